This is an optimization exercise on Yosys and OpenROAD, whose aim is a short achievable clock period and few clock cycles, not a production implementation.
The RTL was checked by simulation tests, not by an equivalence proof against the original design.
Runs are listed by start time; runs that overlapped did not see each other's results, and the first one shown may already differ from the original design.
Not every run is shown, and edits may drop behaviour that the tests do not exercise.

==> flow/design.v <==
module FemtoRV32(
   input          clk,
   output [31:0] mem_addr,   
   output [31:0] mem_wdata,  
   output  [3:0] mem_wmask,  
   input  [31:0] mem_rdata,  
   output        mem_rstrb,  
   input         mem_rbusy,  
   input         mem_wbusy,  
   input         interrupt_request,
   input         reset       
);
   localparam AW = 24;
   wire bus_free = !mem_rbusy & !mem_wbusy;
   reg [31:0] registerFile [31:0];
   reg [AW-1:2] fa;           
   reg          fskip;        
   reg          f_inflight;   
   reg          f_skip;       
   reg          f_kill;       
   reg   [15:0] q0, q1, q2, q3, q4, q5;
   reg    [2:0] qn;           
   reg [AW-1:1] dpc;          
   wire        f_arrive = f_inflight & !mem_rbusy & !f_kill;
   wire [15:0] inc0 = f_skip ? mem_rdata[31:16] : mem_rdata[15:0];
   wire [15:0] inc1 = mem_rdata[31:16];
   wire  [1:0] inc_n = f_arrive ? (f_skip ? 2'd1 : 2'd2) : 2'd0;
   wire [15:0] qa [0:5];
   assign qa[0] = q0; assign qa[1] = q1; assign qa[2] = q2;
   assign qa[3] = q3; assign qa[4] = q4; assign qa[5] = q5;
   wire [15:0] vw [0:7];
   genvar gj;
   generate
      for (gj = 0; gj < 8; gj = gj + 1) begin : g_view
         if (gj < 6) begin : g_q
            assign vw[gj] = (gj < qn) ? qa[gj] :
                            (gj == qn) ? inc0 : inc1;
         end else begin : g_i
            assign vw[gj] = (gj == qn) ? inc0 : inc1;
         end
      end
   endgenerate
   wire  [3:0] vn = {1'b0, qn} + {2'b0, inc_n};
   wire [15:0] v0 = vw[0];
   wire [15:0] v1 = vw[1];
   wire        d_long  = &v0[1:0];
   wire        d_valid = (vn != 0) & (!d_long | (vn > 4'd1));
   wire [31:0] dI;
   femto_decompressor _decomp ( .c({v1, v0}), .d(dI) );
   wire d_isLoad    =  (dI[6:2] == 5'b00000);
   wire d_isALUimm  =  (dI[6:2] == 5'b00100);
   wire d_isAUIPC   =  (dI[6:2] == 5'b00101);
   wire d_isStore   =  (dI[6:2] == 5'b01000);
   wire d_isALUreg  =  (dI[6:2] == 5'b01100);
   wire d_isLUI     =  (dI[6:2] == 5'b01101);
   wire d_isBranch  =  (dI[6:2] == 5'b11000);
   wire d_isJALR    =  (dI[6:2] == 5'b11001);
   wire d_isJAL     =  (dI[6:2] == 5'b11011);
   wire d_isSYSTEM  =  (dI[6:2] == 5'b11100);
   wire d_isMul     =  d_isALUreg & dI[25] & !dI[14];
   wire d_isDiv     =  d_isALUreg & dI[25] &  dI[14];
   wire [4:0] d_rs1 = dI[19:15];
   wire [4:0] d_rs2 = dI[24:20];
   wire [4:0] d_rd  = dI[11:7];
   wire [31:0] d_Uimm = {    dI[31],   dI[30:12], {12{1'b0}}};
   wire [31:0] d_Iimm = {{21{dI[31]}}, dI[30:20]};
   wire [31:0] d_Simm = {{21{dI[31]}}, dI[30:25], dI[11:7]};
   wire [31:0] d_Bimm = {{20{dI[31]}}, dI[7], dI[30:25], dI[11:8], 1'b0};
   wire [31:0] d_Jimm = {{12{dI[31]}}, dI[19:12], dI[20], dI[30:21], 1'b0};
   wire [AW-1:1] d_pcn = dpc + (d_long ? 2 : 1);
   wire [AW-1:0] d_tgt = {dpc, 1'b0} + (dI[3] ? d_Jimm[AW-1:0] :
                                        dI[4] ? d_Uimm[AW-1:0] :
                                                d_Bimm[AW-1:0]);
   reg          e_valid;
   reg   [31:0] e_ins;
   reg   [31:0] e_rs1, e_rs2, e_op2, e_imm;
   reg [AW-1:1] e_pcn;
   reg [AW-1:0] e_tgt;
   reg          e_isLoad, e_isStore, e_isBranch, e_isJAL, e_isJALR;
   reg          e_isALU, e_isLUI, e_isAUIPC, e_isSYSTEM, e_isMul, e_isDiv;
   reg          e_wb, e_mret, e_simple, e_csrw;
   reg          w_valid;      
   reg    [4:0] w_rd;
   reg    [2:0] w_f3;
   reg    [1:0] w_lo;
   wire         w_arr = w_valid & !mem_rbusy;
   wire [4:0] e_rd = e_ins[11:7];
   (* onehot *)
   wire [7:0] funct3Is = 8'b00000001 << e_ins[14:12];
   wire [31:0] aluIn1 = e_rs1;
   wire [31:0] aluIn2 = e_op2;
   wire [31:0] aluPlus = aluIn1 + aluIn2;
   wire [32:0] aluMinus = {1'b1, ~aluIn2} + {1'b0,aluIn1} + 33'b1;
   wire        LT  = (aluIn1[31] ^ aluIn2[31]) ? aluIn1[31] : aluMinus[32];
   wire        LTU = aluMinus[32];
   wire        EQ  = (aluIn1 == aluIn2);
   wire [31:0] shifter_in = funct3Is[1] ?
     {aluIn1[ 0], aluIn1[ 1], aluIn1[ 2], aluIn1[ 3], aluIn1[ 4], aluIn1[ 5],
      aluIn1[ 6], aluIn1[ 7], aluIn1[ 8], aluIn1[ 9], aluIn1[10], aluIn1[11],
      aluIn1[12], aluIn1[13], aluIn1[14], aluIn1[15], aluIn1[16], aluIn1[17],
      aluIn1[18], aluIn1[19], aluIn1[20], aluIn1[21], aluIn1[22], aluIn1[23],
      aluIn1[24], aluIn1[25], aluIn1[26], aluIn1[27], aluIn1[28], aluIn1[29],
      aluIn1[30], aluIn1[31]} : aluIn1;
   /*verilator lint_off WIDTH*/
   wire [31:0] shifter =
               $signed({e_ins[30] & aluIn1[31], shifter_in}) >>> aluIn2[4:0];
   /*verilator lint_on WIDTH*/
   wire [31:0] leftshift = {
     shifter[ 0], shifter[ 1], shifter[ 2], shifter[ 3], shifter[ 4],
     shifter[ 5], shifter[ 6], shifter[ 7], shifter[ 8], shifter[ 9],
     shifter[10], shifter[11], shifter[12], shifter[13], shifter[14],
     shifter[15], shifter[16], shifter[17], shifter[18], shifter[19],
     shifter[20], shifter[21], shifter[22], shifter[23], shifter[24],
     shifter[25], shifter[26], shifter[27], shifter[28], shifter[29],
     shifter[30], shifter[31]};
   wire [31:0] aluOut_base =
     (funct3Is[0]  ? e_ins[30] & e_ins[5] ? aluMinus[31:0] : aluPlus : 32'b0) |
     (funct3Is[1]  ? leftshift                                       : 32'b0) |
     (funct3Is[2]  ? {31'b0, LT}                                     : 32'b0) |
     (funct3Is[3]  ? {31'b0, LTU}                                    : 32'b0) |
     (funct3Is[4]  ? aluIn1 ^ aluIn2                                 : 32'b0) |
     (funct3Is[5]  ? shifter                                         : 32'b0) |
     (funct3Is[6]  ? aluIn1 | aluIn2                                 : 32'b0) |
     (funct3Is[7]  ? aluIn1 & aluIn2                                 : 32'b0) ;
   wire predicate =
        funct3Is[0] &  EQ  |  
        funct3Is[1] & !EQ  |  
        funct3Is[4] &  LT  |  
        funct3Is[5] & !LT  |  
        funct3Is[6] &  LTU |  
        funct3Is[7] & !LTU ;  
   reg         mul_ph;
   reg  [63:0] mul_s, mul_c;
   wire        sign1 = e_rs1[31] &  funct3Is[1];
   wire        sign2 = e_rs2[31] & (funct3Is[1] | funct3Is[2]);
   wire [63:0] csa_s, csa_c;
   femto_mul_csa _mul ( .a({sign1, e_rs1}), .b({sign2, e_rs2}),
                        .s(csa_s), .c(csa_c) );
   wire [63:0] mul_prod = mul_s + mul_c;
   wire [31:0] mul_res  = funct3Is[0] ? mul_prod[31:0] : mul_prod[63:32];
   always @(posedge clk) begin
      mul_s <= csa_s;
      mul_c <= csa_c;
      if (!reset)
         mul_ph <= 1'b0;
      else
         mul_ph <= e_valid & e_isMul & !mul_ph;
   end
   reg  [1:0] div_st;
   reg [31:0] div_a, div_b;      
   reg [31:0] div_r, div_q;
   reg [32:0] div_d, div_m;
   reg        div_sign;
   function [5:0] nbits(input [31:0] x);    
      integer k;
      begin
         nbits = 6'd0;
         for (k = 0; k < 32; k = k + 1)
            if (x[k]) nbits = k + 1;
      end
   endfunction
   wire [5:0] div_na = nbits(div_a);
   wire [5:0] div_nb = nbits(div_b);
   wire [6:0] div_k  = {1'b0, div_na} - {1'b0, div_nb};   
   wire [5:0] div_p  = div_k[5:0] + {5'b0, ~div_k[0]};
   wire        div_ge1 = {1'b0, div_r} >= div_d;
   wire [31:0] div_r1  = div_ge1 ? div_r - div_d[31:0] : div_r;
   wire [31:0] div_q1  = div_ge1 ? div_q | div_m[31:0] : div_q;
   wire [32:0] div_d2  = div_d >> 1;
   wire [32:0] div_m2  = div_m >> 1;
   wire        div_ge2 = {1'b0, div_r1} >= div_d2;
   wire [31:0] div_r2  = div_ge2 ? div_r1 - div_d2[31:0] : div_r1;
   wire [31:0] div_q2  = div_ge2 ? div_q1 | div_m2[31:0] : div_q1;
   wire [31:0] div_absa = ~e_ins[12] & e_rs1[31] ? -e_rs1 : e_rs1;
   always @(posedge clk) begin
      if (!reset) begin
         div_st <= 2'd0;
      end else if (e_valid & e_isDiv) begin
         case (div_st)
            2'd0: begin
               div_a <= div_absa;
               div_b <= ~e_ins[12] & e_rs2[31] ? -e_rs2 : e_rs2;
               div_sign <= ~e_ins[12] & (e_ins[13] ? e_rs1[31] :
                                          (e_rs1[31] != e_rs2[31]) & |e_rs2);
               div_r <= div_absa;
               div_q <= 32'hFFFFFFFF;
               div_st <= (e_rs2 == 32'b0) ? 2'd3 : 2'd1;
            end
            2'd1: begin
               div_q <= 32'b0;
               if (div_k[6]) begin
                  div_st <= 2'd3;
               end else begin
                  div_d <= {1'b0, div_b} << div_p;
                  div_m <= 33'b1 << div_p;
                  div_st <= 2'd2;
               end
            end
            2'd2: begin
               div_r <= div_r2;
               div_q <= div_q2;
               div_d <= div_d >> 2;
               div_m <= div_m >> 2;
               if (div_m[1]) div_st <= 2'd3;
            end
            default: begin
               div_st <= 2'd0;
            end
         endcase
      end
   end
   wire [31:0] div_raw = e_ins[13] ? div_r : div_q;
   wire [31:0] div_res = div_sign ? -div_raw : div_raw;
   reg  [AW-1:0] mepc;
   reg  [AW-1:0] mtvec;
   reg           mstatus;
   reg           mcause;
   reg           pending;
   reg  [63:0]   cycles;
   always @(posedge clk) cycles <= cycles + 1;
   wire sel_mstatus = (e_ins[31:20] == 12'h300);
   wire sel_mtvec   = (e_ins[31:20] == 12'h305);
   wire sel_mepc    = (e_ins[31:20] == 12'h341);
   wire sel_mcause  = (e_ins[31:20] == 12'h342);
   wire sel_cycles  = (e_ins[31:20] == 12'hC00);
   wire sel_cyclesh = (e_ins[31:20] == 12'hC80);
   /*verilator lint_off WIDTH*/
   wire [31:0] CSR_read =
     (sel_mstatus ? {28'b0, mstatus, 3'b0} : 32'b0) |
     (sel_mtvec   ? mtvec                  : 32'b0) |
     (sel_mepc    ? mepc                   : 32'b0) |
     (sel_mcause  ? {mcause, 31'b0}        : 32'b0) |
     (sel_cycles  ? cycles[31:0]           : 32'b0) |
     (sel_cyclesh ? cycles[63:32]          : 32'b0) ;
   /*verilator lint_on WIDTH*/
   wire [31:0] CSR_modifier = e_ins[14] ? {27'd0, e_ins[19:15]} : e_rs1;
   wire [31:0] CSR_write = (e_ins[13:12] == 2'b10) ? CSR_modifier | CSR_read  :
                           (e_ins[13:12] == 2'b11) ? ~CSR_modifier & CSR_read :
                                                     CSR_modifier ;
   wire irq_take = e_valid & e_simple & pending & mstatus & ~mcause;
   always @(posedge clk) begin
      pending <= reset & (interrupt_request | (pending & ~irq_take));
   end
   wire          br_taken = e_isBranch & predicate;
   wire [AW-1:0] jalr_tgt = {aluPlus[AW-1:1], 1'b0};
   wire [AW-1:0] e_next   = e_isJALR            ? jalr_tgt :
                            (e_isJAL | br_taken) ? e_tgt    :
                            e_mret               ? mepc     :
                                                   {e_pcn, 1'b0};
   wire          redirect = e_valid & (e_isJAL | e_isJALR | br_taken |
                                       e_mret | irq_take);
   wire [AW-1:0] tgt      = irq_take ? mtvec : e_next;
   wire          e_ctl    = e_valid & (e_isBranch | e_isJAL | e_mret | irq_take);
   wire [AW-1:0] ctl_tgt  = irq_take ? mtvec : e_mret ? mepc : e_tgt;
   wire          e_jalr   = e_valid & e_isJALR & !irq_take;
   wire [AW-1:0] ls_addr = e_rs1[AW-1:0] + e_imm[AW-1:0];
   wire mem_byteAccess     = e_ins[13:12] == 2'b00;
   wire mem_halfwordAccess = e_ins[13:12] == 2'b01;
   wire [15:0] LOAD_halfword = w_lo[1] ? mem_rdata[31:16] : mem_rdata[15:0];
   wire  [7:0] LOAD_byte     = w_lo[0] ? LOAD_halfword[15:8] : LOAD_halfword[7:0];
   wire        LOAD_sign =
        !w_f3[2] & ((w_f3[1:0] == 2'b00) ? LOAD_byte[7] : LOAD_halfword[15]);
   wire [31:0] LOAD_data =
     (w_f3[1:0] == 2'b00) ? {{24{LOAD_sign}},     LOAD_byte} :
     (w_f3[1:0] == 2'b01) ? {{16{LOAD_sign}}, LOAD_halfword} :
                            mem_rdata ;
   assign mem_wdata[ 7: 0] = e_rs2[7:0];
   assign mem_wdata[15: 8] = ls_addr[0] ? e_rs2[7:0]  : e_rs2[15: 8];
   assign mem_wdata[23:16] = ls_addr[1] ? e_rs2[7:0]  : e_rs2[23:16];
   assign mem_wdata[31:24] = ls_addr[0] ? e_rs2[7:0]  :
                             ls_addr[1] ? e_rs2[15:8] : e_rs2[31:24];
   wire [3:0] STORE_wmask =
              mem_byteAccess      ?
                    (ls_addr[1] ?
                          (ls_addr[0] ? 4'b1000 : 4'b0100) :
                          (ls_addr[0] ? 4'b0010 : 4'b0001)
                    ) :
              mem_halfwordAccess ?
                    (ls_addr[1] ? 4'b1100 : 4'b0011) :
              4'b1111;
   wire e_bus    = e_valid & (e_isLoad | e_isStore);
   wire ld_issue = e_valid & e_isLoad & bus_free;
   wire st_issue = e_valid & e_isStore & bus_free;
   wire e_done = e_valid & (
                   e_isLoad  ? bus_free :
                   e_isStore ? bus_free :
                   e_isMul   ? mul_ph :
                   e_isDiv   ? (div_st == 2'd3) :
                               1'b1 );
   /*verilator lint_off WIDTH*/
   wire [31:0] e_result =
      (e_isSYSTEM          ? CSR_read                : 32'b0) |
      (e_isLUI             ? {e_ins[31:12], 12'b0}   : 32'b0) |
      (e_isALU             ? aluOut_base             : 32'b0) |
      (e_isMul             ? mul_res                 : 32'b0) |
      (e_isDiv             ? div_res                 : 32'b0) |
      (e_isAUIPC           ? e_tgt                   : 32'b0) |
      (e_isJALR | e_isJAL  ? {e_pcn, 1'b0}           : 32'b0);
   /*verilator lint_on WIDTH*/
   wire e_wr = e_done & e_wb & !e_isLoad;
   wire w_wr = w_arr & !(e_wr & (e_rd == w_rd));
   always @(posedge clk) begin
      if (w_wr) registerFile[w_rd] <= LOAD_data;
      if (e_wr) registerFile[e_rd] <= e_result;
   end
   always @(posedge clk) begin
      if (!reset)
         w_valid <= 1'b0;
      else
         w_valid <= ld_issue ? e_wb :
                    w_valid & mem_rbusy & !(e_wr & (e_rd == w_rd));
      if (ld_issue) begin
         w_rd <= e_rd;
         w_f3 <= e_ins[14:12];
         w_lo <= ls_addr[1:0];
      end
   end
   always @(posedge clk) begin
      if (!reset) begin
         mstatus <= 1'b0;
         mcause  <= 1'b0;
      end else begin
         if (e_valid & e_csrw) begin
            if (sel_mstatus) mstatus <= CSR_write[3];
            if (sel_mtvec  ) mtvec   <= CSR_write[AW-1:0];
         end
         if (irq_take) begin
            mcause <= 1'b1;
            mepc   <= e_next;
         end else if (e_valid & e_mret) begin
            mcause <= 1'b0;
         end
      end
   end
   wire [31:0] rf1 = (d_rs1 == 5'd0) ? 32'b0 : registerFile[d_rs1];
   wire [31:0] rf2 = (d_rs2 == 5'd0) ? 32'b0 : registerFile[d_rs2];
   wire        fe1 = e_wr & (e_rd == d_rs1);
   wire        fe2 = e_wr & (e_rd == d_rs2);
   wire        fw1 = w_valid & (w_rd == d_rs1);
   wire        fw2 = w_valid & (w_rd == d_rs2);
   wire [31:0] d_op1 = fe1 ? e_result : fw1 & !mem_rbusy ? LOAD_data : rf1;
   wire [31:0] d_op2 = fe2 ? e_result : fw2 & !mem_rbusy ? LOAD_data : rf2;
   wire d_use1 = !(d_isLUI | d_isAUIPC | d_isJAL);
   wire d_use2 = d_isALUreg | d_isBranch | d_isStore;
   wire eld    = e_valid & e_isLoad & e_wb;
   wire hz     = d_use1 & (eld & (e_rd == d_rs1) | !fe1 & fw1 & mem_rbusy) |
                 d_use2 & (eld & (e_rd == d_rs2) | !fe2 & fw2 & mem_rbusy);
   wire e_accept = !e_valid | e_done;
   wire d_adv    = d_valid & e_accept & !redirect & !hz;
   wire f_want   = ({1'b0, qn} + (f_inflight ? 4'd2 : 4'd0)) <= 4'd4;
   wire f_issue  = bus_free & !e_bus & !e_jalr & (e_ctl | f_want);
   wire f_spec   = f_issue & e_ctl;   
   assign mem_rstrb = ld_issue | f_issue;
   assign mem_wmask = st_issue ? STORE_wmask : 4'b0000;
   assign mem_addr  = e_bus ? {8'b0, ls_addr} :
                      e_ctl ? {8'b0, ctl_tgt[AW-1:2], 2'b00} :
                              {8'b0, fa, 2'b00};
   wire [1:0] cons = d_adv ? (d_long ? 2'd2 : 2'd1) : 2'd0;
   wire [3:0] vn_next = vn - {2'b0, cons};
   always @(posedge clk) begin
      q0 <= vw[cons + 0];
      q1 <= vw[cons + 1];
      q2 <= vw[cons + 2];
      q3 <= vw[cons + 3];
      q4 <= vw[cons + 4];
      q5 <= vw[cons + 5];
   end
   always @(posedge clk) begin
      if (!reset) begin
         fa         <= 0;
         fskip      <= 1'b0;
         f_inflight <= 1'b0;
         f_skip     <= 1'b0;
         f_kill     <= 1'b0;
         qn         <= 3'd0;
         dpc        <= 0;
      end else begin
         f_inflight <= f_issue | (f_inflight & mem_rbusy);
         f_kill     <= f_issue ? f_spec & !redirect :
                       f_inflight & mem_rbusy & (f_kill | redirect);
         if (f_issue)
            f_skip  <= f_spec ? ctl_tgt[1] : fskip;
         if (redirect) begin
            qn    <= 3'd0;
            dpc   <= tgt[AW-1:1];
            fa    <= f_spec ? tgt[AW-1:2] + 1 : tgt[AW-1:2];
            fskip <= f_spec ? 1'b0 : tgt[1];
         end else begin
            qn    <= vn_next[2:0];
            if (d_adv) dpc <= d_pcn;
            if (f_issue & !f_spec) begin
               fa    <= fa + 1;
               fskip <= 1'b0;
            end
         end
      end
   end
   always @(posedge clk) begin
      if (!reset) begin
         e_valid  <= 1'b0;
      end else begin
         if (d_adv) e_valid <= 1'b1;
         else if (e_done) e_valid <= 1'b0;
      end
      if (d_adv) begin
         e_ins      <= dI;
         e_rs1      <= d_op1;
         e_rs2      <= d_op2;
         e_op2      <= (d_isALUreg | d_isBranch) ? d_op2 :
                       d_isStore ? d_Simm : d_Iimm;
         e_imm      <= d_isStore ? d_Simm : d_Iimm;
         e_pcn      <= d_pcn;
         e_tgt      <= d_tgt;
         e_isLoad   <= d_isLoad;
         e_isStore  <= d_isStore;
         e_isBranch <= d_isBranch;
         e_isJAL    <= d_isJAL;
         e_isJALR   <= d_isJALR;
         e_isALU    <= (d_isALUimm | d_isALUreg) & !d_isMul & !d_isDiv;
         e_isLUI    <= d_isLUI;
         e_isAUIPC  <= d_isAUIPC;
         e_isSYSTEM <= d_isSYSTEM;
         e_isMul    <= d_isMul;
         e_isDiv    <= d_isDiv;
         e_wb       <= !(d_isBranch | d_isStore) & (d_rd != 5'd0);
         e_mret     <= d_isSYSTEM & (dI[14:12] == 3'b000);
         e_csrw     <= d_isSYSTEM & (dI[14:12] != 3'b000);
         e_simple   <= !(d_isLoad | d_isStore | d_isMul | d_isDiv);
      end
   end
endmodule
module femto_decompressor(
   input  wire [31:0] c,
   output reg  [31:0] d
);
   localparam illegal = 32'h00000000;
   localparam unknown = 32'h00000000;
   wire [4:0] rcl = {2'b01, c[4:2]};
   wire [4:0] rch = {2'b01, c[9:7]};
   wire [4:0] rwl  = c[ 6:2];
   wire [4:0] rwh  = c[11:7];
   localparam x0 = 5'b00000;
   localparam x1 = 5'b00001;
   localparam x2 = 5'b00010;
   wire  [4:0]    shiftImm = c[6:2];
   wire [11:0] addi4spnImm = {2'b00, c[10:7], c[12:11], c[5], c[6], 2'b00};
   wire [11:0]     lwswImm = {5'b00000, c[5], c[12:10] , c[6], 2'b00};
   wire [11:0]     lwspImm = {4'b0000, c[3:2], c[12], c[6:4], 2'b00};
   wire [11:0]     swspImm = {4'b0000, c[8:7], c[12:9], 2'b00};
   wire [11:0] addi16spImm = {{ 3{c[12]}}, c[4:3], c[5], c[2], c[6], 4'b0000};
   wire [11:0]      addImm = {{ 7{c[12]}}, c[6:2]};
   /*verilator lint_off UNUSED*/
   wire [12:0]        bImm = {{ 5{c[12]}}, c[6:5], c[2], c[11:10], c[4:3], 1'b0};
   wire [20:0]      jalImm = {{10{c[12]}}, c[8], c[10:9], c[6], c[7], c[2], c[11], c[5:3], 1'b0};
   wire [31:0]      luiImm = {{15{c[12]}}, c[6:2], 12'b000000000000};
   /*verilator lint_on UNUSED*/
   always @*
   casez (c[15:0])
      16'b???___????????_???_11 : d =                                                                            c  ;
/*verilator lint_off CASEOVERLAP*/
      16'b000___00000000_000_00 : d =                                                                       illegal ;
      16'b000___????????_???_00 : d = {      addi4spnImm,             x2, 3'b000,                 rcl, 7'b00100_11} ;
/*verilator lint_on CASEOVERLAP*/
      16'b010_???_???_??_???_00 : d = {          lwswImm,            rch, 3'b010,                 rcl, 7'b00000_11} ;
      16'b110_???_???_??_???_00 : d = {    lwswImm[11:5],       rcl, rch, 3'b010,        lwswImm[4:0], 7'b01000_11} ;
      16'b000_???_???_??_???_01 : d = {           addImm,            rwh, 3'b000,                 rwh, 7'b00100_11} ;
      16'b001____???????????_01 : d = {     jalImm[20], jalImm[10:1], jalImm[11], jalImm[19:12],   x1, 7'b11011_11} ;
      16'b010__?_?????_?????_01 : d = {           addImm,             x0, 3'b000,                 rwh, 7'b00100_11} ;
      16'b011__?_00010_?????_01 : d = {      addi16spImm,            rwh, 3'b000,                 rwh, 7'b00100_11} ;
      16'b011__?_?????_?????_01 : d = {    luiImm[31:12],                                         rwh, 7'b01101_11} ;
      16'b100_?_00_???_?????_01 : d = {       7'b0000000,  shiftImm, rch, 3'b101,                 rch, 7'b00100_11} ;
      16'b100_?_01_???_?????_01 : d = {       7'b0100000,  shiftImm, rch, 3'b101,                 rch, 7'b00100_11} ;
      16'b100_?_10_???_?????_01 : d = {           addImm,            rch, 3'b111,                 rch, 7'b00100_11} ;
      16'b100_011_???_00_???_01 : d = {       7'b0100000,       rcl, rch, 3'b000,                 rch, 7'b01100_11} ;
      16'b100_011_???_01_???_01 : d = {       7'b0000000,       rcl, rch, 3'b100,                 rch, 7'b01100_11} ;
      16'b100_011_???_10_???_01 : d = {       7'b0000000,       rcl, rch, 3'b110,                 rch, 7'b01100_11} ;
      16'b100_011_???_11_???_01 : d = {       7'b0000000,       rcl, rch, 3'b111,                 rch, 7'b01100_11} ;
      16'b101____???????????_01 : d = {     jalImm[20], jalImm[10:1], jalImm[11], jalImm[19:12],   x0, 7'b11011_11} ;
      16'b110__???_???_?????_01 : d = {bImm[12], bImm[10:5],     x0, rch, 3'b000, bImm[4:1], bImm[11], 7'b11000_11} ;
      16'b111__???_???_?????_01 : d = {bImm[12], bImm[10:5],     x0, rch, 3'b001, bImm[4:1], bImm[11], 7'b11000_11} ;
      16'b000__?_?????_?????_10 : d = {        7'b0000000, shiftImm, rwh, 3'b001,                 rwh, 7'b00100_11} ;
      16'b010__?_?????_?????_10 : d = {           lwspImm,            x2, 3'b010,                 rwh, 7'b00000_11} ;
      16'b100__0_?????_00000_10 : d = {  12'b000000000000,           rwh, 3'b000,                  x0, 7'b11001_11} ;
      16'b100__0_?????_?????_10 : d = {        7'b0000000,      rwl,  x0, 3'b000,                 rwh, 7'b01100_11} ;
      16'b100__1_?????_00000_10 : d = {  12'b000000000000,           rwh, 3'b000,                  x1, 7'b11001_11} ;
      16'b100__1_?????_?????_10 : d = {        7'b0000000,      rwl, rwh, 3'b000,                 rwh, 7'b01100_11} ;
      16'b110__?_?????_?????_10 : d = {     swspImm[11:5],      rwl,  x2, 3'b010,        swspImm[4:0], 7'b01000_11} ;
      default:                    d =                                                                       unknown ;
   endcase
endmodule
module femto_mul_csa(input [32:0] a, input [32:0] b, output [63:0] s, output [63:0] c);
   wire [63:0] ax = {{31{a[32]}}, a};
   wire [63:0] pp0 = {64{b[0]}} & (ax << 0);
   wire [63:0] pp1 = {64{b[1]}} & (ax << 1);
   wire [63:0] pp2 = {64{b[2]}} & (ax << 2);
   wire [63:0] pp3 = {64{b[3]}} & (ax << 3);
   wire [63:0] pp4 = {64{b[4]}} & (ax << 4);
   wire [63:0] pp5 = {64{b[5]}} & (ax << 5);
   wire [63:0] pp6 = {64{b[6]}} & (ax << 6);
   wire [63:0] pp7 = {64{b[7]}} & (ax << 7);
   wire [63:0] pp8 = {64{b[8]}} & (ax << 8);
   wire [63:0] pp9 = {64{b[9]}} & (ax << 9);
   wire [63:0] pp10 = {64{b[10]}} & (ax << 10);
   wire [63:0] pp11 = {64{b[11]}} & (ax << 11);
   wire [63:0] pp12 = {64{b[12]}} & (ax << 12);
   wire [63:0] pp13 = {64{b[13]}} & (ax << 13);
   wire [63:0] pp14 = {64{b[14]}} & (ax << 14);
   wire [63:0] pp15 = {64{b[15]}} & (ax << 15);
   wire [63:0] pp16 = {64{b[16]}} & (ax << 16);
   wire [63:0] pp17 = {64{b[17]}} & (ax << 17);
   wire [63:0] pp18 = {64{b[18]}} & (ax << 18);
   wire [63:0] pp19 = {64{b[19]}} & (ax << 19);
   wire [63:0] pp20 = {64{b[20]}} & (ax << 20);
   wire [63:0] pp21 = {64{b[21]}} & (ax << 21);
   wire [63:0] pp22 = {64{b[22]}} & (ax << 22);
   wire [63:0] pp23 = {64{b[23]}} & (ax << 23);
   wire [63:0] pp24 = {64{b[24]}} & (ax << 24);
   wire [63:0] pp25 = {64{b[25]}} & (ax << 25);
   wire [63:0] pp26 = {64{b[26]}} & (ax << 26);
   wire [63:0] pp27 = {64{b[27]}} & (ax << 27);
   wire [63:0] pp28 = {64{b[28]}} & (ax << 28);
   wire [63:0] pp29 = {64{b[29]}} & (ax << 29);
   wire [63:0] pp30 = {64{b[30]}} & (ax << 30);
   wire [63:0] pp31 = {64{b[31]}} & (ax << 31);
   wire [63:0] pp32 = {64{b[32]}} & {~ax[31:0], 32'hFFFFFFFF};
   wire [63:0] pp33 = {63'b0, b[32]};
   wire [63:0] s0_0 = pp0 ^ pp1 ^ pp2;
   wire [63:0] c0_0_w = (pp0 & pp1) | (pp0 & pp2) | (pp1 & pp2);
   wire [63:0] c0_0 = {c0_0_w[62:0], 1'b0};
   wire [63:0] s0_1 = pp3 ^ pp4 ^ pp5;
   wire [63:0] c0_1_w = (pp3 & pp4) | (pp3 & pp5) | (pp4 & pp5);
   wire [63:0] c0_1 = {c0_1_w[62:0], 1'b0};
   wire [63:0] s0_2 = pp6 ^ pp7 ^ pp8;
   wire [63:0] c0_2_w = (pp6 & pp7) | (pp6 & pp8) | (pp7 & pp8);
   wire [63:0] c0_2 = {c0_2_w[62:0], 1'b0};
   wire [63:0] s0_3 = pp9 ^ pp10 ^ pp11;
   wire [63:0] c0_3_w = (pp9 & pp10) | (pp9 & pp11) | (pp10 & pp11);
   wire [63:0] c0_3 = {c0_3_w[62:0], 1'b0};
   wire [63:0] s0_4 = pp12 ^ pp13 ^ pp14;
   wire [63:0] c0_4_w = (pp12 & pp13) | (pp12 & pp14) | (pp13 & pp14);
   wire [63:0] c0_4 = {c0_4_w[62:0], 1'b0};
   wire [63:0] s0_5 = pp15 ^ pp16 ^ pp17;
   wire [63:0] c0_5_w = (pp15 & pp16) | (pp15 & pp17) | (pp16 & pp17);
   wire [63:0] c0_5 = {c0_5_w[62:0], 1'b0};
   wire [63:0] s0_6 = pp18 ^ pp19 ^ pp20;
   wire [63:0] c0_6_w = (pp18 & pp19) | (pp18 & pp20) | (pp19 & pp20);
   wire [63:0] c0_6 = {c0_6_w[62:0], 1'b0};
   wire [63:0] s0_7 = pp21 ^ pp22 ^ pp23;
   wire [63:0] c0_7_w = (pp21 & pp22) | (pp21 & pp23) | (pp22 & pp23);
   wire [63:0] c0_7 = {c0_7_w[62:0], 1'b0};
   wire [63:0] s0_8 = pp24 ^ pp25 ^ pp26;
   wire [63:0] c0_8_w = (pp24 & pp25) | (pp24 & pp26) | (pp25 & pp26);
   wire [63:0] c0_8 = {c0_8_w[62:0], 1'b0};
   wire [63:0] s0_9 = pp27 ^ pp28 ^ pp29;
   wire [63:0] c0_9_w = (pp27 & pp28) | (pp27 & pp29) | (pp28 & pp29);
   wire [63:0] c0_9 = {c0_9_w[62:0], 1'b0};
   wire [63:0] s0_10 = pp30 ^ pp31 ^ pp32;
   wire [63:0] c0_10_w = (pp30 & pp31) | (pp30 & pp32) | (pp31 & pp32);
   wire [63:0] c0_10 = {c0_10_w[62:0], 1'b0};
   wire [63:0] s1_0 = s0_0 ^ c0_0 ^ s0_1;
   wire [63:0] c1_0_w = (s0_0 & c0_0) | (s0_0 & s0_1) | (c0_0 & s0_1);
   wire [63:0] c1_0 = {c1_0_w[62:0], 1'b0};
   wire [63:0] s1_1 = c0_1 ^ s0_2 ^ c0_2;
   wire [63:0] c1_1_w = (c0_1 & s0_2) | (c0_1 & c0_2) | (s0_2 & c0_2);
   wire [63:0] c1_1 = {c1_1_w[62:0], 1'b0};
   wire [63:0] s1_2 = s0_3 ^ c0_3 ^ s0_4;
   wire [63:0] c1_2_w = (s0_3 & c0_3) | (s0_3 & s0_4) | (c0_3 & s0_4);
   wire [63:0] c1_2 = {c1_2_w[62:0], 1'b0};
   wire [63:0] s1_3 = c0_4 ^ s0_5 ^ c0_5;
   wire [63:0] c1_3_w = (c0_4 & s0_5) | (c0_4 & c0_5) | (s0_5 & c0_5);
   wire [63:0] c1_3 = {c1_3_w[62:0], 1'b0};
   wire [63:0] s1_4 = s0_6 ^ c0_6 ^ s0_7;
   wire [63:0] c1_4_w = (s0_6 & c0_6) | (s0_6 & s0_7) | (c0_6 & s0_7);
   wire [63:0] c1_4 = {c1_4_w[62:0], 1'b0};
   wire [63:0] s1_5 = c0_7 ^ s0_8 ^ c0_8;
   wire [63:0] c1_5_w = (c0_7 & s0_8) | (c0_7 & c0_8) | (s0_8 & c0_8);
   wire [63:0] c1_5 = {c1_5_w[62:0], 1'b0};
   wire [63:0] s1_6 = s0_9 ^ c0_9 ^ s0_10;
   wire [63:0] c1_6_w = (s0_9 & c0_9) | (s0_9 & s0_10) | (c0_9 & s0_10);
   wire [63:0] c1_6 = {c1_6_w[62:0], 1'b0};
   wire [63:0] s2_0 = s1_0 ^ c1_0 ^ s1_1;
   wire [63:0] c2_0_w = (s1_0 & c1_0) | (s1_0 & s1_1) | (c1_0 & s1_1);
   wire [63:0] c2_0 = {c2_0_w[62:0], 1'b0};
   wire [63:0] s2_1 = c1_1 ^ s1_2 ^ c1_2;
   wire [63:0] c2_1_w = (c1_1 & s1_2) | (c1_1 & c1_2) | (s1_2 & c1_2);
   wire [63:0] c2_1 = {c2_1_w[62:0], 1'b0};
   wire [63:0] s2_2 = s1_3 ^ c1_3 ^ s1_4;
   wire [63:0] c2_2_w = (s1_3 & c1_3) | (s1_3 & s1_4) | (c1_3 & s1_4);
   wire [63:0] c2_2 = {c2_2_w[62:0], 1'b0};
   wire [63:0] s2_3 = c1_4 ^ s1_5 ^ c1_5;
   wire [63:0] c2_3_w = (c1_4 & s1_5) | (c1_4 & c1_5) | (s1_5 & c1_5);
   wire [63:0] c2_3 = {c2_3_w[62:0], 1'b0};
   wire [63:0] s2_4 = s1_6 ^ c1_6 ^ c0_10;
   wire [63:0] c2_4_w = (s1_6 & c1_6) | (s1_6 & c0_10) | (c1_6 & c0_10);
   wire [63:0] c2_4 = {c2_4_w[62:0], 1'b0};
   wire [63:0] s3_0 = s2_0 ^ c2_0 ^ s2_1;
   wire [63:0] c3_0_w = (s2_0 & c2_0) | (s2_0 & s2_1) | (c2_0 & s2_1);
   wire [63:0] c3_0 = {c3_0_w[62:0], 1'b0};
   wire [63:0] s3_1 = c2_1 ^ s2_2 ^ c2_2;
   wire [63:0] c3_1_w = (c2_1 & s2_2) | (c2_1 & c2_2) | (s2_2 & c2_2);
   wire [63:0] c3_1 = {c3_1_w[62:0], 1'b0};
   wire [63:0] s3_2 = s2_3 ^ c2_3 ^ s2_4;
   wire [63:0] c3_2_w = (s2_3 & c2_3) | (s2_3 & s2_4) | (c2_3 & s2_4);
   wire [63:0] c3_2 = {c3_2_w[62:0], 1'b0};
   wire [63:0] s4_0 = s3_0 ^ c3_0 ^ s3_1;
   wire [63:0] c4_0_w = (s3_0 & c3_0) | (s3_0 & s3_1) | (c3_0 & s3_1);
   wire [63:0] c4_0 = {c4_0_w[62:0], 1'b0};
   wire [63:0] s4_1 = c3_1 ^ s3_2 ^ c3_2;
   wire [63:0] c4_1_w = (c3_1 & s3_2) | (c3_1 & c3_2) | (s3_2 & c3_2);
   wire [63:0] c4_1 = {c4_1_w[62:0], 1'b0};
   wire [63:0] s5_0 = s4_0 ^ c4_0 ^ s4_1;
   wire [63:0] c5_0_w = (s4_0 & c4_0) | (s4_0 & s4_1) | (c4_0 & s4_1);
   wire [63:0] c5_0 = {c5_0_w[62:0], 1'b0};
   wire [63:0] s5_1 = c4_1 ^ c2_4 ^ pp33;
   wire [63:0] c5_1_w = (c4_1 & c2_4) | (c4_1 & pp33) | (c2_4 & pp33);
   wire [63:0] c5_1 = {c5_1_w[62:0], 1'b0};
   wire [63:0] s6_0 = s5_0 ^ c5_0 ^ s5_1;
   wire [63:0] c6_0_w = (s5_0 & c5_0) | (s5_0 & s5_1) | (c5_0 & s5_1);
   wire [63:0] c6_0 = {c6_0_w[62:0], 1'b0};
   wire [63:0] s7_0 = s6_0 ^ c6_0 ^ c5_1;
   wire [63:0] c7_0_w = (s6_0 & c6_0) | (s6_0 & c5_1) | (c6_0 & c5_1);
   wire [63:0] c7_0 = {c7_0_w[62:0], 1'b0};
   assign s = s7_0;
   assign c = c7_0;
endmodule
==> flow/run.sh <==
#!/bin/bash
# synth_recipe.tcl (not shown) runs the flow's synth.tcl, then flattens the netlist and writes it again
# the make line also repeats each setting of config.mk as NAME=value (left out here)
make -C /OpenROAD-flow-scripts/flow DESIGN_CONFIG=/design/flow/config.mk WORK_HOME=/design/flow/orfs CLKGATE_MAP_FILE= SYNTH_SCRIPT=/design/flow/synth_recipe.tcl finish
==> flow/config.mk <==
export PLATFORM = sky130hd
export DESIGN_NAME = FemtoRV32
export DESIGN_NICKNAME = FemtoRV32
export VERILOG_FILES = /design/flow/design.v
export SDC_FILE = /design/flow/constraint.sdc
export NUM_CORES = 4
export LEC_CHECK = 0
export CAP_MARGIN = 20
export CORE_MARGIN = 2
export CORE_UTILIZATION = 40
export SETUP_SLACK_MARGIN = 5
export SLEW_MARGIN = 20
==> flow/constraint.sdc <==
create_clock -name core_clock -period 12.0 [get_ports {clk}]
set_input_delay 2.4000 -clock core_clock [delete_from_list [all_inputs] [get_ports {clk}]]
set_output_delay 2.4000 -clock core_clock [all_outputs]
set_load 0.01 [all_outputs]
==> summary.md, run 1 <==
| Metric | Value |
|---|---|
| WL/cell | `30.29 um` |
| Worst setup path class | `reg2out` |
| Vias/cell | `6.276` |
| YS warnings | `2` |
| Worst hold path class | `reg2reg` |
| First-pass GRT wire length | `988300 um` |
| Placer Congestion | `1.055` |
| Worst Path Buf+Inv | `2` |
| Worst Hold End | `cycles[0]` |
| Drt drc | `0` |
| CTS Root Cell | `clkbuf_16` |
| Clock Latency Late Sink | `0.98 ns` |
| GRT Util Overall | `34.01%` |
| Standard-cell row count | `229` |
| FF-to-FF path depth | `18` |
| Core area | `389700 um2` |
| Vias in the first global route | `136.6k` |
| Worst Tran Pin Value | `1.337 ns` |
| Relative slew margins | `8.314%` |
| Seq/Total Area, Yosys | `32.46%` |
| Die area | `397000 um2` |
| Hold Startpoint | `cycles[0]` |
| TritonCTS sink count | `1810` |
| Synthesized cell area | `156800 um2` |
| Post-Route WL | `703300 um` |
| Worst-path fanout max | `2` |
| Reg-to-reg startpoint | `e_rs1[6]` |
| Hold path cells | `1` |
| Htree depth | `4` |
| Initial drt markers | `21.87k` |
| Area delta synth->final | `10.89%` |
| R2r endpoint | `fa[7]` |
| Clock slew at reported path FFs | `0.06 ns` |
| CTS Buffer Depth | `4` |
| Worst Setup End Kind | `output port` |
| Tcrit/Tclk final | `61.98%` |
| Fraction of layout cells with a size suffix above 1 | `9.159%` |
| First-pass detailed-route iteration total | `13` |
| Post-synth EDFFs | `1464` |
| Top delay family on crit path | `compound AO/OA/AOI/OAI gates` |
| Initial antenna violation count | `52` |
| Largest net degree at the start of global routing | `150` |
| CTS tree | `yes` |
| Commonest cells in the netlist | `nand2_1 (3052), nor2_1 (1564), edfxtp_1 (1464), inv_1 (1355), a21oi_1 (1273)` |
| Flop2flop setup slack | `4.88 ns` |
| Slowest cell delay on critical path | `0.43 ns` |
| Syn avg cell area | `8.538 um2` |
| Top-area cell type share of the netlist area | `28.04%` |
| Period minus WS final | `7.437 ns` |
| Critical path's slowest cell | `edfxtp_1` |
| Starting Density | `40.23%` |
| Final setup fails | `0` |
| Hold Fails Final Rpt | `0` |
| Final number of max-transition violations | `0` |
| Crit-path cells | `buf_12 > ha_4 > fa_2 > a21o_1 > a21oi_2 > o21bai_1 > a21o_1 > a21oi_2 > o21ai_2 > o41ai_4 > o211ai_1 > a31oi_1 > nor2b_1 > o21a_1 > o41ai_4 > xor2_4 > mux2i_4 > buf_2` |
| Critical Path RT | `9.60 ns` |
| Number of port buffers | `97` |
| Detailed-placement wirelength estimate | `470200 um` |
| ANT nets after route | `0` |
| Number of max-cap violations | `0` |
| Synth area leader | `edfxtp_1` |
| Chip height | `630.0 um` |
| Top_reg_cell synth | `edfxtp_1` |
| CP Data Arrival Time | `5.04 ns` |
| Status | `no timing/DRC/antenna violations` |
| Synth Instances | `18.36k` |
| Top cells by area, synth | `edfxtp_1 (28%), fa_1 (15%), nand2_1 (7.3%), dfxtp_1 (4.4%), a21oi_1 (4.1%)` |
| Worst Skew | `0.1102 ns` |
| Die W | `630.0 um` |
| Net total in the final layout | `19.44k` |
| Number of buffers created by CTS | `205` |
| RSZ-0062 raised after global routing | `yes` |
| GRT Residual Overflow | `0` |
| Nature of the critical path startpoint | `flip-flop` |
| # IOs | `106` |
| Max frequency | `134.5 MHz` |
| Post-synth cell types | `116` |
| Finished Core Util | `44.62%` |
| Cell with the most instances after synthesis | `nand2_1` |
| Flops & latches, synth | `1810` |
| Post-synth ARST share | `0%` |
| Vias | `145.7k` |
| Setup TNS | `0 ns` |
## worst reg2reg max path, cell delays in order (launching register included)
cell and delay [ns]:
edfxtp_1 0.40, buf_4 0.23, clkinvlp_4 0.54, ha_1 0.62, nor4_1 0.61, o31ai_1 0.28
a31oi_2 0.29, a21oi_2 0.18, o31ai_4 0.40, a211o_1 0.33, o21a_1 0.53, nor2_4 0.09
buf_4 0.18, o311ai_1 0.56, o21bai_1 0.43, or3b_2 0.61, or3_1 0.41, xnor2_1 0.18
a21oi_1 0.09
## routing by layer
metal,vias to the layer above,GRT usage [%],wire length (um)
li1,62150,-,-
met1,71030,42.54,253400
met2,10250,50.78,298200
met3,2242,9.760,92800
met4,28,23.22,58610
met5,-,0.4227,187
## timing repair
item | CTS | global route
setup buffers | 96 | 71
cloned | 11 | 13
resized for setup | 341 | 200
hold endpoints to repair | 0 | 0
setup endpoints to repair | 576 | 229
pin swaps | 72 | 62
hold buffers | 0 | 0
## placed cells by master, fill, tap and decap left out, types with 49 or more instances in the layout
cell type,synthesis,layout
nand2_1,3052,3036
nor2_1,1564,1508
edfxtp_1,1464,1464
inv_1,1355,1346
a21oi_1,1273,1230
fa_1,1138,1130
o21ai_0,1034,975
nand3_1,793,789
and2_1,650,649
buf_4,39,594
ha_1,429,414
and3_1,393,390
a211oi_1,384,376
dfxtp_1,346,344
xnor2_1,277,269
mux2i_1,270,254
a311oi_1,255,242
clkbuf_16,0,215
a31oi_1,207,198
nor3_1,219,197
xor2_1,161,156
a21o_1,127,124
a22oi_1,87,82
mux2_2,71,69
nand4_1,67,67
nor2b_1,68,66
o21ai_1,57,59
o211ai_1,58,58
nand2b_1,56,55
clkdlybuf4s50_1,0,55
clkinv_1,26,53
o22ai_1,59,53
mux4_2,49,49
## kinds of logic (layout without fill, tap and decap cells)
kind of cell	after synthesis	after routing	share of synthesized area (%)
adders and majority gates	1567	1567	17.96
other	1	22	0.002392
xor gates and xnor gates	438	438	2.447
AOI/OAI and AO/OA	4131	4134	16.53
muxes	391	391	2.947
DFF	1810	1810	32.46
buffers and inverters	2915	2546	7.260
and+or+nand+nor	7108	7110	20.40
## sequential cells by signal, indices dropped and copies added (netlist names), 33 cells and up
name / cells
registerFile: 1024
mul_s: 64
div_d: 33
cycles: 64
mul_c: 62
## final cells by class
| cell class | instances | area, um2 |
|---|---|---|
| Antenna cell | 13 | 32.53 |
| Inverter | 1401 | 5416 |
| Timing Repair Buffer | 761 | 6694 |
| Tap cell | 5197 | 6502 |
| Fill cell | 37930 | 215800 |
| Clock buffer | 259 | 5455 |
| Sequential cell | 1810 | 50890 |
| Clock inverter | 119 | 1207 |
| Timing Repair inverter | 6 | 56.30 |
| Multi-Input combinational cell | 13650 | 97600 |
## metrics by stage
step                cell area, um2  setup slack (ns)  cells  hold WS (ns)
floorplan                   157200             3.170  18370        0.3939
global placement            163600             2.259  22630        0.4185
detailed placement          163600             2.183  22630        0.4202
CTS                         172200             4.550  23120        0.4341
global route                173800             4.454  23210        0.4595
finish                      173900             4.563  23220        0.4297
## worst max path at each step
stage | end | start | slack [ns] | depth (start not counted)
after global placement | qn[2] | mem_rdata[16] | 2.26 | 21
final | mem_addr[22] | e_rs1[0] | 4.56 | 18
after detailed placement | qn[2] | mem_rdata[16] | 2.18 | 21
after global routing | mem_addr[22] | e_rs1[0] | 4.45 | 18
after floorplan | qn[1] | mem_rdata[1] | 3.17 | 19
after CTS | mem_addr[22] | e_rs1[0] | 4.55 | 18
Testbench counts, summed over its fixed seeds: cycles 84,659.
Power of run 1 is left out: the tool's default activity adds up to more than one toggle a clock period on the data nets, which glitch-free logic cannot reach.
==> inputs of run 2 (changes only) <==
==> flow/design.v (replaced) <==
module FemtoRV32(
   input          clk,
   output [31:0] mem_addr,   
   output [31:0] mem_wdata,  
   output  [3:0] mem_wmask,  
   input  [31:0] mem_rdata,  
   output        mem_rstrb,  
   input         mem_rbusy,  
   input         mem_wbusy,  
   input         interrupt_request,
   input         reset       
);
   localparam AW = 24;
   wire bus_free = !mem_rbusy & !mem_wbusy;
   reg [31:0] registerFile [31:0];
   reg [AW-1:2] fa;           
   reg          fskip;        
   reg          f_inflight;   
   reg          f_skip;       
   reg          f_kill;       
   localparam QC = 10;        
   reg   [15:0] q [0:QC-1];
   reg    [3:0] qn;           
   reg [AW-1:1] dpc;          
   localparam CL = 4;
   reg           f_hit;        
   reg  [AW-1:2] f_addr;       
   reg    [31:0] cdata;        
   reg    [31:0] cdata1;       
   reg           f_hit1;       
   reg    [31:0] c_dat [0:(1<<CL)-1];
   reg [AW-1:2+CL] c_tag [0:(1<<CL)-1];
   reg [(1<<CL)-1:0] c_v;
   wire        f_deliver = f_inflight & (f_hit | !mem_rbusy);
   wire        f_arrive  = f_deliver & !f_kill;
   wire [31:0] f_word = f_hit ? cdata : mem_rdata;
   wire [15:0] inc [0:3];
   assign inc[0] = f_skip ? f_word[31:16] : f_word[15:0];
   assign inc[1] = f_skip ? cdata1[15:0]  : f_word[31:16];
   assign inc[2] = f_skip ? cdata1[31:16] : cdata1[15:0];
   assign inc[3] = cdata1[31:16];
   wire  [2:0] inc_n = !f_arrive ? 3'd0 :
                       {f_hit1, !f_hit1, 1'b0} - {2'b0, f_skip};
   wire [15:0] vw [0:QC+1];
   genvar gj;
   generate
      for (gj = 0; gj < QC + 2; gj = gj + 1) begin : g_view
         wire [3:0] rel = gj - qn;
         if (gj < QC) begin : g_q
            assign vw[gj] = (gj < qn) ? q[gj] : inc[rel[1:0]];
         end else begin : g_i
            assign vw[gj] = inc[rel[1:0]];
         end
      end
   endgenerate
   wire  [4:0] vn = {1'b0, qn} + {2'b0, inc_n};
   wire [15:0] cinc0 = f_skip ? cdata[31:16] : cdata[15:0];
   wire [15:0] cinc1 = f_skip ? cdata1[15:0] : cdata[31:16];
   wire        fin_hit = f_inflight & f_hit & !f_kill;
   wire [15:0] v0 = (qn != 0) ? q[0] : cinc0;
   wire [15:0] v1 = (qn > 4'd1) ? q[1] : (qn == 4'd1) ? cinc0 : cinc1;
   wire        p_ge1 = (qn != 4'd0) | fin_hit;
   wire        p_ge2 = (qn > 4'd1) | fin_hit & ((qn == 4'd1) | f_hit1 | !f_skip);
   wire        d_long  = &v0[1:0];
   wire        d_valid = d_long ? p_ge2 : p_ge1;
   wire [31:0] dI;
   femto_decompressor _decomp ( .c({v1, v0}), .d(dI) );
   wire d_isLoad    =  (dI[6:2] == 5'b00000);
   wire d_isALUimm  =  (dI[6:2] == 5'b00100);
   wire d_isAUIPC   =  (dI[6:2] == 5'b00101);
   wire d_isStore   =  (dI[6:2] == 5'b01000);
   wire d_isALUreg  =  (dI[6:2] == 5'b01100);
   wire d_isLUI     =  (dI[6:2] == 5'b01101);
   wire d_isBranch  =  (dI[6:2] == 5'b11000);
   wire d_isJALR    =  (dI[6:2] == 5'b11001);
   wire d_isJAL     =  (dI[6:2] == 5'b11011);
   wire d_isSYSTEM  =  (dI[6:2] == 5'b11100);
   wire d_isMul     =  d_isALUreg & dI[25] & !dI[14];
   wire d_isDiv     =  d_isALUreg & dI[25] &  dI[14];
   wire [4:0] d_rs1 = dI[19:15];
   wire [4:0] d_rs2 = dI[24:20];
   wire [4:0] d_rd  = dI[11:7];
   wire [31:0] d_Uimm = {    dI[31],   dI[30:12], {12{1'b0}}};
   wire [31:0] d_Iimm = {{21{dI[31]}}, dI[30:20]};
   wire [31:0] d_Simm = {{21{dI[31]}}, dI[30:25], dI[11:7]};
   wire [31:0] d_Bimm = {{20{dI[31]}}, dI[7], dI[30:25], dI[11:8], 1'b0};
   wire [31:0] d_Jimm = {{12{dI[31]}}, dI[19:12], dI[20], dI[30:21], 1'b0};
   wire [AW-1:1] d_pcn = dpc + (d_long ? 2 : 1);
   wire [31:0] rw = {v1, v0};
   wire [AW-1:0] o_J32 = {{12{rw[31]}}, rw[19:12], rw[20], rw[30:21], 1'b0};
   wire [AW-1:0] o_U32 = {rw[23:12], 12'b0};
   wire [AW-1:0] o_B32 = {{20{rw[31]}}, rw[7], rw[30:25], rw[11:8], 1'b0};
   wire [AW-1:0] o_CB  = {{16{rw[12]}}, rw[6:5], rw[2], rw[11:10], rw[4:3], 1'b0};
   wire [AW-1:0] o_CJ  = {{13{rw[12]}}, rw[8], rw[10:9], rw[6], rw[7], rw[2], rw[11], rw[5:3], 1'b0};
   wire [AW-1:0] d_pc0 = {dpc, 1'b0};
   wire [AW-1:0] t_J32 = d_pc0 + o_J32;
   wire [AW-1:0] t_U32 = d_pc0 + o_U32;
   wire [AW-1:0] t_B32 = d_pc0 + o_B32;
   wire [AW-1:0] t_CB  = d_pc0 + o_CB;
   wire [AW-1:0] t_CJ  = d_pc0 + o_CJ;
   wire [AW-1:0] d_tgt = d_long ? (rw[3] ? t_J32 : rw[4] ? t_U32 : t_B32)
                                : (rw[14] ? t_CB : t_CJ);
   localparam BL = 6;
   reg  [1:0] bht [0:(1<<BL)-1];
   wire       d_bt = bht[dpc[BL:1]][1];
   localparam TL = 3;
   reg   [(1<<TL)-1:0] bt_v;
   reg   [(1<<TL)-1:0] bt_h1;
   reg  [AW-1:TL+1]    bt_tag [0:(1<<TL)-1];
   reg  [AW-1:1]       bt_t   [0:(1<<TL)-1];    
   reg  [AW-1:2]       bt_fn  [0:(1<<TL)-1];    
   reg  [31:0]         bt_w0  [0:(1<<TL)-1];
   reg  [31:0]         bt_w1  [0:(1<<TL)-1];
   wire [TL-1:0]       bti    = dpc[TL:1];
   wire                bt_hit = bt_v[bti] & (bt_tag[bti] == dpc[AW-1:TL+1]);
   function ptake(input [31:0] w, input dyn);
      begin
         if (&w[1:0])
            ptake = (w[6:0] == 7'b1101111) |
                    ((w[6:0] == 7'b1100011) & (w[31] | dyn));
         else
            ptake = (w[1:0] == 2'b01) & ((w[14:13] == 2'b01) |
                                        ((w[15:14] == 2'b11) & (w[12] | dyn)));
      end
   endfunction
   reg          e_valid;
   reg   [31:0] e_ins;
   reg   [31:0] e_rs1, e_rs2, e_op2, e_imm;
   reg [AW-1:1] e_pcn;
   reg [AW-1:0] e_tgt;
   reg          e_isLoad, e_isStore, e_isBranch, e_isJAL, e_isJALR;
   reg          e_isALU, e_isLUI, e_isAUIPC, e_isSYSTEM, e_isMul, e_isDiv;
   reg          e_wb, e_mret, e_simple, e_csrw;
   reg          e_pred;       
   reg          e_ctls;       
   reg          e_plain;      
   reg [AW-1:1] e_pc;
   reg          e_useRs2;     
   reg          e_hz1, e_hz2;  
   reg          e_hx1, e_hx2;  
   wire         e_go = e_valid & !e_hz1 & !e_hz2 & !e_hx1 & !e_hx2;
   reg          m_valid, m_load, m_wb;
   reg [AW-1:0] m_addr;
   reg   [31:0] m_wdata;
   reg    [3:0] m_wmask;
   reg    [4:0] m_rd;
   reg    [2:0] m_f3;
   reg          w_valid;      
   reg    [4:0] w_rd;
   reg    [2:0] w_f3;
   reg    [1:0] w_lo;
   wire         w_arr = w_valid & !mem_rbusy;
   wire [4:0] e_rd = e_ins[11:7];
   (* onehot *)
   wire [7:0] funct3Is = 8'b00000001 << e_ins[14:12];
   wire [31:0] aluIn1 = e_rs1;
   wire [31:0] aluIn2 = e_op2;
   wire [31:0] aluPlus = aluIn1 + aluIn2;
   wire [32:0] aluMinus = {1'b1, ~aluIn2} + {1'b0,aluIn1} + 33'b1;
   wire        LT  = (aluIn1[31] ^ aluIn2[31]) ? aluIn1[31] : aluMinus[32];
   wire        LTU = aluMinus[32];
   wire        EQ  = (aluIn1 == aluIn2);
   wire [31:0] shifter_in = funct3Is[1] ?
     {aluIn1[ 0], aluIn1[ 1], aluIn1[ 2], aluIn1[ 3], aluIn1[ 4], aluIn1[ 5],
      aluIn1[ 6], aluIn1[ 7], aluIn1[ 8], aluIn1[ 9], aluIn1[10], aluIn1[11],
      aluIn1[12], aluIn1[13], aluIn1[14], aluIn1[15], aluIn1[16], aluIn1[17],
      aluIn1[18], aluIn1[19], aluIn1[20], aluIn1[21], aluIn1[22], aluIn1[23],
      aluIn1[24], aluIn1[25], aluIn1[26], aluIn1[27], aluIn1[28], aluIn1[29],
      aluIn1[30], aluIn1[31]} : aluIn1;
   /*verilator lint_off WIDTH*/
   wire [31:0] shifter =
               $signed({e_ins[30] & aluIn1[31], shifter_in}) >>> aluIn2[4:0];
   /*verilator lint_on WIDTH*/
   wire [31:0] leftshift = {
     shifter[ 0], shifter[ 1], shifter[ 2], shifter[ 3], shifter[ 4],
     shifter[ 5], shifter[ 6], shifter[ 7], shifter[ 8], shifter[ 9],
     shifter[10], shifter[11], shifter[12], shifter[13], shifter[14],
     shifter[15], shifter[16], shifter[17], shifter[18], shifter[19],
     shifter[20], shifter[21], shifter[22], shifter[23], shifter[24],
     shifter[25], shifter[26], shifter[27], shifter[28], shifter[29],
     shifter[30], shifter[31]};
   wire [31:0] aluOut_base =
     (funct3Is[0]  ? e_ins[30] & e_ins[5] ? aluMinus[31:0] : aluPlus : 32'b0) |
     (funct3Is[1]  ? leftshift                                       : 32'b0) |
     (funct3Is[2]  ? {31'b0, LT}                                     : 32'b0) |
     (funct3Is[3]  ? {31'b0, LTU}                                    : 32'b0) |
     (funct3Is[4]  ? aluIn1 ^ aluIn2                                 : 32'b0) |
     (funct3Is[5]  ? shifter                                         : 32'b0) |
     (funct3Is[6]  ? aluIn1 | aluIn2                                 : 32'b0) |
     (funct3Is[7]  ? aluIn1 & aluIn2                                 : 32'b0) ;
   wire predicate =
        funct3Is[0] &  EQ  |  
        funct3Is[1] & !EQ  |  
        funct3Is[4] &  LT  |  
        funct3Is[5] & !LT  |  
        funct3Is[6] &  LTU |  
        funct3Is[7] & !LTU ;  
   reg         x_valid;
   reg   [4:0] x_rd;
   reg         x_hi;
   reg  [63:0] mul_s, mul_c;
   wire        sign1 = e_rs1[31] &  funct3Is[1];
   wire        sign2 = e_rs2[31] & (funct3Is[1] | funct3Is[2]);
   wire [63:0] csa_s, csa_c;
   femto_mul_csa _mul ( .a({sign1, e_rs1}), .b({sign2, e_rs2}),
                        .s(csa_s), .c(csa_c) );
   wire [63:0] mul_prod = mul_s + mul_c;
   wire [31:0] x_res    = x_hi ? mul_prod[63:32] : mul_prod[31:0];
   always @(posedge clk) begin
      mul_s <= csa_s;
      mul_c <= csa_c;
      x_valid <= reset & e_go & e_isMul & e_wb;
      x_rd    <= e_rd;
      x_hi    <= !funct3Is[0];
   end
   reg  [1:0] div_st;
   reg [31:0] div_r, div_q;
   reg [34:0] div_d, div_m;
   reg        div_sign;
   function [5:0] nbits(input [31:0] x);    
      integer k;
      begin
         nbits = 6'd0;
         for (k = 0; k < 32; k = k + 1)
            if (x[k]) nbits = k + 1;
      end
   endfunction
   wire        div_sa   = ~e_ins[12] & e_rs1[31];
   wire        div_sb   = ~e_ins[12] & e_rs2[31];
   wire [31:0] div_absa = div_sa ? -e_rs1 : e_rs1;
   wire [31:0] div_absb = div_sb ? -e_rs2 : e_rs2;
   wire  [5:0] div_na   = div_sa ? nbits(~e_rs1) + 6'd1 : nbits(e_rs1);
   wire  [5:0] div_nb   = div_sb ? nbits(~e_rs2) : nbits(e_rs2);
   wire  [6:0] div_k    = {1'b0, div_na} - {1'b0, div_nb};   
   wire        div_one  = (e_rs2 == 32'd1) | (~e_ins[12] & (e_rs2 == 32'hFFFFFFFF));
   wire  [5:0] div_p    = div_k[5:0] + {5'b0, ~div_k[0]};
   reg  [36:0] div_d3;              
   reg  [31:0] div_b;               
   reg   [5:0] div_pr;              
   wire [35:0] div_h1 = {1'b0, div_d[34:1]};    
   wire [35:0] div_h2 = {1'b0, div_d};          
   wire [35:0] div_h3 = div_d3[36:1];           
   wire [36:0] div_t1 = {5'b0, div_r} - {1'b0, div_h1};
   wire [36:0] div_t2 = {5'b0, div_r} - {1'b0, div_h2};
   wire [36:0] div_t3 = {5'b0, div_r} - {1'b0, div_h3};
   wire        div_g1 = !div_t1[36];
   wire        div_g2 = !div_t2[36];
   wire        div_g3 = !div_t3[36];
   wire [31:0] div_rn = div_g3 ? div_t3[31:0] :
                        div_g2 ? div_t2[31:0] :
                        div_g1 ? div_t1[31:0] : div_r;
   wire [31:0] div_qn = div_q | (div_g2 ? div_m[31:0] : 32'b0)
                              | (div_g1 & (div_g3 | !div_g2) ? div_m[32:1] : 32'b0);
   always @(posedge clk) begin
      if (!reset) begin
         div_st <= 2'd0;
      end else if (e_go & e_isDiv) begin
         case (div_st)
            2'd0: begin
               div_sign <= ~e_ins[12] & (e_ins[13] ? e_rs1[31] :
                                          (e_rs1[31] != e_rs2[31]) & |e_rs2);
               div_r <= div_one ? 32'b0 : div_absa;
               div_q <= (e_rs2 == 32'b0) ? 32'hFFFFFFFF :
                        div_one ? div_absa : 32'b0;
               div_b  <= div_absb;
               div_pr <= div_p;
               div_st <= div_early ? 2'd0 :
                         ((e_rs2 == 32'b0) | div_one | div_k[6]) ? 2'd3 : 2'd1;
            end
            2'd1: begin
               div_d  <= {3'b0, div_b} << div_pr;
               div_d3 <= ({5'b0, div_b} + {4'b0, div_b, 1'b0}) << div_pr;
               div_m  <= 35'b1 << div_pr;
               div_st <= 2'd2;
            end
            2'd2: begin
               div_r  <= div_rn;
               div_q  <= div_qn;
               div_d  <= div_d >> 2;
               div_d3 <= div_d3 >> 2;
               div_m  <= div_m >> 2;
               if (div_m[1]) div_st <= 2'd3;
            end
            default: begin
               div_st <= 2'd0;
            end
         endcase
      end
   end
   wire [31:0] div_raw = e_ins[13] ? div_r : div_q;
   wire [31:0] div_res = div_sign ? -div_raw : div_raw;
   wire        div_z     = (e_rs2 == 32'b0);
   wire        div_rem   = e_ins[13];
   wire        div_early = div_z | div_one & (div_rem | (e_rs2 == 32'd1));
   wire [31:0] div_eval  = div_z   ? (div_rem ? e_rs1 : 32'hFFFFFFFF) :
                           div_one ? (div_rem ? 32'b0 : e_rs1) :
                                     (div_rem ? e_rs1 : 32'b0);
   reg  [AW-1:0] mepc;
   reg  [AW-1:0] mtvec;
   reg           mstatus;
   reg           mcause;
   reg           pending;
   reg  [63:0]   cycles;
   always @(posedge clk) cycles <= cycles + 1;
   wire sel_mstatus = (e_ins[31:20] == 12'h300);
   wire sel_mtvec   = (e_ins[31:20] == 12'h305);
   wire sel_mepc    = (e_ins[31:20] == 12'h341);
   wire sel_mcause  = (e_ins[31:20] == 12'h342);
   wire sel_cycles  = (e_ins[31:20] == 12'hC00);
   wire sel_cyclesh = (e_ins[31:20] == 12'hC80);
   /*verilator lint_off WIDTH*/
   wire [31:0] CSR_read =
     (sel_mstatus ? {28'b0, mstatus, 3'b0} : 32'b0) |
     (sel_mtvec   ? mtvec                  : 32'b0) |
     (sel_mepc    ? mepc                   : 32'b0) |
     (sel_mcause  ? {mcause, 31'b0}        : 32'b0) |
     (sel_cycles  ? cycles[31:0]           : 32'b0) |
     (sel_cyclesh ? cycles[63:32]          : 32'b0) ;
   /*verilator lint_on WIDTH*/
   wire [31:0] CSR_modifier = e_ins[14] ? {27'd0, e_ins[19:15]} : e_rs1;
   wire [31:0] CSR_write = (e_ins[13:12] == 2'b10) ? CSR_modifier | CSR_read  :
                           (e_ins[13:12] == 2'b11) ? ~CSR_modifier & CSR_read :
                                                     CSR_modifier ;
   wire irq_pre  = e_simple & pending & mstatus & ~mcause;
   wire irq_take = e_go & irq_pre;
   always @(posedge clk) begin
      pending <= reset & (interrupt_request | (pending & ~irq_take));
   end
   wire          br_taken = e_isBranch & predicate;
   wire [AW-1:0] jalr_tgt = {aluPlus[AW-1:1], 1'b0};
   wire [AW-1:0] e_next   = e_isJALR            ? jalr_tgt :
                            (e_isJAL | br_taken) ? e_tgt    :
                            e_mret               ? e_tgt    :
                                                   {e_pcn, 1'b0};
   wire          redirect = e_go & (e_isJALR | e_mret | irq_take |
                                    ((e_isJAL | br_taken) != e_pred));
   wire [AW-1:0] tgt      = irq_take ? mtvec : e_next;
   wire          e_ctlp   = e_valid & (e_ctls | irq_pre);
   wire          e_ctl    = e_ctlp & !e_hz1 & !e_hz2 & !e_hx1 & !e_hx2;
   wire [AW-1:0] ctl_tgt  = irq_pre ? mtvec : e_tgt;
   wire          e_jalrp  = e_valid & e_isJALR & !irq_pre;
   wire [AW-1:0] ls_addr = e_rs1[AW-1:0] + e_imm[AW-1:0];
   wire mem_byteAccess     = e_ins[13:12] == 2'b00;
   wire mem_halfwordAccess = e_ins[13:12] == 2'b01;
   wire [15:0] LOAD_halfword = w_lo[1] ? mem_rdata[31:16] : mem_rdata[15:0];
   wire  [7:0] LOAD_byte     = w_lo[0] ? LOAD_halfword[15:8] : LOAD_halfword[7:0];
   wire        LOAD_sign =
        !w_f3[2] & ((w_f3[1:0] == 2'b00) ? LOAD_byte[7] : LOAD_halfword[15]);
   wire [31:0] LOAD_data =
     (w_f3[1:0] == 2'b00) ? {{24{LOAD_sign}},     LOAD_byte} :
     (w_f3[1:0] == 2'b01) ? {{16{LOAD_sign}}, LOAD_halfword} :
                            mem_rdata ;
   wire [31:0] STORE_data;
   assign STORE_data[ 7: 0] = e_rs2[7:0];
   assign STORE_data[15: 8] = ls_addr[0] ? e_rs2[7:0]  : e_rs2[15: 8];
   assign STORE_data[23:16] = ls_addr[1] ? e_rs2[7:0]  : e_rs2[23:16];
   assign STORE_data[31:24] = ls_addr[0] ? e_rs2[7:0]  :
                              ls_addr[1] ? e_rs2[15:8] : e_rs2[31:24];
   wire [3:0] STORE_wmask =
              mem_byteAccess      ?
                    (ls_addr[1] ?
                          (ls_addr[0] ? 4'b1000 : 4'b0100) :
                          (ls_addr[0] ? 4'b0010 : 4'b0001)
                    ) :
              mem_halfwordAccess ?
                    (ls_addr[1] ? 4'b1100 : 4'b0011) :
              4'b1111;
   wire ld_issue = m_valid & m_load & bus_free;
   wire st_issue = m_valid & !m_load & bus_free;
   wire m_accept = !m_valid | bus_free;
   wire e_to_m   = e_go & (e_isLoad | e_isStore) & m_accept;
   wire e_done = e_go & (
                   e_isLoad  ? m_accept :
                   e_isStore ? m_accept :
                   e_isDiv   ? (div_st == 2'd3) | (div_st == 2'd0) & div_early :
                               1'b1 );
   /*verilator lint_off WIDTH*/
   wire [31:0] e_result =
      (e_isSYSTEM          ? CSR_read                : 32'b0) |
      (e_isLUI             ? {e_ins[31:12], 12'b0}   : 32'b0) |
      (e_isALU             ? aluOut_base             : 32'b0) |
      (e_isDiv             ? ((div_st == 2'd0) ? div_eval : div_res) : 32'b0) |
      (e_isAUIPC           ? e_tgt                   : 32'b0) |
      (e_isJALR | e_isJAL  ? {e_pcn, 1'b0}           : 32'b0);
   /*verilator lint_on WIDTH*/
   wire e_wr = e_done & e_wb & !e_isLoad & !e_isMul;
   wire x_wr = x_valid & !(e_wr & (e_rd == x_rd));
   wire w_wr = w_arr & !(e_wr & (e_rd == w_rd)) & !(x_wr & (x_rd == w_rd));
   always @(posedge clk) begin
      if (w_wr) registerFile[w_rd] <= LOAD_data;
      if (x_wr) registerFile[x_rd] <= x_res;
      if (e_wr) registerFile[e_rd] <= e_result;
   end
   wire m_wb_now = m_wb & !(e_wr & (e_rd == m_rd)) & !(x_wr & (x_rd == m_rd));
   always @(posedge clk) begin
      if (!reset) begin
         m_valid <= 1'b0;
         w_valid <= 1'b0;
      end else begin
         m_valid <= e_to_m | (m_valid & !bus_free);
         w_valid <= ld_issue ? m_wb_now :
                    w_valid & mem_rbusy & !(e_wr & (e_rd == w_rd)) &
                                          !(x_wr & (x_rd == w_rd));
      end
      if (e_to_m) begin
         m_load  <= e_isLoad;
         m_wb    <= e_isLoad & e_wb;
         m_addr  <= ls_addr;
         m_wdata <= STORE_data;
         m_wmask <= STORE_wmask;
         m_rd    <= e_rd;
         m_f3    <= e_ins[14:12];
      end else begin
         m_wb    <= m_wb_now;
      end
      if (ld_issue) begin
         w_rd <= m_rd;
         w_f3 <= m_f3;
         w_lo <= m_addr[1:0];
      end
   end
   always @(posedge clk) begin
      if (!reset) begin
         mstatus <= 1'b0;
         mcause  <= 1'b0;
      end else begin
         if (e_go & e_csrw) begin
            if (sel_mstatus) mstatus <= CSR_write[3];
            if (sel_mtvec  ) mtvec   <= CSR_write[AW-1:0];
         end
         if (irq_take) begin
            mcause <= 1'b1;
            mepc   <= e_next;
         end else if (e_go & e_mret) begin
            mcause <= 1'b0;
         end
      end
   end
   wire [31:0] rf1 = (d_rs1 == 5'd0) ? 32'b0 : registerFile[d_rs1];
   wire [31:0] rf2 = (d_rs2 == 5'd0) ? 32'b0 : registerFile[d_rs2];
   wire        fe1 = e_wr & (e_rd == d_rs1);
   wire        fe2 = e_wr & (e_rd == d_rs2);
   wire        fw1 = w_valid & (w_rd == d_rs1);
   wire        fw2 = w_valid & (w_rd == d_rs2);
   wire        fx1 = x_valid & (x_rd == d_rs1);
   wire        fx2 = x_valid & (x_rd == d_rs2);
   wire        emu = e_valid & e_isMul & e_wb;
   wire        em1 = emu & (e_rd == d_rs1);
   wire        em2 = emu & (e_rd == d_rs2);
   wire [31:0] d_op1 = fe1 ? e_result : fx1 ? x_res :
                       fw1 & !mem_rbusy ? LOAD_data : rf1;
   wire [31:0] d_op2 = fe2 ? e_result : fx2 ? x_res :
                       fw2 & !mem_rbusy ? LOAD_data : rf2;
   wire d_use1 = !(d_isLUI | d_isAUIPC | d_isJAL);
   wire d_use2 = d_isALUreg | d_isBranch | d_isStore;
   wire eld    = e_valid & e_isLoad & e_wb;
   wire mld    = m_valid & m_load & m_wb;
   wire hz1    = d_use1 & !fe1 & !em1 & !fx1 &
                 (eld & (e_rd == d_rs1) | mld & (m_rd == d_rs1) | fw1 & mem_rbusy);
   wire hz2    = d_use2 & !fe2 & !em2 & !fx2 &
                 (eld & (e_rd == d_rs2) | mld & (m_rd == d_rs2) | fw2 & mem_rbusy);
   wire hx1    = d_use1 & em1;
   wire hx2    = d_use2 & em2;
   wire [4:0] e_rs1i = e_ins[19:15];
   wire [4:0] e_rs2i = e_ins[24:20];
   wire cap1 = e_hz1 & w_arr & (w_rd == e_rs1i) & !(mld & (m_rd == e_rs1i));
   wire cap2 = e_hz2 & w_arr & (w_rd == e_rs2i) & !(mld & (m_rd == e_rs2i));
   wire e_accept = !e_valid | e_done;
   wire d_adv    = d_valid & e_accept & !redirect;
   wire e_quiet  = !e_valid | e_go & !irq_take &
                   (e_plain | e_isMul | (e_isLoad | e_isStore) & !m_valid |
                    (e_isBranch | e_isJAL) & e_pred);
   wire d_sure   = ptake({v1, v0}, d_bt) & d_valid & e_quiet & bt_hit;
   wire d_redir  = d_sure & !redirect;
   wire f_want   = ({1'b0, qn} + (f_inflight ? 5'd4 : 5'd0)) <= QC - 4;
   wire          f_free = !f_inflight | f_hit | !mem_rbusy;
   wire [AW-1:2] lk_a [0:1];
   assign lk_a[0] = fa;
   assign lk_a[1] = ctl_tgt[AW-1:2];
   wire    [1:0] lk_h, lk_h1;
   wire   [31:0] lk_d0 [0:1];
   wire   [31:0] lk_d1 [0:1];
   wire [AW-1:2] lk_n  [0:1];    
   genvar gl;
   generate
      for (gl = 0; gl < 2; gl = gl + 1) begin : g_lk
         wire [CL-1:0] i0 = lk_a[gl][2+CL-1:2];
         wire [CL-1:0] i1 = i0 + 1'b1;
         wire          t0 = c_tag[i0] == lk_a[gl][AW-1:2+CL];
         wire          t1 = c_tag[i1] == lk_a[gl][AW-1:2+CL];
         assign lk_h[gl]  = c_v[i0] & t0;
         assign lk_h1[gl] = c_v[i0] & t0 & (i0 != {CL{1'b1}}) & c_v[i1] & t1;
         assign lk_d0[gl] = c_dat[i0];
         assign lk_d1[gl] = c_dat[i1];
         wire [AW-1:2] a1 = lk_a[gl] + 1;
         wire [AW-1:2] a2 = lk_a[gl] + 2;
         assign lk_n[gl] = lk_h1[gl] ? a2 : a1;
      end
   endgenerate
   wire          c_hit  = e_ctlp ? lk_h[1]  : lk_h[0];
   wire          c_hit1 = e_ctlp ? lk_h1[1] : lk_h1[0];
   wire [AW-1:2] faddr  = e_ctlp ? lk_a[1]  : lk_a[0];
   wire f_mem    = bus_free & !m_valid & !e_jalrp & (e_ctl | f_want & !e_ctlp);
   wire f_issue  = f_free & !e_jalrp & (e_ctl | d_sure | f_want & !e_ctlp) &
                   (d_sure | c_hit | bus_free & !m_valid);
   wire f_spec   = f_issue & e_ctl;   
   wire f_dsp    = f_issue & d_sure;  
   assign mem_rstrb = ld_issue | f_mem;
   wire [CL-1:0] fill_idx = f_addr[2+CL-1:2];
   wire [CL-1:0] st_idx   = m_addr[2+CL-1:2];
   always @(posedge clk) begin
      if (f_issue) begin
         f_hit  <= d_sure | c_hit;
         f_addr <= faddr;
         cdata  <= d_sure ? bt_w0[bti] : e_ctlp ? lk_d0[1] : lk_d0[0];
         cdata1 <= d_sure ? bt_w1[bti] : e_ctlp ? lk_d1[1] : lk_d1[0];
         f_hit1 <= d_sure ? bt_h1[bti] : c_hit1;
      end
      if (f_inflight & !f_hit & !mem_rbusy) begin
         c_dat[fill_idx] <= mem_rdata;
         c_tag[fill_idx] <= f_addr[AW-1:2+CL];
      end
      if (!reset)
         c_v <= 0;
      else begin
         if (f_inflight & !f_hit & !mem_rbusy) c_v[fill_idx] <= 1'b1;
         if (st_issue & (c_tag[st_idx] == m_addr[AW-1:2+CL]))
            c_v[st_idx] <= 1'b0;
      end
   end
   assign mem_wmask = st_issue ? m_wmask : 4'b0000;
   assign mem_wdata = m_wdata;
   assign mem_addr  = m_valid ? {8'b0, m_addr} :
                      e_ctlp  ? {8'b0, ctl_tgt[AW-1:2], 2'b00} :
                                {8'b0, fa, 2'b00};
   wire [1:0] cons = d_adv ? (d_long ? 2'd2 : 2'd1) : 2'd0;
   wire [4:0] vn_next = vn - {3'b0, cons};
   integer qi;
   always @(posedge clk) begin
      for (qi = 0; qi < QC; qi = qi + 1)
         q[qi] <= vw[qi + cons];
   end
   always @(posedge clk) begin
      if (!reset) begin
         fa         <= 0;
         fskip      <= 1'b0;
         f_inflight <= 1'b0;
         f_skip     <= 1'b0;
         f_kill     <= 1'b0;
         qn         <= 4'd0;
         dpc        <= 0;
      end else begin
         f_inflight <= f_issue | (f_inflight & !f_deliver);
         f_kill     <= f_issue ? (f_spec ? !redirect : redirect) :
                       f_inflight & !f_deliver & (f_kill | redirect | d_redir);
         if (f_issue)
            f_skip  <= f_spec ? ctl_tgt[1] : f_dsp ? bt_t[bti][1] : fskip;
         if (redirect) begin
            qn    <= 4'd0;
            dpc   <= tgt[AW-1:1];
            fa    <= f_spec ? lk_n[1] : tgt[AW-1:2];
            fskip <= f_spec ? 1'b0 : tgt[1];
         end else if (d_redir) begin
            qn    <= 4'd0;
            dpc   <= bt_t[bti];
            fa    <= f_dsp ? bt_fn[bti] : bt_t[bti][AW-1:2];
            fskip <= f_dsp ? 1'b0 : bt_t[bti][1];
         end else begin
            qn    <= vn_next[3:0];
            if (d_adv) dpc <= d_pcn;
            if (f_issue & !f_spec) begin
               fa    <= lk_n[0];
               fskip <= 1'b0;
            end
         end
      end
   end
   always @(posedge clk) begin
      if (!reset) begin
         e_valid  <= 1'b0;
      end else begin
         if (d_adv) e_valid <= 1'b1;
         else if (e_done) e_valid <= 1'b0;
      end
      if (!reset) begin
         e_hz1 <= 1'b0;
         e_hz2 <= 1'b0;
         e_hx1 <= 1'b0;
         e_hx2 <= 1'b0;
      end else if (d_adv) begin
         e_hz1 <= hz1;
         e_hz2 <= hz2;
         e_hx1 <= hx1;
         e_hx2 <= hx2;
      end else begin
         if (cap1) e_hz1 <= 1'b0;
         if (cap2) e_hz2 <= 1'b0;
         if (x_valid) e_hx1 <= 1'b0;
         if (x_valid) e_hx2 <= 1'b0;
      end
      if (!d_adv) begin
         if (cap1) e_rs1 <= LOAD_data;
         if (cap2) e_rs2 <= LOAD_data;
         if (cap2 & e_useRs2) e_op2 <= LOAD_data;
         if (e_hx1 & x_valid) e_rs1 <= x_res;
         if (e_hx2 & x_valid) e_rs2 <= x_res;
         if (e_hx2 & x_valid & e_useRs2) e_op2 <= x_res;
      end
      if (d_adv) begin
         e_ins      <= dI;
         e_rs1      <= d_op1;
         e_rs2      <= d_op2;
         e_useRs2   <= d_isALUreg | d_isBranch;
         e_op2      <= (d_isALUreg | d_isBranch) ? d_op2 :
                       d_isStore ? d_Simm : d_Iimm;
         e_imm      <= d_isStore ? d_Simm : d_Iimm;
         e_pcn      <= d_pcn;
         e_pc       <= dpc;
         e_pred     <= d_sure;
         e_plain    <= !(d_isLoad | d_isStore | d_isMul | d_isDiv |
                         d_isBranch | d_isJAL | d_isJALR |
                         (d_isSYSTEM & (dI[14:12] == 3'b000)));
         e_tgt      <= (d_isSYSTEM & (dI[14:12] == 3'b000)) ? mepc : d_tgt;
         e_ctls     <= (d_isBranch | d_isJAL) & !d_sure |
                       (d_isSYSTEM & (dI[14:12] == 3'b000));
         e_isLoad   <= d_isLoad;
         e_isStore  <= d_isStore;
         e_isBranch <= d_isBranch;
         e_isJAL    <= d_isJAL;
         e_isJALR   <= d_isJALR;
         e_isALU    <= (d_isALUimm | d_isALUreg) & !d_isMul & !d_isDiv;
         e_isLUI    <= d_isLUI;
         e_isAUIPC  <= d_isAUIPC;
         e_isSYSTEM <= d_isSYSTEM;
         e_isMul    <= d_isMul;
         e_isDiv    <= d_isDiv;
         e_wb       <= !(d_isBranch | d_isStore) & (d_rd != 5'd0);
         e_mret     <= d_isSYSTEM & (dI[14:12] == 3'b000);
         e_csrw     <= d_isSYSTEM & (dI[14:12] != 3'b000);
         e_simple   <= !(d_isLoad | d_isStore | d_isMul | d_isDiv);
      end
   end
   integer bi;
   always @(posedge clk) begin
      if (!reset) begin
         for (bi = 0; bi < (1<<BL); bi = bi + 1) bht[bi] <= 2'b01;
      end else if (e_go & e_isBranch) begin
         if (br_taken & (bht[e_pc[BL:1]] != 2'b11))
            bht[e_pc[BL:1]] <= bht[e_pc[BL:1]] + 2'b01;
         else if (!br_taken & (bht[e_pc[BL:1]] != 2'b00))
            bht[e_pc[BL:1]] <= bht[e_pc[BL:1]] - 2'b01;
      end
   end
   reg          bf_pend, bf_wr, bf_h1;
   reg [AW-1:1] bf_pc;
   reg [AW-1:1] bf_t;
   reg   [31:0] bf_w0, bf_w1;
   wire [TL-1:0] bfi = bf_pc[TL:1];
   always @(posedge clk) begin
      bf_pend <= reset & redirect & f_spec & (e_isBranch | e_isJAL) & !irq_take;
      bf_wr   <= reset & bf_pend & f_deliver;
      if (redirect) begin
         bf_pc   <= e_pc;
         bf_t    <= tgt[AW-1:1];
      end
      if (bf_pend) begin
         bf_h1   <= f_hit & f_hit1;
         bf_w0   <= f_word;
         bf_w1   <= cdata1;
      end
      if (!reset) begin
         bt_v <= 0;
      end else if (bf_wr) begin
         bt_v[bfi]   <= 1'b1;
         bt_h1[bfi]  <= bf_h1;
         bt_tag[bfi] <= bf_pc[AW-1:TL+1];
         bt_t[bfi]   <= bf_t;
         bt_fn[bfi]  <= bf_t[AW-1:2] + (bf_h1 ? 2'd2 : 2'd1);
         bt_w0[bfi]  <= bf_w0;
         bt_w1[bfi]  <= bf_w1;
      end
   end
endmodule
module femto_decompressor(
   input  wire [31:0] c,
   output reg  [31:0] d
);
   localparam illegal = 32'h00000000;
   localparam unknown = 32'h00000000;
   wire [4:0] rcl = {2'b01, c[4:2]};
   wire [4:0] rch = {2'b01, c[9:7]};
   wire [4:0] rwl  = c[ 6:2];
   wire [4:0] rwh  = c[11:7];
   localparam x0 = 5'b00000;
   localparam x1 = 5'b00001;
   localparam x2 = 5'b00010;
   wire  [4:0]    shiftImm = c[6:2];
   wire [11:0] addi4spnImm = {2'b00, c[10:7], c[12:11], c[5], c[6], 2'b00};
   wire [11:0]     lwswImm = {5'b00000, c[5], c[12:10] , c[6], 2'b00};
   wire [11:0]     lwspImm = {4'b0000, c[3:2], c[12], c[6:4], 2'b00};
   wire [11:0]     swspImm = {4'b0000, c[8:7], c[12:9], 2'b00};
   wire [11:0] addi16spImm = {{ 3{c[12]}}, c[4:3], c[5], c[2], c[6], 4'b0000};
   wire [11:0]      addImm = {{ 7{c[12]}}, c[6:2]};
   /*verilator lint_off UNUSED*/
   wire [12:0]        bImm = {{ 5{c[12]}}, c[6:5], c[2], c[11:10], c[4:3], 1'b0};
   wire [20:0]      jalImm = {{10{c[12]}}, c[8], c[10:9], c[6], c[7], c[2], c[11], c[5:3], 1'b0};
   wire [31:0]      luiImm = {{15{c[12]}}, c[6:2], 12'b000000000000};
   /*verilator lint_on UNUSED*/
   always @*
   casez (c[15:0])
      16'b???___????????_???_11 : d =                                                                            c  ;
/*verilator lint_off CASEOVERLAP*/
      16'b000___00000000_000_00 : d =                                                                       illegal ;
      16'b000___????????_???_00 : d = {      addi4spnImm,             x2, 3'b000,                 rcl, 7'b00100_11} ;
/*verilator lint_on CASEOVERLAP*/
      16'b010_???_???_??_???_00 : d = {          lwswImm,            rch, 3'b010,                 rcl, 7'b00000_11} ;
      16'b110_???_???_??_???_00 : d = {    lwswImm[11:5],       rcl, rch, 3'b010,        lwswImm[4:0], 7'b01000_11} ;
      16'b000_???_???_??_???_01 : d = {           addImm,            rwh, 3'b000,                 rwh, 7'b00100_11} ;
      16'b001____???????????_01 : d = {     jalImm[20], jalImm[10:1], jalImm[11], jalImm[19:12],   x1, 7'b11011_11} ;
      16'b010__?_?????_?????_01 : d = {           addImm,             x0, 3'b000,                 rwh, 7'b00100_11} ;
      16'b011__?_00010_?????_01 : d = {      addi16spImm,            rwh, 3'b000,                 rwh, 7'b00100_11} ;
      16'b011__?_?????_?????_01 : d = {    luiImm[31:12],                                         rwh, 7'b01101_11} ;
      16'b100_?_00_???_?????_01 : d = {       7'b0000000,  shiftImm, rch, 3'b101,                 rch, 7'b00100_11} ;
      16'b100_?_01_???_?????_01 : d = {       7'b0100000,  shiftImm, rch, 3'b101,                 rch, 7'b00100_11} ;
      16'b100_?_10_???_?????_01 : d = {           addImm,            rch, 3'b111,                 rch, 7'b00100_11} ;
      16'b100_011_???_00_???_01 : d = {       7'b0100000,       rcl, rch, 3'b000,                 rch, 7'b01100_11} ;
      16'b100_011_???_01_???_01 : d = {       7'b0000000,       rcl, rch, 3'b100,                 rch, 7'b01100_11} ;
      16'b100_011_???_10_???_01 : d = {       7'b0000000,       rcl, rch, 3'b110,                 rch, 7'b01100_11} ;
      16'b100_011_???_11_???_01 : d = {       7'b0000000,       rcl, rch, 3'b111,                 rch, 7'b01100_11} ;
      16'b101____???????????_01 : d = {     jalImm[20], jalImm[10:1], jalImm[11], jalImm[19:12],   x0, 7'b11011_11} ;
      16'b110__???_???_?????_01 : d = {bImm[12], bImm[10:5],     x0, rch, 3'b000, bImm[4:1], bImm[11], 7'b11000_11} ;
      16'b111__???_???_?????_01 : d = {bImm[12], bImm[10:5],     x0, rch, 3'b001, bImm[4:1], bImm[11], 7'b11000_11} ;
      16'b000__?_?????_?????_10 : d = {        7'b0000000, shiftImm, rwh, 3'b001,                 rwh, 7'b00100_11} ;
      16'b010__?_?????_?????_10 : d = {           lwspImm,            x2, 3'b010,                 rwh, 7'b00000_11} ;
      16'b100__0_?????_00000_10 : d = {  12'b000000000000,           rwh, 3'b000,                  x0, 7'b11001_11} ;
      16'b100__0_?????_?????_10 : d = {        7'b0000000,      rwl,  x0, 3'b000,                 rwh, 7'b01100_11} ;
      16'b100__1_?????_00000_10 : d = {  12'b000000000000,           rwh, 3'b000,                  x1, 7'b11001_11} ;
      16'b100__1_?????_?????_10 : d = {        7'b0000000,      rwl, rwh, 3'b000,                 rwh, 7'b01100_11} ;
      16'b110__?_?????_?????_10 : d = {     swspImm[11:5],      rwl,  x2, 3'b010,        swspImm[4:0], 7'b01000_11} ;
      default:                    d =                                                                       unknown ;
   endcase
endmodule
module femto_mul_csa(input [32:0] a, input [32:0] b, output [63:0] s, output [63:0] c);
   wire [63:0] ax  = {{31{a[32]}}, a};
   wire [63:0] ax2 = {ax[62:0], 1'b0};
   wire [34:0] bx  = {b[32], b, 1'b0};    
   wire ng0 = bx[2];
   wire on0 = bx[1] ^ bx[0];
   wire tw0 = (bx[2] & ~bx[1] & ~bx[0]) | (~bx[2] & bx[1] & bx[0]);
   wire [63:0] sl0 = ({64{on0}} & ax) | ({64{tw0}} & ax2);
   wire [63:0] pr0 = {64{ng0}} ^ sl0;
   wire [63:0] pp0 = pr0;
   wire ng1 = bx[4];
   wire on1 = bx[3] ^ bx[2];
   wire tw1 = (bx[4] & ~bx[3] & ~bx[2]) | (~bx[4] & bx[3] & bx[2]);
   wire [63:0] sl1 = ({64{on1}} & ax) | ({64{tw1}} & ax2);
   wire [63:0] pr1 = {64{ng1}} ^ sl1;
   wire [63:0] pp1 = {pr1[61:0], 2'b0};
   wire ng2 = bx[6];
   wire on2 = bx[5] ^ bx[4];
   wire tw2 = (bx[6] & ~bx[5] & ~bx[4]) | (~bx[6] & bx[5] & bx[4]);
   wire [63:0] sl2 = ({64{on2}} & ax) | ({64{tw2}} & ax2);
   wire [63:0] pr2 = {64{ng2}} ^ sl2;
   wire [63:0] pp2 = {pr2[59:0], 4'b0};
   wire ng3 = bx[8];
   wire on3 = bx[7] ^ bx[6];
   wire tw3 = (bx[8] & ~bx[7] & ~bx[6]) | (~bx[8] & bx[7] & bx[6]);
   wire [63:0] sl3 = ({64{on3}} & ax) | ({64{tw3}} & ax2);
   wire [63:0] pr3 = {64{ng3}} ^ sl3;
   wire [63:0] pp3 = {pr3[57:0], 6'b0};
   wire ng4 = bx[10];
   wire on4 = bx[9] ^ bx[8];
   wire tw4 = (bx[10] & ~bx[9] & ~bx[8]) | (~bx[10] & bx[9] & bx[8]);
   wire [63:0] sl4 = ({64{on4}} & ax) | ({64{tw4}} & ax2);
   wire [63:0] pr4 = {64{ng4}} ^ sl4;
   wire [63:0] pp4 = {pr4[55:0], 8'b0};
   wire ng5 = bx[12];
   wire on5 = bx[11] ^ bx[10];
   wire tw5 = (bx[12] & ~bx[11] & ~bx[10]) | (~bx[12] & bx[11] & bx[10]);
   wire [63:0] sl5 = ({64{on5}} & ax) | ({64{tw5}} & ax2);
   wire [63:0] pr5 = {64{ng5}} ^ sl5;
   wire [63:0] pp5 = {pr5[53:0], 10'b0};
   wire ng6 = bx[14];
   wire on6 = bx[13] ^ bx[12];
   wire tw6 = (bx[14] & ~bx[13] & ~bx[12]) | (~bx[14] & bx[13] & bx[12]);
   wire [63:0] sl6 = ({64{on6}} & ax) | ({64{tw6}} & ax2);
   wire [63:0] pr6 = {64{ng6}} ^ sl6;
   wire [63:0] pp6 = {pr6[51:0], 12'b0};
   wire ng7 = bx[16];
   wire on7 = bx[15] ^ bx[14];
   wire tw7 = (bx[16] & ~bx[15] & ~bx[14]) | (~bx[16] & bx[15] & bx[14]);
   wire [63:0] sl7 = ({64{on7}} & ax) | ({64{tw7}} & ax2);
   wire [63:0] pr7 = {64{ng7}} ^ sl7;
   wire [63:0] pp7 = {pr7[49:0], 14'b0};
   wire ng8 = bx[18];
   wire on8 = bx[17] ^ bx[16];
   wire tw8 = (bx[18] & ~bx[17] & ~bx[16]) | (~bx[18] & bx[17] & bx[16]);
   wire [63:0] sl8 = ({64{on8}} & ax) | ({64{tw8}} & ax2);
   wire [63:0] pr8 = {64{ng8}} ^ sl8;
   wire [63:0] pp8 = {pr8[47:0], 16'b0};
   wire ng9 = bx[20];
   wire on9 = bx[19] ^ bx[18];
   wire tw9 = (bx[20] & ~bx[19] & ~bx[18]) | (~bx[20] & bx[19] & bx[18]);
   wire [63:0] sl9 = ({64{on9}} & ax) | ({64{tw9}} & ax2);
   wire [63:0] pr9 = {64{ng9}} ^ sl9;
   wire [63:0] pp9 = {pr9[45:0], 18'b0};
   wire ng10 = bx[22];
   wire on10 = bx[21] ^ bx[20];
   wire tw10 = (bx[22] & ~bx[21] & ~bx[20]) | (~bx[22] & bx[21] & bx[20]);
   wire [63:0] sl10 = ({64{on10}} & ax) | ({64{tw10}} & ax2);
   wire [63:0] pr10 = {64{ng10}} ^ sl10;
   wire [63:0] pp10 = {pr10[43:0], 20'b0};
   wire ng11 = bx[24];
   wire on11 = bx[23] ^ bx[22];
   wire tw11 = (bx[24] & ~bx[23] & ~bx[22]) | (~bx[24] & bx[23] & bx[22]);
   wire [63:0] sl11 = ({64{on11}} & ax) | ({64{tw11}} & ax2);
   wire [63:0] pr11 = {64{ng11}} ^ sl11;
   wire [63:0] pp11 = {pr11[41:0], 22'b0};
   wire ng12 = bx[26];
   wire on12 = bx[25] ^ bx[24];
   wire tw12 = (bx[26] & ~bx[25] & ~bx[24]) | (~bx[26] & bx[25] & bx[24]);
   wire [63:0] sl12 = ({64{on12}} & ax) | ({64{tw12}} & ax2);
   wire [63:0] pr12 = {64{ng12}} ^ sl12;
   wire [63:0] pp12 = {pr12[39:0], 24'b0};
   wire ng13 = bx[28];
   wire on13 = bx[27] ^ bx[26];
   wire tw13 = (bx[28] & ~bx[27] & ~bx[26]) | (~bx[28] & bx[27] & bx[26]);
   wire [63:0] sl13 = ({64{on13}} & ax) | ({64{tw13}} & ax2);
   wire [63:0] pr13 = {64{ng13}} ^ sl13;
   wire [63:0] pp13 = {pr13[37:0], 26'b0};
   wire ng14 = bx[30];
   wire on14 = bx[29] ^ bx[28];
   wire tw14 = (bx[30] & ~bx[29] & ~bx[28]) | (~bx[30] & bx[29] & bx[28]);
   wire [63:0] sl14 = ({64{on14}} & ax) | ({64{tw14}} & ax2);
   wire [63:0] pr14 = {64{ng14}} ^ sl14;
   wire [63:0] pp14 = {pr14[35:0], 28'b0};
   wire ng15 = bx[32];
   wire on15 = bx[31] ^ bx[30];
   wire tw15 = (bx[32] & ~bx[31] & ~bx[30]) | (~bx[32] & bx[31] & bx[30]);
   wire [63:0] sl15 = ({64{on15}} & ax) | ({64{tw15}} & ax2);
   wire [63:0] pr15 = {64{ng15}} ^ sl15;
   wire [63:0] pp15 = {pr15[33:0], 30'b0};
   wire ng16 = bx[34];
   wire on16 = bx[33] ^ bx[32];
   wire tw16 = (bx[34] & ~bx[33] & ~bx[32]) | (~bx[34] & bx[33] & bx[32]);
   wire [63:0] sl16 = ({64{on16}} & ax) | ({64{tw16}} & ax2);
   wire [63:0] pr16 = {64{ng16}} ^ sl16;
   wire [63:0] pp16 = {pr16[31:0], 32'b0};
   wire [63:0] ppc = {1'b0, 1'b0, 1'b0, 1'b0, 1'b0, 1'b0, 1'b0, 1'b0, 1'b0, 1'b0, 1'b0, 1'b0, 1'b0, 1'b0, 1'b0, 1'b0, 1'b0, 1'b0, 1'b0, 1'b0, 1'b0, 1'b0, 1'b0, 1'b0, 1'b0, 1'b0, 1'b0, 1'b0, 1'b0, 1'b0, 1'b0, ng16, 1'b0, ng15, 1'b0, ng14, 1'b0, ng13, 1'b0, ng12, 1'b0, ng11, 1'b0, ng10, 1'b0, ng9, 1'b0, ng8, 1'b0, ng7, 1'b0, ng6, 1'b0, ng5, 1'b0, ng4, 1'b0, ng3, 1'b0, ng2, 1'b0, ng1, 1'b0, ng0};
   wire [63:0] s0_0 = pp0 ^ pp1 ^ pp2;
   wire [63:0] c0_0_w = (pp0 & pp1) | (pp0 & pp2) | (pp1 & pp2);
   wire [63:0] c0_0 = {c0_0_w[62:0], 1'b0};
   wire [63:0] s0_1 = pp3 ^ pp4 ^ pp5;
   wire [63:0] c0_1_w = (pp3 & pp4) | (pp3 & pp5) | (pp4 & pp5);
   wire [63:0] c0_1 = {c0_1_w[62:0], 1'b0};
   wire [63:0] s0_2 = pp6 ^ pp7 ^ pp8;
   wire [63:0] c0_2_w = (pp6 & pp7) | (pp6 & pp8) | (pp7 & pp8);
   wire [63:0] c0_2 = {c0_2_w[62:0], 1'b0};
   wire [63:0] s0_3 = pp9 ^ pp10 ^ pp11;
   wire [63:0] c0_3_w = (pp9 & pp10) | (pp9 & pp11) | (pp10 & pp11);
   wire [63:0] c0_3 = {c0_3_w[62:0], 1'b0};
   wire [63:0] s0_4 = pp12 ^ pp13 ^ pp14;
   wire [63:0] c0_4_w = (pp12 & pp13) | (pp12 & pp14) | (pp13 & pp14);
   wire [63:0] c0_4 = {c0_4_w[62:0], 1'b0};
   wire [63:0] s0_5 = pp15 ^ pp16 ^ ppc;
   wire [63:0] c0_5_w = (pp15 & pp16) | (pp15 & ppc) | (pp16 & ppc);
   wire [63:0] c0_5 = {c0_5_w[62:0], 1'b0};
   wire [63:0] s1_0 = s0_0 ^ c0_0 ^ s0_1;
   wire [63:0] c1_0_w = (s0_0 & c0_0) | (s0_0 & s0_1) | (c0_0 & s0_1);
   wire [63:0] c1_0 = {c1_0_w[62:0], 1'b0};
   wire [63:0] s1_1 = c0_1 ^ s0_2 ^ c0_2;
   wire [63:0] c1_1_w = (c0_1 & s0_2) | (c0_1 & c0_2) | (s0_2 & c0_2);
   wire [63:0] c1_1 = {c1_1_w[62:0], 1'b0};
   wire [63:0] s1_2 = s0_3 ^ c0_3 ^ s0_4;
   wire [63:0] c1_2_w = (s0_3 & c0_3) | (s0_3 & s0_4) | (c0_3 & s0_4);
   wire [63:0] c1_2 = {c1_2_w[62:0], 1'b0};
   wire [63:0] s1_3 = c0_4 ^ s0_5 ^ c0_5;
   wire [63:0] c1_3_w = (c0_4 & s0_5) | (c0_4 & c0_5) | (s0_5 & c0_5);
   wire [63:0] c1_3 = {c1_3_w[62:0], 1'b0};
   wire [63:0] s2_0 = s1_0 ^ c1_0 ^ s1_1;
   wire [63:0] c2_0_w = (s1_0 & c1_0) | (s1_0 & s1_1) | (c1_0 & s1_1);
   wire [63:0] c2_0 = {c2_0_w[62:0], 1'b0};
   wire [63:0] s2_1 = c1_1 ^ s1_2 ^ c1_2;
   wire [63:0] c2_1_w = (c1_1 & s1_2) | (c1_1 & c1_2) | (s1_2 & c1_2);
   wire [63:0] c2_1 = {c2_1_w[62:0], 1'b0};
   wire [63:0] s3_0 = s2_0 ^ c2_0 ^ s2_1;
   wire [63:0] c3_0_w = (s2_0 & c2_0) | (s2_0 & s2_1) | (c2_0 & s2_1);
   wire [63:0] c3_0 = {c3_0_w[62:0], 1'b0};
   wire [63:0] s3_1 = c2_1 ^ s1_3 ^ c1_3;
   wire [63:0] c3_1_w = (c2_1 & s1_3) | (c2_1 & c1_3) | (s1_3 & c1_3);
   wire [63:0] c3_1 = {c3_1_w[62:0], 1'b0};
   wire [63:0] s4_0 = s3_0 ^ c3_0 ^ s3_1;
   wire [63:0] c4_0_w = (s3_0 & c3_0) | (s3_0 & s3_1) | (c3_0 & s3_1);
   wire [63:0] c4_0 = {c4_0_w[62:0], 1'b0};
   wire [63:0] s5_0 = s4_0 ^ c4_0 ^ c3_1;
   wire [63:0] c5_0_w = (s4_0 & c4_0) | (s4_0 & c3_1) | (c4_0 & c3_1);
   wire [63:0] c5_0 = {c5_0_w[62:0], 1'b0};
   assign s = s5_0;
   assign c = c5_0;
endmodule
==> flow/flow/run.sh (new file) <==
#!/bin/bash
set -euo pipefail
bash standard.sh SETUP_SLACK_MARGIN=6.5 finish > flow_standard.log 2>&1
==> flow/standard.sh (new file) <==
#!/bin/bash
# synth_recipe.tcl (not shown) runs the flow's synth.tcl, then flattens the netlist and writes it again
# the make line also repeats each setting of config.mk as NAME=value (left out here)
make -C /OpenROAD-flow-scripts/flow DESIGN_CONFIG=/design/flow/config.mk WORK_HOME=/design/flow/orfs CLKGATE_MAP_FILE= SYNTH_SCRIPT=/design/flow/synth_recipe.tcl "${@:-finish}"
--- a/flow/config.mk
+++ b/flow/config.mk
@@ -5,8 +5,9 @@
 export SDC_FILE = /design/flow/constraint.sdc
 export NUM_CORES = 4
 export LEC_CHECK = 0
+export ABC_CLOCK_PERIOD_IN_PS = 3000
 export CAP_MARGIN = 20
 export CORE_MARGIN = 2
-export CORE_UTILIZATION = 40
-export SETUP_SLACK_MARGIN = 5
+export CORE_UTILIZATION = 25
+export PLACE_DENSITY = 0.4
 export SLEW_MARGIN = 20
removed: flow/run.sh
==> run 2 against run 1 <==
Non-clock buffer count rose by 1758. Fmax increased by 18%. Synthesized cell count rose by 47%. Critical endpoint is now mem_rstrb. Routed wire length is 130% higher. Count of clock-buffer cells in the layout increased by 453. Still clean on timing, DRC and antenna. Via count is 78% higher. Critical path depth fell by 13. Critical path type is now in2out. Utilization is 13 points lower. Hold slack got worse by 0.012 ns. Highest routed layer unchanged.
==> summary.md, run 2 <==
| Metric | Value |
|---|---|
| Seq/Total Area, Yosys | `43.23%` |
| Synthesized cell area | `281500 um2` |
| Fraction of layout cells with a size suffix above 1 | `22.52%` |
| Critical path's slowest cell | `o31ai_4` |
| Largest net degree at the start of global routing | `110` |
| Final number of max-transition violations | `0` |
| Worst Hold End | `w_f3[1]` |
| GRT Residual Overflow | `0` |
| Placer Congestion | `0.9738` |
| Initial drt markers | `41.70k` |
| Vias | `259.7k` |
| Post-Route WL | `1644000 um` |
| Synth area leader | `edfxtp_1` |
| Chip height | `1065 um` |
| Worst path depth | `5` |
| Flops & latches, synth | `4208` |
| Worst setup path class | `in2out` |
| Top delay family on crit path | `compound AO/OA/AOI/OAI gates` |
| Detailed-placement wirelength estimate | `990200 um` |
| # IOs | `106` |
| Standard-cell row count | `389` |
| Cell with the most instances after synthesis | `nand2_1` |
| Worst Setup End Kind | `output port` |
| Hold Startpoint | `m_f3[1]` |
| Most common cell after layout, fill and taps aside | `nand2_1` |
| Largest regs | `registerFile (1024), c_dat (512), c_tag (288)` |
| TritonCTS sink count | `4208` |
| Vias/cell | `6.044` |
| Setup TNS | `0 ns` |
| Vias in the first global route | `240.5k` |
| ANT nets after route | `0` |
| Worst-path fanout max | `3` |
| CP Data Arrival Time | `3.92 ns` |
| CTS Root Cell | `clkbuf_16` |
| Number of port buffers | `97` |
| Area delta synth->final | `25.00%` |
| Nature of the critical path startpoint | `primary input` |
| Final setup fails | `0` |
| Crit-path cells | `buf_8 > buf_12 > or3_4 > o31ai_4 > buf_2` |
| Critical Path RT | `9.60 ns` |
| Number of buffers created by CTS | `545` |
| Largest register by flop count | `registerFile` |
| Reg-to-reg startpoint | `qn[3]` |
| FF-to-FF path depth | `23` |
| Htree depth | `6` |
| Core area | `1122000 um2` |
| Hold Fails Final Rpt | `0` |
| Max frequency | `158.3 MHz` |
| Worst Path Buf+Inv | `3` |
| Worst hold path class | `reg2reg` |
| Period minus WS final | `6.317 ns` |
| Post-synth ARST share | `0%` |
| Drt drc | `0` |
| Worst Tran Pin Value | `1.266 ns` |
| Starting Density | `25.08%` |
| Max reg flops | `1024` |
| Synth Instances | `26.99k` |
| Finished Core Util | `31.35%` |
| Syn avg cell area | `10.43 um2` |
| Die area | `1134000 um2` |
| Initial antenna violation count | `135` |
| Post-synth EDFFs | `3742` |
| Top-area cell type share of the netlist area | `39.92%` |
| Relative slew margins | `15.63%` |
| Hold path cells | `0` |
| Most frequent cells in the layout | `nand2_1 (4573), edfxtp_1 (3742), buf_4 (1445)` |
| Flop2flop setup slack | `5.97 ns` |
| CTS Buffer Depth | `5` |
| GRT Util Overall | `27.04%` |
| Tcrit/Tclk final | `52.64%` |
| RSZ-0062 raised after global routing | `yes` |
| Slowest cell delay on critical path | `0.57 ns` |
| Worst Skew | `0.1387 ns` |
| Top cells by area, synth | `edfxtp_1 (40%), mux4_2 (9.4%), nand2_1 (6.3%), fa_1 (4.2%), dfxtp_1 (3.3%)` |
| YS warnings | `3` |
| Clock slew at reported path FFs | `0.05 ns` |
| Commonest cells in the netlist | `nand2_1 (4719), edfxtp_1 (3742), clkbuf_1 (1882), a21oi_1 (1242), nor2_1 (1203)` |
| First-pass GRT wire length | `2146000 um` |
| Net total in the final layout | `28.74k` |
| Post-synth cell types | `119` |
| Number of max-cap violations | `0` |
| Die W | `1065 um` |
| Status | `no timing/DRC/antenna violations` |
| Top_reg_cell synth | `edfxtp_1` |
| First-pass detailed-route iteration total | `13` |
| Clock Latency Late Sink | `1.12 ns` |
| CTS tree | `yes` |
| R2r endpoint | `e_rs2[10]` |
| WL/cell | `38.25 um` |
run 2: cell types whose count changed after synthesis, sizes merged, moves of 738 or more:
cell / before / now
nand2: 3052 / 4721
xnor2: 277 / 1044
mux4: 49 / 1175
o221ai: 49 / 838
clkbuf: 1146 / 1884
edfxtp: 1464 / 3742
run 2: kinds of logic (layout without fill, tap and decap cells):
group / count (synthesis) / after routing / synth area share, %
mux: 2103 / 2103 / 12.80
flops: 4208 / 4208 / 43.23
buf+inv: 3527 / 4511 / 4.830
compound gates: 6279 / 6282 / 15.51
xor+xnor: 1245 / 1245 / 3.876
simple gates: 8504 / 8511 / 13.21
other cells: 1 / 122 / 0.001332
fa+ha+maj: 1122 / 1122 / 6.547
run 2: how the worst max path moves through the flow:
stage | start | to | slack [ns]
5_1_grt | mem_rbusy | mem_rstrb | 5.68
4_1_cts | mem_rbusy | mem_rstrb | 5.59
3_5_place_dp | f_skip | e_op2[24] | 2.99
6_report | mem_rbusy | mem_rstrb | 5.68
3_3_place_gp | qn[3] | e_op2[2] | 3.07
2_1_floorplan | reset | bt_fn[1][0] | 4.94
run 2: per-stage QoR:
step	setup WS, ns	std cells	cell area (um2)	hold WS, ns
finish	5.683	42960	351900	0.4176
global route	5.683	42870	351600	0.4231
CTS	5.589	42250	339300	0.4196
detailed placement	2.990	40520	302500	0.4065
global placement	3.066	40510	302300	0.4004
floorplan	4.938	27000	281600	0.3635
run 2: layout make-up:
cell class              instances  area [um2]
flip-flops and latches       4208      121800
repair inverters               21       234.0
diodes                        113       282.8
inverters                    1014        4333
repair buffers               2519       31080
fillers                    113700      770500
clock inverters               245        2158
multi-input cells           19270      158400
clock buffers                 712       15010
well taps                   14860       18590
run 2: timing repair:
item,4_1_cts,5_1_grt
hold buffers,0,0
pin swaps,310,477
buffers inserted,600,508
resized for setup,2163,1192
endpoints found under the setup margin,3376,1772
gates cloned,174,90
run 2: per-layer routing:
metal  track usage [%]  wire length, um  vias up
li1                  -                -   103000
met3             8.101           192200     4892
met5            0.3372              972        -
met2             39.20           678400    19240
met4             17.48           134500       43
met1             34.96           637500   132400
Testbench counts for the RTL of run 2, summed over its fixed seeds: cycles 72,653.
Power of run 2 is left out for the same reason.

[what the ideal ports hide]
The flow's constraints put no driver on any port. The routed layouts listed below were extracted and timed again, unchanged, in two steps. Step 1 assumes that a clkbuf_16 drives the clock port and a buf_2 every other input. Step 2, shift: input delay + t, output delay - t, t = (earliest + latest rising clock arrival at the registers) / 2. This alone moves slack from input paths to output paths. Slacks: ideal / step 1 / step 2; pairs: ideal / step 1.
run	shift t [ns]	setup slack, ns	hold WS [ns]	worst setup path after step 2	clock arrival spread, ns
run 1	1.046	4.563 / 4.441 / 3.954	0.430 / 0.430 / 0.430	input to register	0.111 / 0.111
run 2	1.211	5.683 / 5.516 / 5.293	0.418 / 0.418 / 0.418	input to register	0.138 / 0.139
After both steps every run listed still meets setup and hold. The setup slack of run 1, which loses most, moves by -0.122 ns with the drivers and by -0.609 ns with both steps.
